This is an optimization exercise on Yosys and OpenROAD, whose aim is a short achievable clock period and few clock cycles, not a production implementation.
Where RTL was checked, it was by simulation tests only, not by an equivalence proof against the original.
The runs stand in the order in which they began. Some may have run side by side, so a run need not build on the results above it, and the first need not be the original design.
Some runs may be left out. An edit can pass the tests and still lose a function that they never use.
For runs 2 and 3, only the layout was checked, not whether the RTL still works.
Power figures rest on the tool's default switching activity, not on a simulated workload.

$ cat flow/run.sh
#!/bin/bash
# synth_recipe.tcl (not shown) runs the flow's synth.tcl, then flattens the netlist and writes it again
# the make line also repeats each setting of config.mk as NAME=value (left out here)
make -C /OpenROAD-flow-scripts/flow DESIGN_CONFIG=/design/flow/config.mk WORK_HOME=/design/flow/orfs CLKGATE_MAP_FILE= SYNTH_SCRIPT=/design/flow/synth_recipe.tcl finish
$ cat flow/config.mk
export PLATFORM = sky130hd
export DESIGN_NAME = avion_cpu
export DESIGN_NICKNAME = avion_cpu
export VERILOG_FILES = /design/flow/design.v
export SDC_FILE = /design/flow/constraint.sdc
export NUM_CORES = 4
export LEC_CHECK = 0
export CAP_MARGIN = 20
export CORE_MARGIN = 2
export CORE_UTILIZATION = 40
export SLEW_MARGIN = 20
$ cat flow/constraint.sdc
create_clock -name core_clock -period 20.0 [get_ports {clk}]
set_input_delay 4.0000 -clock core_clock [delete_from_list [all_inputs] [get_ports {clk}]]
set_output_delay 4.0000 -clock core_clock [all_outputs]
set_load 0.01 [all_outputs]
$ cat flow/design.v
module avion_cpu #(
    parameter ADDRESS_WIDTH = 6,
    parameter DATA_WIDTH = 10
)(
    input clk, 
    input rst, 
    output reg [DATA_WIDTH-1:0] MDRIn, 
    output reg RAMWr, 
    output reg [ADDRESS_WIDTH-1:0] MAR, 
    input [DATA_WIDTH-1:0] MDROut, 
    output reg [5:0] PC,
    output halted
);
reg [DATA_WIDTH - 1:0] IR, IRNext;
reg [5:0] PCNext;
reg [9:0] ACC, ACCNext;
reg [2:0] state, stateNext;
assign halted = (state == 4);
always @(posedge clk) begin
    state <= stateNext;
    PC    <= PCNext;
    IR    <= IRNext;
    ACC   <= ACCNext;
end
always @(*) begin
    stateNext = state;
    PCNext    = PC;
    IRNext    = IR;
    ACCNext   = ACC;
    MAR       = 0;
    RAMWr     = 0;
    MDRIn     = 0;
    if (rst) begin
        stateNext = 0;
        PCNext    = 0;
        IRNext    = 0;
        ACCNext   = 0;
        MAR       = 0;
        RAMWr     = 0;
        MDRIn     = 0;
    end else begin
        case (state)
            0: begin
                MAR = PC;
                RAMWr = 0;
                stateNext = 1;
            end
            1: begin
                IRNext = MDROut;
                PCNext = PC + 1;
                stateNext = 2;
            end
            2: begin
                if (IR[9:6] < 6) begin
                    MAR = IR[5:0];
                    stateNext = 3;
                end else if (IR[9:6] == 6) begin
                    PCNext = IR[5:0];
                    stateNext = 0;
                end else if (IR[9:6] == 7) begin
                    if (ACC == 0)
                        PCNext = IR[5:0];
                    stateNext = 0;
                end else if (IR[9:6] == 8) begin
                    stateNext = 0;
                end else if (IR[9:6] == 9) begin
                    stateNext = 4;
                end
            end
            3: begin
                stateNext = 0;
                RAMWr = 0;
                MAR = 0;
                if (IR[9:6] == 0) begin
                    ACCNext = MDROut;
                end else if (IR[9:6] == 1) begin
                    MAR    = IR[5:0];
                    RAMWr  = 1;
                    MDRIn  = ACC;
                end else if (IR[9:6] == 2) begin
                    ACCNext = ACC + MDROut;
                end else if (IR[9:6] == 3) begin
                    ACCNext = ACC - MDROut;
                end else if (IR[9:6] == 4) begin
                    ACCNext = ACC * MDROut;
                end else if (IR[9:6] == 5) begin
                    if (MDROut != 0)
                        ACCNext = ACC / MDROut;
                    else
                        ACCNext = 0;
                end
            end
            4: begin
                stateNext = 4;  
            end
        endcase
    end
end
endmodule
==> results of run 1 <==
power by group through the flow:
stage | Combinational [W] | Sequential [W] | Clock [W]
floorplan | 0.0000896 | 0.0000654 | 0
finish | 0.000125 | 0.0000682 | 0.0000816
detailed placement | 0.000122 | 0.0000692 | 0
CTS | 0.000123 | 0.0000681 | 0.0000814
global placement | 0.000122 | 0.0000694 | 0
global route | 0.000138 | 0.0000688 | 0.0000852
critical path: cells and delay by family:
kind | cells | cell delay [ps]
muxes | 3 | 1130
and+or+nand+nor | 16 | 3050
buffers and inverters | 2 | 850
AOI/OAI and AO/OA | 32 | 6910
adders and majority gates | 9 | 2800
cells by family after synthesis:
logic type,count (synthesis),share of synthesized area
mux,30,0.0517
flops,29,0.0902
buf+inv,106,0.0626
simple gates,297,0.223
xor+xnor,52,0.0750
compound gates,211,0.227
fa+ha+maj,125,0.271
cell type report:
type                       count  area (sq um)
fill                        1618          8610
multi-input combinational    715          5460
sequential                    29           581
timing repair buffer          55           500
tap                          216           270
inverter                      67           251
clock buffer                   7           153
clock inverter                 1          5.00
per-layer routing:
metal,vias to the layer above,GRT usage,wire length [um]
met4,0,0.0895,844
met3,57,0.0318,1310
met5,-,0,0
met1,2980,0.328,9140
li1,3105,-,-
met2,278,0.419,9380
state kept, by name, indices dropped and copies added (netlist names):
signal  count
ACC        10
PC          6
IR         10
state       3
cell usage in the layout (no fill, tap or decap), types with 10 or more instances in the layout:
| cell | n |
|---|---|
| nand3_1 | 18 |
| nor3_1 | 26 |
| o21ai_0 | 32 |
| buf_4 | 20 |
| o211ai_1 | 18 |
| xor2_1 | 13 |
| mux2_2 | 14 |
| a22oi_1 | 12 |
| clkdlybuf4s50_1 | 35 |
| nand2_1 | 79 |
| nor2_1 | 93 |
| mux2i_1 | 13 |
| a31oi_1 | 10 |
| nor2b_1 | 10 |
| ha_1 | 101 |
| a21oi_1 | 49 |
| and2_1 | 14 |
| xnor2_1 | 37 |
| o21a_1 | 13 |
| inv_1 | 66 |
| dfxtp_1 | 29 |
| fa_1 | 24 |
repair_timing:
item | 4_1_cts | 5_1_grt
hold buffers | 0 | 0
setup buffers | 0 | 1
endpoints found under the setup margin | 0 | 1
resized for setup | 0 | 3
how the worst max path moves through the flow:
stage	startpoint	to	slack, ps	cells after the start
6_report	MDROut[7]	ACC[0]	1360	62
5_1_grt	MDROut[7]	ACC[0]	30	62
4_1_cts	MDROut[7]	ACC[0]	830	62
3_5_place_dp	MDROut[7]	ACC[0]	600	62
3_3_place_gp	MDROut[7]	ACC[0]	990	62
2_1_floorplan	MDROut[6]	ACC[0]	2340	61
stage by stage:
| stage | setup WS (ps) | total power, W |
|---|---|---|
| 4_1_cts | 831 | 0.000272 |
| 3_3_place_gp | 993 | 0.000192 |
| 3_5_place_dp | 596 | 0.000191 |
| 2_1_floorplan | 2340 | 0.000155 |
| 6_report | 1360 | 0.000274 |
| 5_1_grt | 33.7 | 0.000292 |
==> impl_results.md, run 1 <==
* Synth area leader: ha_1
* Residual DRC at 0
* First-pass GRT wire length at between 30000 and 40000 um
* Slowest-stage cell, CP: clkdlybuf4s50_1
* Lkg Pwr at around 3.2 nW
* RSZ-0062 raised after global routing: false
* Largest net degree at the start of global routing at 41
* Main flop type after synthesis: dfxtp_1
* Commonest cells post-synth: 101 x ha_1, 93 x nor2_1, 79 x nand2_1
* Util after Layout at 0.456
* Post-synth EDFFs at 0
* Status: timing/DRC/antenna clean
* Combinational Power Share at 0.454
* Critical R2R Capture: ACC[0]
* Sw frac at 0.401
* Fmax at approximately 0.054 GHz
* IO buf count at 35
* WHS at 516 ps
* Crit path largest cell delay at 670 ps
* # clock sinks at 29
* Dpl cells at 1081
* Reg-to-reg slack, setup at around 5400 ps
* Placeable Area at around 16000 sq um
* Design Area, Final at approximately 7200 sq um
* Most frequent cell after synthesis: ha_1
* Syn_nets at 987
* Yosys top cell area share at 0.196
* Crit Path Class: input pin to flop
* Die height at between 100 and 150 um
* Final Critical Period at roughly 19000 ps
* Critical Path Start Type: input pin
* Cell Area, Synth at around 6400 sq um
* Vias in the first global route at roughly 6.2k
* R2R depth at 61
* Maxcap violations at 0
* I/O Pins at 36
* FF+latch count, synth at 29
* Setup_tns at 0 ps
* Slew HR at 0.420
* Sequential share of the synthesized area at 0.0902
* CTS tree: built
* Area delta synth->final at 12.2%
* CP endpoint kind: flop
* Part of the cycle the worst path needs at 0.932
* Vias/cell at between 5 and 6
* Initial antenna violation count at 0
* Final Setup Violations at 0
* Clock Latency Late Sink at 280 ps
* CTS Buffer Depth at 2
* Syn Area/Cell at 7.57 sq um
* HP Start: IR[0]
* Initial Utilization at 0.407
* Net Sw Power at roughly 0.00011 W
* Root buffer cell: clkbuf_16
* # diodes at 0
* Hpwl dp at roughly 16000 um
* Synth area leaders: ha_1 20%, dfxtp_1 9.0%, fa_1 7.5%, nor2_1 5.4%, xnor2_1 5.0%
* Max Clock Skew at between 6 and 7 ps
* Sequential share of power at 0.249
* Routability Congestion at 0.932
* Remaining Overflow, GRT at 0
* Drt initial violations at about 650
* Synthesized instance count at 850
* Drt total wl at 20700 um
* Die width at around 130 um
* Total track usage at 0.249
* Cell row count at 46
* Nets at just over 1k
* Worst EP required at between 20000 and 25000 ps
* Die ar. at approximately 17000 sq um
* Hold Crit Class: flop to flop
* P per Cell Area at 38.0 nW/um^2
* Worst path most repeated cell: ha_1
* Hold Crit Endpoint: PC[0]
* DRT antenna net count at 0
* Worst Path Arrival at between 15000 and 20000 ps
* Worst slew pin tran at about 860 ps
* Peak VDD IR at roughly 0.000031 V
* Slew Viols, Final at 0
* Clock network power share at 0.297
* Drt pass-1 iters at 5
* R2r startpoint: ACC[9]
* CTS Buf Count at 5
* Via count at ~6.4k
* Placed inst area at roughly 7000 sq um
* Post-synthesis async set-or-reset flop share at 0
* Hold path depth at 2
* Synth warnings at 1
* Unique masters post-synth at 72
* Critical path fanouts, max at 14
* Clock-pin slew on the worst setup and hold paths at 60 ps
* Finished Layout Cells at around 1.1k
* H-tree Lvls at 2
* Hold Vio Cnt, Final at 0
* Int Pwr at 0.000164 W
* Layout cells sized above 1 at 0.0709
* Wire per inst at 19.0 um
Testbench counts, summed over its fixed seeds: cycles 95,145.
==> run 2: changes to the inputs <==
==> flow/design.v (replaced) <==
module avion_cpu #(
    parameter ADDRESS_WIDTH = 6,
    parameter DATA_WIDTH = 10
)(
    input clk,
    input rst,
    output reg [DATA_WIDTH-1:0] MDRIn,
    output reg RAMWr,
    output reg [ADDRESS_WIDTH-1:0] MAR,
    input [DATA_WIDTH-1:0] MDROut,
    output reg [5:0] PC,
    output reg halted
);
localparam OP_LOD = 4'd0, OP_STO = 4'd1, OP_ADD = 4'd2, OP_SUB = 4'd3,
           OP_MUL = 4'd4, OP_DIV = 4'd5, OP_JMP = 4'd6, OP_JMZ = 4'd7,
           OP_HLT = 4'd9;
reg [9:0]  cd [0:63];    
reg [63:0] cv;           
reg [63:0] rq;           
reg [5:0] fpc;           
reg       s2v;           
reg [9:0] s2ir;
reg [5:0] s2pc1;         
reg [9:0] acc;
reg       rdv;           
reg       flv;           
reg [5:0] fla;
reg        mdb;          
reg [1:0]  mdph;
reg [9:0]  opr;
reg [9:0]  dq;           
reg [10:0] drem;         
reg [2:0]  dcnt;
wire [3:0] op  = s2ir[9:6];
wire [5:0] ea  = s2ir[5:0];
wire       run = s2v & ~halted;
wire       uses_opnd = run & (op == OP_LOD || op == OP_ADD || op == OP_SUB ||
                              op == OP_MUL || op == OP_DIV);
wire [9:0] opnd  = cd[ea];
wire       opnd_ok = cv[ea];
wire       s2_miss = uses_opnd & ~opnd_ok & ~mdb;
wire       is_md = (op == OP_MUL || op == OP_DIV);
reg [10:0] r1, r2;
reg [9:0]  q1, q2;
always @(*) begin
    r1 = {drem[9:0], dq[9]};
    q1 = {dq[8:0], 1'b0};
    if (r1 >= {1'b0, opr}) begin r1 = r1 - {1'b0, opr}; q1[0] = 1'b1; end
    r2 = {r1[9:0], q1[9]};
    q2 = {q1[8:0], 1'b0};
    if (r2 >= {1'b0, opr}) begin r2 = r2 - {1'b0, opr}; q2[0] = 1'b1; end
end
wire md_done = mdb & ((s2ir[9:6] == OP_MUL) ? 1'b1 : (dcnt == 3'd4));
wire s2_busy = s2_miss | (run & is_md & ~md_done);    
wire sto     = run & (op == OP_STO);
wire jmz_tk  = run & (op == OP_JMZ) & (acc == 10'd0);
wire hlt     = run & (op == OP_HLT);
wire       byp   = sto & (ea == fpc);
wire [9:0] fw    = byp ? acc : cd[fpc];
wire       f_hit = byp | cv[fpc];
wire       f_jmp = (fw[9:6] == OP_JMP);
wire [63:0] need = ~(cv | rq);
wire        d2   = s2_miss & need[ea];
wire        d1   = ~halted & ~f_hit & need[fpc];
wire [127:0] need2 = {need, need} >> fpc;
reg  [5:0]  pfo;
reg         pfv;
integer k;
always @(*) begin
    pfo = 6'd0; pfv = 1'b0;
    for (k = 63; k >= 0; k = k - 1)
        if (need2[k]) begin pfo = k[5:0]; pfv = 1'b1; end
end
wire [5:0] pfa = fpc + pfo;
always @(posedge clk) begin
    if (rst) begin
        cv <= 64'd0; rq <= 64'd1;
        fpc <= 6'd0; s2v <= 1'b0; s2ir <= 10'd0; s2pc1 <= 6'd0; acc <= 10'd0;
        MAR <= 6'd0; RAMWr <= 1'b0; MDRIn <= 10'd0; rdv <= 1'b1; flv <= 1'b0; fla <= 6'd0;
        halted <= 1'b0; PC <= 6'd0;
        mdb <= 1'b0; mdph <= 2'd0; dcnt <= 3'd0;
    end else begin
        flv <= rdv; fla <= MAR;
        if (flv && !cv[fla]) begin cd[fla] <= MDROut; cv[fla] <= 1'b1; end
        RAMWr <= 1'b0; rdv <= 1'b0;
        if (sto) begin
            cd[ea] <= acc; cv[ea] <= 1'b1; rq[ea] <= 1'b1;
            MAR <= ea; RAMWr <= 1'b1; MDRIn <= acc;
        end else if (d2) begin
            MAR <= ea; rdv <= 1'b1; rq[ea] <= 1'b1;
        end else if (d1) begin
            MAR <= fpc; rdv <= 1'b1; rq[fpc] <= 1'b1;
        end else if (pfv) begin
            MAR <= pfa; rdv <= 1'b1; rq[pfa] <= 1'b1;
        end
        if (run && !s2_busy) begin
            case (op)
                OP_LOD: acc <= opnd;
                OP_ADD: acc <= acc + opnd;
                OP_SUB: acc <= acc - opnd;
                OP_MUL: acc <= acc * opr;
                OP_DIV: acc <= (opr == 10'd0) ? 10'd0 : q2;
                default: ;
            endcase
        end
        if (hlt) begin halted <= 1'b1; PC <= s2pc1; end
        if (run && is_md && !s2_miss) begin
            if (!mdb) begin
                mdb <= 1'b1; opr <= opnd; dq <= acc; drem <= 11'd0; dcnt <= 3'd0;
            end else if (md_done) begin
                mdb <= 1'b0;
            end else begin
                dq <= q2; drem <= r2; dcnt <= dcnt + 3'd1;
            end
        end
        if (!s2_busy && !halted) begin
            if (jmz_tk) begin
                fpc <= ea; s2v <= 1'b0;
            end else if (f_hit && !hlt) begin
                fpc <= f_jmp ? fw[5:0] : fpc + 6'd1;
                s2v <= ~f_jmp; s2ir <= fw; s2pc1 <= fpc + 6'd1;
            end else begin
                s2v <= 1'b0;
            end
        end
    end
end
endmodule
==> impl_results.md, run 2 <==
* Crit Path Class: flop to flop
* Unique masters post-synth at a little over 90
* Max FFs per register at between 600 and 700
* Sequential share of power at 0.287
* Yosys top cell area share at 0.324
* CP Buf/Inv Count at 2
* Post-CTS Hold Buffers at 0
* Syn Area/Cell at 11.9 sq um
* Post-route setup slack at 11060 ps
* Combinational Power Share at 0.472
* Initial Utilization at 0.403
* Max Clock Skew at 144 ps
* Part of the cycle the worst path needs at 0.447
* Hpwl dp at 176000 um
* R2R depth at 25
* Placeable Area at roughly 150000 sq um
* FF+latch count, synth at 879
* Post-synthesis async set-or-reset flop share at 0
* Status: timing/DRC/antenna clean
* Int Pwr at between 0.004 and 0.005 W
* Die height at ~400 um
* DRT antenna net count at 0
* RSZ-0062 raised after global routing: false
* Biggest register: cd
* Residual DRC at 0
* Main flop type after synthesis: edfxtp_1
* Critical Path Start Type: flop
* Wire per inst at 35.4 um
* Root buffer cell: clkbuf_16
* Critical path fanouts, max at between 60 and 70
* First-pass GRT wire length at about 360000 um
* Slew Viols, Final at 0
* Sequential share of the synthesized area at 0.391
* Synth warnings at 1
* Initial antenna violation count at 13
* Peak VDD IR at 0.0000843 V
* Via count at 49.1k
* Pre-CTS setup slack at approximately 11000 ps
* Most frequent cells in the layout: 670 x edfxtp_1, 647 x mux2_2, 540 x mux4_2
* Cell Area, Synth at between 60000 and 70000 sq um
* Worst slew pin tran at ~1300 ps
* Largest regs: cd (640), cv (64), rq (64)
* Setup_tns at 0 ps
* Syn_nets at 5348
* Net Sw Power at 0.00336 W
* Clock Latency Late Sink at roughly 800 ps
* Largest net degree at the start of global routing at 94
* Synthesized instance count at around 5.2k
* # clock sinks at between 800 and 900
* CP endpoint kind: flop
* Total track usage at 0.314
* Slowest-stage cell, CP: o31ai_1
* Sw frac at 0.433
* Fmax at 0.112 GHz
* Die ar. at approximately 160000 sq um
* Clock network power share at 0.241
* Most common cell after layout, fill and taps aside: edfxtp_1
* Post-cts resize count at 0
* Vias/cell at just under 7
* Hold path depth at 2
* Crit path largest cell delay at between 800 and 900 ps
* Most frequent cell after synthesis: edfxtp_1
* CTS Buf Count at slightly below 100
* Worst EP required at approximately 21000 ps
* Area delta synth->final at 8.76%
* Cell family with most CP delay: compound AO/OA/AOI/OAI gates
* Clock-pin slew on the worst setup and hold paths at 70 ps
* Hold Vio Cnt, Final at 0
* Hold Crit Class: flop to flop
* Drt pass-1 iters at 6
* Routability Congestion at slightly above 1
* Synth area leader: edfxtp_1
* Cell row count at around 140
* Commonest cells post-synth: 670 x edfxtp_1, 647 x mux2_2, 540 x mux4_2
* CTS tree: built
* WP depth at 25
* Nets at roughly 5k
* Final Critical Period at roughly 8900 ps
* IO buf count at 35
* Post-CTS Setup Bufs at 0
* Post-synth EDFFs at 670
* Final Setup Violations at 0
* Die width at 398 um
* P per Cell Area at 115 nW/um^2
* Drt total wl at approximately 250000 um
* Remaining Overflow, GRT at 0
* Vias in the first global route at ~47k
* Maxcap violations at 0
* Synth area leaders: edfxtp_1 32%, mux4_2 20%, mux2_2 12%, dfxtp_1 6.7%, clkbuf_1 2.4%
* Worst Path Arrival at 9630 ps
* WHS at roughly 460 ps
* Slew HR at 0.147
* Lkg Pwr at between 20 and 25 nW
* Drt initial violations at between 7k and 8k
* Layout cells sized above 1 at 0.322
* H-tree Lvls at 3
* I/O Pins at 36
* CTS Buffer Depth at 3
-- run 2: changes by cell type after synthesis, sizes merged, moves of 101 or more --
cell    change
clkbuf    +372
edfxtp    +670
o21ai     +229
nand2     +298
a21oi     +117
mux4      +540
mux2      +631
dfxtp     +180
nor2      +256
buf       +120
nor3      +101
-- run 2: kinds of logic after synthesis --
logic type                 Yosys count  share of synthesized area
xor gates and xnor gates            83                     0.0119
buffers and inverters              619                     0.0394
and+or+nand+nor                   1281                     0.0991
DFF                                879                      0.391
muxes                             1292                      0.330
adders and majority gates          104                     0.0241
AOI/OAI and AO/OA                  974                      0.105
-- run 2: worst paths after layout --
check | to | slack [ps] | start
max | rq[33] | 11060 | fpc[1]
min | MDRIn[7] | 460 | MDRIn[7]
max reg2reg | rq[33] | 11060 | fpc[1]
min reg2reg | MDRIn[7] | 460 | MDRIn[7]
-- run 2: routing by layer --
metal / routed length (um) / GRT usage / up-vias
met5: 81 / 0 / -
met4: 14500 / 0.154 / 12
met3: 28600 / 0.0804 / 625
met2: 113000 / 0.479 / 3133
met1: 96400 / 0.417 / 25200
li1: - / - / 20100
-- run 2: stage by stage --
step | instances | area [sq um] | total power (W) | utilization
floorplan | 5232 | 62200 | 0.00449 | -
global placement | 6951 | 64300 | 0.00580 | 0.417
detailed placement | 6951 | 64300 | 0.00580 | 0.417
CTS | 7136 | 67600 | 0.00765 | 0.438
global route | 7136 | 67600 | 0.00798 | 0.438
finish | 7141 | 67600 | 0.00776 | 0.439
-- run 2: layout make-up --
class                           instances  area (sq um)
Fill cell                           14400         86600
Multi-Input combinational cell       3734         35500
Sequential cell                       879         24400
Clock buffer                          125          2620
Tap cell                             2044          2560
Timing Repair Buffer                  206          1610
Clock inverter                         60           643
Inverter                               88           332
Antenna cell                            5          12.5
-- run 2: tightest hold or removal path, cell delays in order, from the launching register on --
cell	delay (ps)
dfxtp_1	310
nand2_1	50
a21oi_1	50
-- run 2: power by group through the flow --
stage	Clock (W)	Sequential [W]	Combinational, W
3_5_place_dp	0	0.00225	0.00354
2_1_floorplan	0	0.00213	0.00236
6_report	0.00187	0.00223	0.00367
5_1_grt	0.00195	0.00223	0.00381
4_1_cts	0.00188	0.00222	0.00355
3_3_place_gp	0	0.00225	0.00355
==> run 3: changes to the inputs <==
==> flow/design.v (replaced) <==
module avion_cpu #(
    parameter ADDRESS_WIDTH = 6,
    parameter DATA_WIDTH = 10
)(
    input clk,
    input rst,
    output reg [DATA_WIDTH-1:0] MDRIn,
    output reg RAMWr,
    output reg [ADDRESS_WIDTH-1:0] MAR,
    input [DATA_WIDTH-1:0] MDROut,
    output reg [5:0] PC,
    output reg halted
);
localparam OP_LOD = 4'd0, OP_STO = 4'd1, OP_ADD = 4'd2, OP_SUB = 4'd3,
           OP_MUL = 4'd4, OP_DIV = 4'd5, OP_JMP = 4'd6, OP_JMZ = 4'd7,
           OP_HLT = 4'd9;
function is_dop(input [3:0] o);    
    is_dop = (o == OP_LOD) | (o == OP_ADD) | (o == OP_SUB) | (o == OP_MUL) | (o == OP_DIV);
endfunction
reg [9:0]  cd [0:63];    
reg [63:0] cv;           
reg [63:0] rq;           
reg [5:0] fpc;           
reg       s2v;           
reg [9:0] s2ir;
reg [9:0] acc;
reg       rdv;           
reg       flv;           
reg [5:0] fla;
reg       oqv;           
reg [5:0] oqa;
reg [5:0] pp;            
reg        mdb;          
reg [9:0]  opr;
reg [9:0]  dq;           
reg [10:0] drem;         
reg [2:0]  dcnt;
wire [3:0] op  = s2ir[9:6];
wire [5:0] ea  = s2ir[5:0];
wire       run = s2v & ~halted;
wire       uses_opnd = run & is_dop(op);
wire [9:0] opnd  = cd[ea];
wire       s2_miss = uses_opnd & ~cv[ea] & ~mdb;
wire       is_mul = (op == OP_MUL);
wire       is_div = (op == OP_DIV);
wire       dz  = (opnd == 10'd0);
wire       ge1 = (acc >= opnd);
wire       ge2 = ({1'b0, acc} >= {opnd, 1'b0});
wire       dfast = dz | ~ge2;
reg [10:0] r1, r2;
reg [9:0]  q1, q2;
always @(*) begin
    r1 = {drem[9:0], dq[9]};
    q1 = {dq[8:0], 1'b0};
    if (r1 >= {1'b0, opr}) begin r1 = r1 - {1'b0, opr}; q1[0] = 1'b1; end
    r2 = {r1[9:0], q1[9]};
    q2 = {q1[8:0], 1'b0};
    if (r2 >= {1'b0, opr}) begin r2 = r2 - {1'b0, opr}; q2[0] = 1'b1; end
end
wire [2:0] lzp = acc[9:8] != 2'd0 ? 3'd0 :
                 acc[7:6] != 2'd0 ? 3'd1 :
                 acc[5:4] != 2'd0 ? 3'd2 :
                 acc[3:2] != 2'd0 ? 3'd3 : 3'd4;
wire md_first = run & (is_mul | is_div) & ~mdb & ~s2_miss;
wire md_start = md_first & (is_mul | ~dfast);
wire md_done  = mdb & (is_mul | (dcnt == 3'd4));
wire s2_busy  = s2_miss | md_start | (mdb & ~md_done);
wire sto      = run & (op == OP_STO);
wire jmz_tk   = run & (op == OP_JMZ) & (acc == 10'd0);
wire hlt2     = run & (op == OP_HLT);
wire [5:0] fpc1  = fpc + 6'd1;
wire       byp0  = sto & (ea == fpc);
wire       byp1  = sto & (ea == fpc1);
wire [9:0] w0    = byp0 ? acc : cd[fpc];
wire [9:0] w1    = byp1 ? acc : cd[fpc1];
wire       h0    = byp0 | cv[fpc];
wire       h1    = byp1 | cv[fpc1];
wire       j0    = (w0[9:6] == OP_JMP);
wire       fold  = h1 & (w1[9:6] == OP_JMP) & (w0[9:6] != OP_HLT) &
                   ~((w0[9:6] == OP_STO) & (w0[5:0] == fpc1));
wire       hlt1  = h0 & (w0[9:6] == OP_HLT) & ~(run & ((op == OP_STO) | (op == OP_JMZ)));
wire       halt_now = ~halted & (hlt2 | hlt1);
wire [63:0] need = ~(cv | rq);
wire        d2   = s2_miss & need[ea];
wire        d1   = ~halted & ~h0 & need[fpc];
wire        o1   = oqv & need[oqa];
wire        p1   = need[pp];
always @(posedge clk) begin
    if (rst) begin
        cv <= 64'd0; rq <= 64'd1;
        fpc <= 6'd0; s2v <= 1'b0; s2ir <= 10'd0; acc <= 10'd0;
        MAR <= 6'd0; RAMWr <= 1'b0; MDRIn <= 10'd0; rdv <= 1'b1; flv <= 1'b0; fla <= 6'd0;
        oqv <= 1'b0; oqa <= 6'd0; pp <= 6'd1;
        halted <= 1'b0; PC <= 6'd0;
        mdb <= 1'b0; dcnt <= 3'd0;
    end else begin
        flv <= rdv; fla <= MAR;
        if (flv && !cv[fla]) begin cd[fla] <= MDROut; cv[fla] <= 1'b1; end
        if (flv && is_dop(MDROut[9:6])) begin oqv <= 1'b1; oqa <= MDROut[5:0]; end
        else if (o1) oqv <= 1'b0;
        RAMWr <= 1'b0; rdv <= 1'b0;
        if (sto) begin
            cd[ea] <= acc; cv[ea] <= 1'b1; rq[ea] <= 1'b1;
            MAR <= ea; RAMWr <= 1'b1; MDRIn <= acc;
        end else if (d2) begin
            MAR <= ea; rdv <= 1'b1; rq[ea] <= 1'b1;
        end else if (d1) begin
            MAR <= fpc; rdv <= 1'b1; rq[fpc] <= 1'b1;
        end else if (o1) begin
            MAR <= oqa; rdv <= 1'b1; rq[oqa] <= 1'b1;
        end else if (p1) begin
            MAR <= pp; rdv <= 1'b1; rq[pp] <= 1'b1; pp <= pp + 6'd1;
        end else begin
            pp <= pp + 6'd1;
        end
        if (run && !s2_busy) begin
            case (op)
                OP_LOD: acc <= opnd;
                OP_ADD: acc <= acc + opnd;
                OP_SUB: acc <= acc - opnd;
                OP_MUL: acc <= acc * opr;
                OP_DIV: acc <= mdb ? q2 : {9'd0, ge1 & ~dz};
                default: ;
            endcase
        end
        if (halt_now) begin halted <= 1'b1; PC <= hlt2 ? fpc : fpc1; end
        if (md_start) begin
            mdb <= 1'b1; opr <= opnd;
            dq <= acc << {lzp, 1'b0}; drem <= 11'd0; dcnt <= lzp;
        end else if (md_done) begin
            mdb <= 1'b0;
        end else if (mdb) begin
            dq <= q2; drem <= r2; dcnt <= dcnt + 3'd1;
        end
        if (!s2_busy && !halted) begin
            if (jmz_tk) begin
                fpc <= ea; s2v <= 1'b0;
            end else if (h0 && !hlt2) begin
                fpc <= j0 ? w0[5:0] : fold ? w1[5:0] : fpc1;
                s2v <= ~j0; s2ir <= w0;
            end else begin
                s2v <= 1'b0;
            end
        end
    end
end
endmodule
==> flow/flow/run.sh (new file) <==
#!/bin/bash
set -euo pipefail
bash standard.sh SETUP_SLACK_MARGIN=${MARGIN:-14.5} finish > standard_flow.log 2>&1
==> flow/standard.sh (new file) <==
#!/bin/bash
# synth_recipe.tcl (not shown) runs the flow's synth.tcl, then flattens the netlist and writes it again
# the make line also repeats each setting of config.mk as NAME=value (left out here)
make -C /OpenROAD-flow-scripts/flow DESIGN_CONFIG=/design/flow/config.mk WORK_HOME=/design/flow/orfs CLKGATE_MAP_FILE= SYNTH_SCRIPT=/design/flow/synth_recipe.tcl "${@:-finish}"
removed: flow/run.sh
==> impl_results.md, run 3 <==
* Status: timing/DRC/antenna clean
* Slowest-stage cell, CP: nor2_2
* Synth area leader: edfxtp_1
* Crit Path Class: input pin to flop
* Main flop type after synthesis: edfxtp_1
* Sequential share of the synthesized area at 0.381
* Drt total wl at between 200000 and 300000 um
* Hpwl dp at about 200000 um
* Synth warnings at 1
* Largest net degree at the start of global routing at 100
* Area delta synth->final at 13.3%
* Reg area at approximately 25000 sq um
* R2r startpoint: s2ir[2]
* I/O Pins at 36
* Syn Area/Cell at around 11 sq um
* Largest regs: cd (640), cv (64), rq (64)
* Most common cell after layout, fill and taps aside: edfxtp_1
* Synth area leaders: edfxtp_1 31%, mux4_2 19%, mux2_2 9.1%, dfxtp_1 6.7%, nand2_1 3.0%
* Post-route setup slack at 14430 ps
* Critical path fanouts, max at 76
* DRT antenna net count at 0
* Slew Viols, Final at 0
* Total track usage at 0.347
* Worst path cell trace: buf_12, nor2_4, nand4b_1, buf_4, nor2_2, mux2_2
* Slew HR at 0.177
* Post-synth EDFFs at 670
* Setup_tns at 0 ps
* CTS Buf Count at between 100 and 150
* # clock sinks at ~890
* Via count at approximately 55k
* First-pass GRT wire length at between 400000 and 500000 um
* Setup crit start: rst
* Max FFs per register at 640
* Cell Area, Synth at 64100 sq um
* Post-CTS Hold Buffers at 0
* Fill cells at roughly 14k
* Most frequent cells in the layout: 670 x edfxtp_1, 552 x mux4_2, 520 x mux2_2
* Die height at around 400 um
* RSZ-0062 raised after global routing: true
* Cell row count at 146
* Part of the cycle the worst path needs at 0.278
* Nets at about 5.6k
* Critical R2R Capture: rq[62]
* Pre-CTS setup slack at about 13000 ps
* P per Cell Area at roughly 120 nW/um^2
* Hold Crit Class: flop to flop
* Synthesized instance count at roughly 5.7k
* Finished Layout Cells at 7669
* Worst EP required at roughly 20000 ps
* Syn_nets at around 5.8k
* Wire per inst at between 30 and 40 um
* Crit path largest cell delay at between 500 and 600 ps
* Initial antenna violation count at 28
* Fmax at approximately 0.18 GHz
* Post-synthesis async set-or-reset flop share at 0
* Placed inst area at 66700 sq um
* Final Setup Violations at 0
* Maxcap violations at 0
* Reg-to-reg slack, setup at 14560 ps
* Routability Congestion at ~1.1
* Unique masters post-synth at 87
* Clock Latency Late Sink at roughly 800 ps
* Commonest cells post-synth: 670 x edfxtp_1, 552 x mux4_2, 520 x mux2_2
* Critical Path Start Type: input pin
* Area occupied by multi-input gates at roughly 38000 sq um
* Vias/cell at ~7.1
* Biggest register: cd
* Drt initial violations at around 9.5k
* Initial Utilization at 0.404
* Vias in the first global route at around 50k
* Hold Vio Cnt, Final at 0
* Root buffer cell: clkbuf_16
* CP Capture Point: cd[40][9]
* Lkg Pwr at around 23 nW
* Residual DRC at 0
* Die width at between 400 and 500 um
* Final Critical Period at approximately 5600 ps
* CP endpoint kind: flop
* Most frequent cell after synthesis: edfxtp_1
* CTS tree: built
* Dpl cells at roughly 7.4k
* Max Clock Skew at 60.7 ps
* Design Area, Final at a little over 70000 sq um
* WHS at 442 ps
* Layout cells sized above 1 at 0.312
* Worst slew pin tran at roughly 1200 ps
* Drt pass-1 iters at 8
* IO buf count at 35
* Placeable Area at between 150000 and 200000 sq um
* R2R depth at 13
* H-tree Lvls at 3
* Peak VDD IR at 0.000104 V
* Yosys top cell area share at 0.314
* FF+latch count, synth at slightly below 900
* Clock-pin slew on the worst setup and hold paths at 60 ps
* Remaining Overflow, GRT at 0
* CTS Buffer Depth at 3
* Worst Path Arrival at between 6000 and 7000 ps
* Die ar. at roughly 160000 sq um
[run 3: cell types whose count changed after synthesis, sizes merged, moves of 29 or more]
cell,before,now
nand3b,8,49
a22oi,22,51
mux2i,104,162
o21ai,262,328
nand2,377,519
nand2b,98,67
nor2,350,397
inv,82,163
or2,64,11
nand3,48,83
mux2,648,520
[run 3: timing repair]
action                      CTS  global route
setup endpoints to repair  1437           712
hold endpoints to repair      0             0
buffers inserted             63            32
gates resized for setup     187            41
gates cloned                  3             1
pin swaps                    38            23
[run 3: critical path: cells and delay by family]
kind,cells,cell delay (ps)
and+or+nand+nor,3,1070
muxes,1,410
buffers and inverters,2,560
[run 3: layout make-up]
type                    count  area share
diodes                     19    0.000654
clock buffers             131      0.0385
clock inverters            56     0.00892
inverters                 168     0.00875
multi-input cells        4053       0.526
flip-flops and latches    886       0.337
well taps                2072      0.0357
repair buffers            284      0.0441
[run 3: how the worst min path moves through the flow]
stage / startpoint / endpoint / slack, ps / cells after the start
2_1_floorplan: rdv / flv / 410 / 1
3_3_place_gp: rdv / flv / 420 / 1
3_5_place_dp: rdv / flv / 440 / 1
4_1_cts: rdv / flv / 440 / 1
5_1_grt: rdv / flv / 470 / 1
6_report: rdv / flv / 440 / 1
[run 3: power breakdown]
part	total (W)	internal (W)	switching, W
logic	0.00478	0.00167	0.00311
clock network	0.00200	0.00114	0.000853
registers	0.00226	0.00206	0.000207
[run 3: logic make-up (layout without fill, tap and decap cells)]
kind of cell / count (synthesis) / count (layout) / synth area share
compound gates: 1102 / 1103 / 0.114
simple gates: 1507 / 1507 / 0.111
buf+inv: 730 / 639 / 0.0451
flops: 886 / 886 / 0.381
xor+xnor: 87 / 87 / 0.0119
other cells: 0 / 19 / 0
fa+ha+maj: 122 / 122 / 0.0269
mux: 1234 / 1234 / 0.311
[run 3: metrics by stage]
| stage | util | power, W |
|---|---|---|
| 6_report | 0.458 | 0.00904 |
| 5_1_grt | 0.457 | 0.00920 |
| 3_3_place_gp | 0.420 | 0.00667 |
| 4_1_cts | 0.453 | 0.00876 |
| 3_5_place_dp | 0.420 | 0.00667 |
| 2_1_floorplan | - | 0.00502 |
[run 3: layer usage]
metal | GRT usage | vias up | part of all wire
met5 | 0 | - | 0.00046
met4 | 0.207 | 22 | 0.074
met3 | 0.110 | 1082 | 0.14
met2 | 0.505 | 4679 | 0.43
met1 | 0.450 | 27200 | 0.36
li1 | - | 21800 | -
==> run 4: changes to the inputs <==
==> flow/design.v (replaced) <==
module avion_cpu #(
    parameter ADDRESS_WIDTH = 6,
    parameter DATA_WIDTH = 10
)(
    input clk,
    input rst,
    output reg [DATA_WIDTH-1:0] MDRIn,
    output reg RAMWr,
    output reg [ADDRESS_WIDTH-1:0] MAR,
    input [DATA_WIDTH-1:0] MDROut,
    output reg [5:0] PC,
    output reg halted
);
localparam OP_LOD = 4'd0, OP_STO = 4'd1, OP_ADD = 4'd2, OP_SUB = 4'd3,
           OP_MUL = 4'd4, OP_DIV = 4'd5, OP_JMP = 4'd6, OP_JMZ = 4'd7,
           OP_NOP = 4'd8, OP_HLT = 4'd9;
function is_dop(input [3:0] o);    
    is_dop = (o == OP_LOD) | (o == OP_ADD) | (o == OP_SUB) | (o == OP_MUL) | (o == OP_DIV);
endfunction
function is_las(input [3:0] o);    
    is_las = (o == OP_LOD) | (o == OP_ADD) | (o == OP_SUB);
endfunction
reg [9:0]  cd [0:63];    
reg [63:0] cv;           
reg [63:0] rq;           
reg [5:0] fpc;           
reg [5:0] fpc1, fpc2;    
reg [9:0] acc;
reg       s2v;           
reg [5:0] a0, a1;        
reg       u0, u1;        
reg       cb;            
reg [1:0] ct0, ct1;      
reg       cwe;           
reg       cst;           
reg       csr;           
reg [5:0] csa;           
reg       cb1;           
reg [1:0] cjz;           
reg [5:0] cja;           
reg       cmul, cdiv, chlt;
reg       cmd1;          
reg       clod0;         
reg       rdv;           
reg       rdk;           
reg       flv;           
reg       flk;
reg [5:0] fla;
reg       oqv0, oqv1;    
reg [5:0] oqa0, oqa1;
reg [5:0] pp;            
reg        mdb;          
reg [9:0]  opr;
reg        dnrm;         
reg [10:0] dr;           
reg [10:0] ds;           
reg [9:0]  dqq;          
reg [2:0]  dn;           
wire       run = s2v & ~halted;
wire       pb0 = RAMWr & (MAR == a0);
wire       pb1 = RAMWr & (MAR == a1);
wire [9:0] e0  = pb0 ? MDRIn : cd[a0];
wire [9:0] e1  = cb1 ? acc : pb1 ? MDRIn : cd[a1];
wire       m0  = run & u0 & ~cv[a0] & ~mdb;
wire       m1  = run & u1 & ~cv[a1];
wire       s2_miss = m0 | m1;
wire [9:0] t0  = ct0[0] ? e0 : ct0[1] ? ~e0 : 10'd0;
wire [9:0] t1  = ct1[0] ? e1 : ct1[1] ? ~e1 : 10'd0;
wire [9:0] sum = (cb ? acc : 10'd0) + t0 + t1 + {8'd0, ct0[1] & ct1[1], ct0[1] ^ ct1[1]};
wire [9:0] mo  = cmd1 ? e1 : e0;                      
wire [9:0] mb  = (cmd1 & clod0) ? e0 : acc;           
wire       dz  = (mo == 10'd0);
wire       ge1 = (mb >= mo);
wire       ge2 = ({1'b0, mb} >= {mo, 1'b0});
wire       dfast = dz | ~ge2;
function [3:0] msb10(input [9:0] x);
    integer b;
    begin
        msb10 = 4'd0;
        for (b = 1; b < 10; b = b + 1) if (x[b]) msb10 = b[3:0];
    end
endfunction
wire [3:0] kd  = msb10(dr[9:0]) - msb10(opr);             
wire [2:0] kc  = kd[3:1];                                 
wire [3:0] ksh = {kc, 1'b1};                              
reg [10:0] x1, x2, y1;
reg [9:0]  q3;
always @(*) begin
    q3 = {dqq[7:0], 2'b00};
    x1 = dr;
    if (x1 >= ds) begin x1 = x1 - ds; q3[1] = 1'b1; end
    y1 = {1'b0, ds[10:1]};
    x2 = x1;
    if (x2 >= y1) begin x2 = x2 - y1; q3[0] = 1'b1; end
end
wire md_first = run & (cmul | cdiv) & ~mdb & ~s2_miss;
wire md_start = md_first & (cmul | ~dfast);
wire md_done  = mdb & (cmul | (~dnrm & (dn == 3'd0)));
wire s2_busy  = s2_miss | md_start | (mdb & ~md_done);
wire s2_go    = run & ~s2_busy;
wire sto_ex   = s2_go & cst;
wire [9:0] stv = csr ? sum : acc;
wire jmz_tk = s2_go & (cjz[0] ? (acc == 10'd0) : cjz[1] ? (e0 == 10'd0) : 1'b0);
wire hlt2   = run & chlt;
wire       k0    = (sto_ex & (csa == fpc))  | (RAMWr & (MAR == fpc));
wire       k1    = (sto_ex & (csa == fpc1)) | (RAMWr & (MAR == fpc1));
wire       k2    = (sto_ex & (csa == fpc2)) | (RAMWr & (MAR == fpc2));
wire [9:0] w0    = cd[fpc];
wire [9:0] w1    = cd[fpc1];
wire [9:0] w2    = cd[fpc2];
wire       h0    = ~k0 & cv[fpc];
wire       h1    = ~k1 & cv[fpc1];
wire       h2    = ~k2 & cv[fpc2];
wire [3:0] f0    = w0[9:6];
wire [3:0] f1    = w1[9:6];
wire [3:0] f2    = w2[9:6];
wire       j0    = (f0 == OP_JMP);
wire       st0   = (f0 == OP_STO);
wire       st1   = (f1 == OP_STO);
wire       n0    = (f0 == OP_NOP);
wire       hit1  = st0 & (w0[5:0] == fpc1);            
wire       pchain = (is_las(f0) | st0 | n0) & is_las(f1);
wire       pstore = (is_las(f0) | n0) & st1;
wire       pjmz   = ((f0 == OP_LOD) | st0) & (f1 == OP_JMZ);
wire       pnop   = (f1 == OP_NOP) & ~j0 & (f0 != OP_JMZ) & (f0 != OP_HLT);
wire       pmul   = (is_las(f0) | st0 | n0) & (f1 == OP_MUL);
wire       pdiv   = ((f0 == OP_LOD) | st0 | n0) & (f1 == OP_DIV);
wire       pair  = h1 & ~hit1 & (pchain | pstore | pjmz | pnop | pmul | pdiv);
wire       fold1 = ~pair & h1 & (f1 == OP_JMP) & (f0 != OP_HLT) & ~hit1;
wire       fold2 = pair & h2 & (f2 == OP_JMP) & ~(st0 & (w0[5:0] == fpc2)) &
                   ~(st1 & (w1[5:0] == fpc2));
wire       hlt1  = h0 & (f0 == OP_HLT) & ~(run & (cst | (cjz != 2'd0)));
wire       halt_now = ~halted & (hlt2 | hlt1);
reg        nu0, nu1, ncb, ncwe, ncst, ncsr, ncb1;
reg  [1:0] nct0, nct1, ncjz;
reg  [5:0] ncsa, ncja;
always @(*) begin
    nu0 = is_dop(f0); nu1 = 1'b0;
    ncb = (f0 != OP_LOD); nct0 = (f0 == OP_ADD) ? 2'b01 : (f0 == OP_SUB) ? 2'b10 :
                                 (f0 == OP_LOD) ? 2'b01 : 2'b00;
    nct1 = 2'b00; ncwe = is_las(f0);
    ncst = st0; ncsr = 1'b0; ncsa = w0[5:0]; ncb1 = 1'b0;
    ncjz = (f0 == OP_JMZ) ? 2'b01 : 2'b00; ncja = w0[5:0];
    if (pair) begin
        if ((f1 == OP_MUL) | (f1 == OP_DIV)) begin
            ncb1 = st0 & (w1[5:0] == w0[5:0]);
            nu1 = ~ncb1;
        end
        if (is_las(f1)) begin
            ncwe = 1'b1;
            ncb1 = st0 & (w1[5:0] == w0[5:0]);
            nu1 = ~ncb1;
            if (f1 == OP_LOD) begin ncb = 1'b0; nct0 = 2'b00; nct1 = 2'b01; end
            else nct1 = (f1 == OP_ADD) ? 2'b01 : 2'b10;
        end
        if (st1) begin ncst = 1'b1; ncsr = 1'b1; ncsa = w1[5:0]; end
        if (f1 == OP_JMZ) begin ncjz = st0 ? 2'b01 : 2'b10; ncja = w1[5:0]; end
    end
end
wire [63:0] need = ~(cv | rq);
wire        d2   = m0 ? need[a0] : (m1 & need[a1]);
wire [5:0]  d2a  = m0 ? a0 : a1;
wire        d1   = ~halted & ~h0 & ~k0 & need[fpc];
wire        o1   = oqv0 & need[oqa0];
wire        p1   = need[pp];
wire [5:0]  pp1  = pp + 6'd1;
wire        p2   = need[pp1];
wire        push = flv & flk & is_dop(MDROut[9:6]);
wire        pop  = oqv0 & ~(d2 | d1 | sto_ex);    
always @(posedge clk) begin
    if (flv && !cv[fla]) cd[fla] <= MDROut;
    if (RAMWr) cd[MAR] <= MDRIn;
end
always @(posedge clk) begin
    if (rst) begin
        cv <= 64'd0; rq <= 64'd1;
        fpc <= 6'd0; fpc1 <= 6'd1; fpc2 <= 6'd2; s2v <= 1'b0; acc <= 10'd0;
        a0 <= 6'd0; a1 <= 6'd0; u0 <= 1'b0; u1 <= 1'b0; cb <= 1'b0; ct0 <= 2'd0; ct1 <= 2'd0;
        cwe <= 1'b0; cst <= 1'b0; csr <= 1'b0; csa <= 6'd0; cb1 <= 1'b0; cjz <= 2'd0; cja <= 6'd0;
        cmul <= 1'b0; cdiv <= 1'b0; chlt <= 1'b0; cmd1 <= 1'b0; clod0 <= 1'b0;
        MAR <= 6'd0; RAMWr <= 1'b0; MDRIn <= 10'd0;
        rdv <= 1'b1; rdk <= 1'b1; flv <= 1'b0; flk <= 1'b0; fla <= 6'd0;
        oqv0 <= 1'b0; oqv1 <= 1'b0; oqa0 <= 6'd0; oqa1 <= 6'd0; pp <= 6'd1;
        halted <= 1'b0; PC <= 6'd0;
        mdb <= 1'b0; opr <= 10'd0; dnrm <= 1'b0; dr <= 11'd0; ds <= 11'd0; dqq <= 10'd0; dn <= 3'd0;
    end else begin
        flv <= rdv; fla <= MAR; flk <= rdk;
        if (flv && !cv[fla]) cv[fla] <= 1'b1;
        if (pop) begin
            if (push && oqv1) begin oqa0 <= oqa1; oqa1 <= MDROut[5:0]; end
            else if (push) begin oqa0 <= MDROut[5:0]; oqv1 <= 1'b0; end
            else begin oqv0 <= oqv1; oqa0 <= oqa1; oqv1 <= 1'b0; end
        end else if (push) begin
            if (!oqv0) begin oqv0 <= 1'b1; oqa0 <= MDROut[5:0]; end
            else begin oqv1 <= 1'b1; oqa1 <= MDROut[5:0]; end
        end
        RAMWr <= 1'b0; rdv <= 1'b0; rdk <= 1'b0;
        if (sto_ex) begin
            cv[csa] <= 1'b1; rq[csa] <= 1'b1;
            MAR <= csa; RAMWr <= 1'b1; MDRIn <= stv;
        end else if (d2) begin
            MAR <= d2a; rdv <= 1'b1; rq[d2a] <= 1'b1;
        end else if (d1) begin
            MAR <= fpc; rdv <= 1'b1; rdk <= 1'b1; rq[fpc] <= 1'b1; pp <= fpc1;
        end else if (o1) begin
            MAR <= oqa0; rdv <= 1'b1; rq[oqa0] <= 1'b1;
        end else if (p1) begin
            MAR <= pp; rdv <= 1'b1; rdk <= 1'b1; rq[pp] <= 1'b1; pp <= pp1;
        end else if (p2) begin
            MAR <= pp1; rdv <= 1'b1; rdk <= 1'b1; rq[pp1] <= 1'b1; pp <= pp + 6'd2;
        end else begin
            pp <= pp + 6'd2;
        end
        if (s2_go) begin
            if (cmul)      acc <= acc * opr;
            else if (cdiv) acc <= mdb ? q3 : {9'd0, ge1 & ~dz};
            else if (cwe)  acc <= sum;
        end else if (md_start && cwe) begin
            acc <= sum;                                   
        end
        if (halt_now) begin halted <= 1'b1; PC <= hlt2 ? fpc : fpc1; end
        if (md_start) begin
            mdb <= 1'b1; opr <= mo; dr <= {1'b0, mb}; dnrm <= 1'b1;
        end else if (md_done) begin
            mdb <= 1'b0;
        end else if (mdb && dnrm) begin
            dnrm <= 1'b0; ds <= {1'b0, opr} << ksh; dqq <= 10'd0; dn <= kc;
        end else if (mdb) begin
            dr <= x2; ds <= {2'b00, ds[10:2]}; dqq <= q3; dn <= dn - 3'd1;
        end
        if (!s2_busy && !halted) begin
            if (jmz_tk) begin
                fpc <= cja; fpc1 <= cja + 6'd1; fpc2 <= cja + 6'd2; s2v <= 1'b0;
            end else if (h0 && !hlt2 && !j0) begin
                fpc  <= fold1 ? w1[5:0] : fold2 ? w2[5:0] : pair ? fpc2 : fpc1;
                fpc1 <= fold1 ? w1[5:0] + 6'd1 : fold2 ? w2[5:0] + 6'd1 : pair ? fpc2 + 6'd1 : fpc2;
                fpc2 <= fold1 ? w1[5:0] + 6'd2 : fold2 ? w2[5:0] + 6'd2 : pair ? fpc2 + 6'd2 : fpc2 + 6'd1;
                s2v <= 1'b1;
                a0 <= w0[5:0]; a1 <= w1[5:0]; u0 <= nu0; u1 <= nu1;
                cb <= ncb; ct0 <= nct0; ct1 <= nct1; cwe <= ncwe;
                cst <= ncst; csr <= ncsr; csa <= ncsa; cb1 <= ncb1; cjz <= ncjz; cja <= ncja;
                cmul <= (f0 == OP_MUL) | (pair & (f1 == OP_MUL));
                cdiv <= (f0 == OP_DIV) | (pair & (f1 == OP_DIV));
                cmd1 <= pair & ((f1 == OP_MUL) | (f1 == OP_DIV));
                clod0 <= (f0 == OP_LOD);
                chlt <= (f0 == OP_HLT);
            end else if (h0 && !hlt2 && j0) begin
                fpc <= w0[5:0]; fpc1 <= w0[5:0] + 6'd1; fpc2 <= w0[5:0] + 6'd2; s2v <= 1'b0;
            end else begin
                s2v <= 1'b0;
            end
        end
    end
end
endmodule
==> impl_results.md, run 4 <==
* Worst EP required at between 20000 and 25000 ps
* I/O Pins at 36
* Worst slew pin tran at 1330 ps
* Unique masters post-synth at 103
* Cell Area, Synth at ~86000 sq um
* H-tree Lvls at 3
* Synth area leaders: mux4_2 24%, edfxtp_1 22%, mux2_2 9.3%, dfxtp_1 7.7%, mux2i_1 5.7%
* Setup_tns at 0 ps
* Initial antenna violation count at 66
* Die height at approximately 470 um
* Final Critical Period at 6350 ps
* Finished Layout Cells at 10.8k
* Maxcap violations at 0
* Clock Latency Late Sink at approximately 850 ps
* Sw frac at 0.512
* Fmax at approximately 0.16 GHz
* Hold Crit Class: flop to flop
* Main flop type after synthesis: edfxtp_1
* Layout cells sized above 1 at 0.426
* Slew Viols, Final at 0
* Drt total wl at 509000 um
* Syn_nets at about 7.8k
* Lkg Pwr at ~33 nW
* Synthesized instance count at between 7k and 8k
* Routability Congestion at between 1 and 1.5
* Remaining Overflow, GRT at 0
* Syn Area/Cell at ~11 sq um
* Dpl cells at ~10k
* RSZ-0062 raised after global routing: true
* Reg-to-reg slack, setup at 13650 ps
* Biggest register: cd
* Worst Path Arrival at between 7000 and 8000 ps
* First-pass GRT wire length at slightly below 700000 um
* Synth area leader: mux4_2
* Clock network power share at 0.135
* Critical path fanouts, max at 38
* Most frequent cell after synthesis: mux4_2
* Largest regs: cd (640), cv (64), rq (64)
* Drt initial violations at 17.0k
* R2R depth at 27
* Max FFs per register at 640
* Fill cells at 18.7k
* Initial Utilization at 0.403
* Wire per inst at ~47 um
* Vias in the first global route at 77.2k
* CTS Buffer Depth at 3
* Critical Path Start Type: flop
* Placeable Area at around 210000 sq um
* Hpwl dp at around 340000 um
* Die ar. at around 220000 sq um
* Placed inst area at just under 90000 sq um
* Synth warnings at 1
* Final Setup Violations at 0
* Yosys top cell area share at 0.235
* Total track usage at 0.453
* Vias/cell at around 8
* Die width at 467 um
* Hold path depth at 2
* Max Clock Skew at ~47 ps
* Hold Vio Cnt, Final at 0
* Slew HR at 0.102
* Cell row count at 169
* Via count at 84.4k
* CTS Buf Count at 117
* DRT antenna net count at 0
* IO buf count at 35
* Sequential share of the synthesized area at 0.301
* Pre-CTS setup slack at about 10000 ps
* P per Cell Area at between 150 and 200 nW/um^2
* CTS tree: built
* # clock sinks at approximately 970
* Residual DRC at 0
* Critical R2R Capture: MDRIn[9]
* CP endpoint kind: flop
* Area delta synth->final at 22.4%
* Net Sw Power at about 0.0091 W
* Commonest cells post-synth: 894 x mux4_2, 706 x mux2_2, 640 x edfxtp_1
* Design Area, Final at roughly 100000 sq um
* Largest net degree at the start of global routing at around 100
* Most common cell after layout, fill and taps aside: mux4_2
* Int Pwr at around 0.0087 W
* Peak VDD IR at 0.000136 V
* FF+latch count, synth at between 900 and 1k
* Drt pass-1 iters at 14
* Status: timing/DRC/antenna clean
* Sequential share of power at 0.148
* Post-route setup slack at approximately 14000 ps
* Hold Crit Endpoint: dqq[7]
* Most frequent cells in the layout: 894 x mux4_2, 701 x mux2_2, 640 x edfxtp_1
* Root buffer cell: clkbuf_16
* Util after Layout at 0.494
* Clock-pin slew on the worst setup and hold paths at 60 ps
* Crit Path Class: flop to flop
* Nets at just under 8k
* Post-synth EDFFs at 640
* HP Start: dqq[7]
* Part of the cycle the worst path needs at 0.317
* Combinational Power Share at 0.717
* Post-synthesis async set-or-reset flop share at 0
run 4: cell count changes after synthesis, sizes merged, moves of 57 or more:
| cell | previous run | this run |
|---|---|---|
| a21oi | 187 | 298 |
| buf | 151 | 284 |
| mux2i | 162 | 488 |
| o221ai | 92 | 17 |
| xnor2 | 64 | 121 |
| a22oi | 51 | 170 |
| nand3 | 83 | 155 |
| mux2 | 520 | 706 |
| a211oi | 43 | 104 |
| o21ai | 328 | 218 |
| nor2 | 397 | 549 |
| clkbuf | 411 | 532 |
| dfxtp | 216 | 328 |
| mux4 | 552 | 894 |
run 4: timing repair:
item                        CTS  global route
gates resized for setup    1049           344
setup endpoints to repair   323           305
buffers inserted            356            86
hold buffers                  0             0
cloned                       71             6
pin swaps                   277           203
run 4: cell families (layout without fill, tap and decap cells):
kind of cell / count (synthesis) / after routing / share of synthesized area
multiplexers: 2088 / 2088 / 0.385
adder cells (fa/ha/maj): 160 / 160 / 0.0265
flip-flops: 968 / 968 / 0.301
buffers and inverters: 967 / 1196 / 0.0480
AO/OA/AOI/OAI: 1459 / 1462 / 0.118
other: 0 / 57 / 0
AND/OR/NAND/NOR: 1815 / 1825 / 0.102
XOR/XNOR: 190 / 190 / 0.0194
run 4: power groups by stage:
| stage | logic (W) | registers, W | clock network (W) |
|---|---|---|---|
| 4_1_cts | 0.0112 | 0.00260 | 0.00238 |
| 3_5_place_dp | 0.00851 | 0.00273 | 0 |
| 6_report | 0.0128 | 0.00264 | 0.00240 |
| 5_1_grt | 0.0127 | 0.00263 | 0.00246 |
| 3_3_place_gp | 0.00848 | 0.00272 | 0 |
| 2_1_floorplan | 0.00544 | 0.00240 | 0 |
run 4: how the worst max path moves through the flow:
stage,to
floorplan,acc[9]
global placement,flop
detailed placement,fpc2[4]
CTS,MDRIn[9]
global route,MDRIn[9]
finish,MDRIn[9]
run 4: layout make-up:
class | count | area (sq um) | area share
inverter | 151 | 567 | 0.00541
timing repair buffer | 824 | 9900 | 0.0945
multi-input combinational | 5725 | 60600 | 0.578
sequential | 968 | 25900 | 0.247
clock inverter | 90 | 1130 | 0.0108
tap | 2821 | 3530 | 0.0337
clock buffer | 131 | 3050 | 0.0291
antenna | 57 | 143 | 0.00136
run 4: per-stage QoR:
step                power [W]  hold WS, ps
floorplan             0.00783          414
global placement       0.0112          435
detailed placement     0.0112          449
CTS                    0.0162          456
global route           0.0178          478
finish                 0.0178          457
run 4: worst max-delay path: stages (launching register included):
cell and delay, ps:
dfxtp_2 320, buf_8 240, nor2_1 930, a32oi_2 240
nand4_1 480, a211oi_2 130, buf_4 210, a21oi_4 140
mux2i_2 310, fa_2 250, inv_2 40, fa_1 490
ha_2 180, inv_2 40, fa_2 350, inv_2 70
a21oi_2 50, o21bai_1 180, a21oi_1 100, o21bai_1 190
a21o_1 160, a21oi_2 60, xnor2_2 150, xnor2_2 160
xnor2_2 210, nand2_1 80, o211ai_1 220, a21oi_1 120
run 4: metal layers:
layer,global-route usage,routed length [um],up-vias
met4,0.271,41300,66
met1,0.555,176000,42800
li1,-,-,30800
met3,0.262,93100,2121
met2,0.605,197000,8576
met5,0.0314,1490,-
Testbench counts for the RTL of run 4, summed over its fixed seeds: cycles 22,558.
==> run 5: changes to the inputs <==
--- a/flow/design.v
+++ b/flow/design.v
@@ -25,15 +25,18 @@
 reg [63:0] rq;           
 reg [5:0] fpc;           
 reg [5:0] fpc1, fpc2;    
+reg [63:0] foh;          
 reg [9:0] acc;
 reg       s2v;           
 reg [5:0] a0, a1;        
+reg [63:0] oh0, oh1;     
 reg       u0, u1;        
 reg       cb;            
 reg [1:0] ct0, ct1;      
 reg       cwe;           
 reg       cst;           
 reg       csr;           
+reg       csl;           
 reg [5:0] csa;           
 reg       cb1;           
 reg [1:0] cjz;           
@@ -56,17 +59,62 @@
 reg [10:0] ds;           
 reg [9:0]  dqq;          
 reg [2:0]  dn;           
+function [63:0] dec6(input [5:0] x);
+    begin
+        dec6 = 64'd0;
+        dec6[x] = 1'b1;
+    end
+endfunction
+function [9:0] ks_add(input [9:0] a, input [9:0] b, input ci);
+    reg [9:0] g, p, gg, pp_;
+    integer d, b_;
+    begin
+        g = a & b; p = a ^ b;
+        g[0] = g[0] | (p[0] & ci);
+        gg = g; pp_ = p;
+        for (d = 1; d < 10; d = d * 2)
+            for (b_ = 9; b_ >= d; b_ = b_ - 1) begin
+                gg[b_]  = gg[b_] | (pp_[b_] & gg[b_ - d]);
+                pp_[b_] = pp_[b_] & pp_[b_ - d];
+            end
+        ks_add = p ^ {gg[8:0], ci};
+    end
+endfunction
+reg [9:0] w0, w1, w2, w3, e0r, e1r;
+reg       cf0, cf1, cf2, cf3, cva0, cva1;
+integer i;
+always @(*) begin
+    w0 = 10'd0; w1 = 10'd0; w2 = 10'd0; w3 = 10'd0; e0r = 10'd0; e1r = 10'd0;
+    cf0 = 1'b0; cf1 = 1'b0; cf2 = 1'b0; cf3 = 1'b0; cva0 = 1'b0; cva1 = 1'b0;
+    for (i = 0; i < 64; i = i + 1) begin
+        w0  = w0  | (cd[i] & {10{foh[i]}});
+        w1  = w1  | (cd[(i + 1) & 63] & {10{foh[i]}});
+        w2  = w2  | (cd[(i + 2) & 63] & {10{foh[i]}});
+        w3  = w3  | (cd[(i + 3) & 63] & {10{foh[i]}});
+        e0r = e0r | (cd[i] & {10{oh0[i]}});
+        e1r = e1r | (cd[i] & {10{oh1[i]}});
+        cf0  = cf0  | (cv[i] & foh[i]);
+        cf1  = cf1  | (cv[(i + 1) & 63] & foh[i]);
+        cf2  = cf2  | (cv[(i + 2) & 63] & foh[i]);
+        cf3  = cf3  | (cv[(i + 3) & 63] & foh[i]);
+        cva0 = cva0 | (cv[i] & oh0[i]);
+        cva1 = cva1 | (cv[i] & oh1[i]);
+    end
+end
 wire       run = s2v & ~halted;
 wire       pb0 = RAMWr & (MAR == a0);
 wire       pb1 = RAMWr & (MAR == a1);
-wire [9:0] e0  = pb0 ? MDRIn : cd[a0];
-wire [9:0] e1  = cb1 ? acc : pb1 ? MDRIn : cd[a1];
-wire       m0  = run & u0 & ~cv[a0] & ~mdb;
-wire       m1  = run & u1 & ~cv[a1];
+wire [9:0] e0  = pb0 ? MDRIn : e0r;
+wire [9:0] e1  = cb1 ? acc : pb1 ? MDRIn : e1r;
+wire       m0  = run & u0 & ~cva0 & ~mdb;
+wire       m1  = run & u1 & ~cva1;
 wire       s2_miss = m0 | m1;
 wire [9:0] t0  = ct0[0] ? e0 : ct0[1] ? ~e0 : 10'd0;
 wire [9:0] t1  = ct1[0] ? e1 : ct1[1] ? ~e1 : 10'd0;
-wire [9:0] sum = (cb ? acc : 10'd0) + t0 + t1 + {8'd0, ct0[1] & ct1[1], ct0[1] ^ ct1[1]};
+wire [9:0] xb  = cb ? acc : 10'd0;
+wire [9:0] cs  = xb ^ t0 ^ t1;
+wire [9:0] cc  = {(xb[8:0] & t0[8:0]) | (xb[8:0] & t1[8:0]) | (t0[8:0] & t1[8:0]), ct0[1]};
+wire [9:0] sum = ks_add(cs, cc, ct1[1]);
 wire [9:0] mo  = cmd1 ? e1 : e0;                      
 wire [9:0] mb  = (cmd1 & clod0) ? e0 : acc;           
 wire       dz  = (mo == 10'd0);
@@ -98,22 +146,24 @@
 wire md_done  = mdb & (cmul | (~dnrm & (dn == 3'd0)));
 wire s2_busy  = s2_miss | md_start | (mdb & ~md_done);
 wire s2_go    = run & ~s2_busy;
-wire sto_ex   = s2_go & cst;
-wire [9:0] stv = csr ? sum : acc;
+wire sto_ex   = run & cst & ~s2_miss & (csl ? mdb : ~mdb);
+wire [9:0] prod = acc * opr;
+wire [9:0] stv = csl ? prod : csr ? sum : acc;
 wire jmz_tk = s2_go & (cjz[0] ? (acc == 10'd0) : cjz[1] ? (e0 == 10'd0) : 1'b0);
 wire hlt2   = run & chlt;
 wire       k0    = (sto_ex & (csa == fpc))  | (RAMWr & (MAR == fpc));
 wire       k1    = (sto_ex & (csa == fpc1)) | (RAMWr & (MAR == fpc1));
 wire       k2    = (sto_ex & (csa == fpc2)) | (RAMWr & (MAR == fpc2));
-wire [9:0] w0    = cd[fpc];
-wire [9:0] w1    = cd[fpc1];
-wire [9:0] w2    = cd[fpc2];
-wire       h0    = ~k0 & cv[fpc];
-wire       h1    = ~k1 & cv[fpc1];
-wire       h2    = ~k2 & cv[fpc2];
+wire [5:0] fpc3  = fpc2 + 6'd1;
+wire       k3    = (sto_ex & (csa == fpc3)) | (RAMWr & (MAR == fpc3));
+wire       h0    = ~k0 & cf0;
+wire       h1    = ~k1 & cf1;
+wire       h2    = ~k2 & cf2;
+wire       h3    = ~k3 & cf3;
 wire [3:0] f0    = w0[9:6];
 wire [3:0] f1    = w1[9:6];
 wire [3:0] f2    = w2[9:6];
+wire [3:0] f3    = w3[9:6];
 wire       j0    = (f0 == OP_JMP);
 wire       st0   = (f0 == OP_STO);
 wire       st1   = (f1 == OP_STO);
@@ -125,13 +175,16 @@
 wire       pnop   = (f1 == OP_NOP) & ~j0 & (f0 != OP_JMZ) & (f0 != OP_HLT);
 wire       pmul   = (is_las(f0) | st0 | n0) & (f1 == OP_MUL);
 wire       pdiv   = ((f0 == OP_LOD) | st0 | n0) & (f1 == OP_DIV);
-wire       pair  = h1 & ~hit1 & (pchain | pstore | pjmz | pnop | pmul | pdiv);
+wire       pmst   = (f0 == OP_MUL) & st1;
+wire       pair  = h1 & ~hit1 & (pchain | pstore | pjmz | pnop | pmul | pdiv | pmst);
+wire       triple = pair & pchain & ~st0 & h2 & (f2 == OP_STO);
 wire       fold1 = ~pair & h1 & (f1 == OP_JMP) & (f0 != OP_HLT) & ~hit1;
-wire       fold2 = pair & h2 & (f2 == OP_JMP) & ~(st0 & (w0[5:0] == fpc2)) &
+wire       fold2 = pair & ~triple & h2 & (f2 == OP_JMP) & ~(st0 & (w0[5:0] == fpc2)) &
                    ~(st1 & (w1[5:0] == fpc2));
+wire       fold3 = triple & h3 & (f3 == OP_JMP) & (w2[5:0] != fpc3);
 wire       hlt1  = h0 & (f0 == OP_HLT) & ~(run & (cst | (cjz != 2'd0)));
 wire       halt_now = ~halted & (hlt2 | hlt1);
-reg        nu0, nu1, ncb, ncwe, ncst, ncsr, ncb1;
+reg        nu0, nu1, ncb, ncwe, ncst, ncsr, ncsl, ncb1;
 reg  [1:0] nct0, nct1, ncjz;
 reg  [5:0] ncsa, ncja;
 always @(*) begin
@@ -139,7 +192,7 @@
     ncb = (f0 != OP_LOD); nct0 = (f0 == OP_ADD) ? 2'b01 : (f0 == OP_SUB) ? 2'b10 :
                                  (f0 == OP_LOD) ? 2'b01 : 2'b00;
     nct1 = 2'b00; ncwe = is_las(f0);
-    ncst = st0; ncsr = 1'b0; ncsa = w0[5:0]; ncb1 = 1'b0;
+    ncst = st0; ncsr = 1'b0; ncsl = 1'b0; ncsa = w0[5:0]; ncb1 = 1'b0;
     ncjz = (f0 == OP_JMZ) ? 2'b01 : 2'b00; ncja = w0[5:0];
     if (pair) begin
         if ((f1 == OP_MUL) | (f1 == OP_DIV)) begin
@@ -153,14 +206,15 @@
             if (f1 == OP_LOD) begin ncb = 1'b0; nct0 = 2'b00; nct1 = 2'b01; end
             else nct1 = (f1 == OP_ADD) ? 2'b01 : 2'b10;
         end
-        if (st1) begin ncst = 1'b1; ncsr = 1'b1; ncsa = w1[5:0]; end
+        if (st1) begin ncst = 1'b1; ncsr = 1'b1; ncsl = (f0 == OP_MUL); ncsa = w1[5:0]; end
         if (f1 == OP_JMZ) begin ncjz = st0 ? 2'b01 : 2'b10; ncja = w1[5:0]; end
+        if (triple) begin ncst = 1'b1; ncsr = 1'b1; ncsa = w2[5:0]; end
     end
 end
 wire [63:0] need = ~(cv | rq);
-wire        d2   = m0 ? need[a0] : (m1 & need[a1]);
+wire        d2   = m0 ? ~rq[a0] : (m1 & ~rq[a1]);
 wire [5:0]  d2a  = m0 ? a0 : a1;
-wire        d1   = ~halted & ~h0 & ~k0 & need[fpc];
+wire        d1   = ~halted & ~h0 & ~k0 & ~cf0 & ~rq[fpc];
 wire        o1   = oqv0 & need[oqa0];
 wire        p1   = need[pp];
 wire [5:0]  pp1  = pp + 6'd1;
@@ -171,16 +225,23 @@
     if (flv && !cv[fla]) cd[fla] <= MDROut;
     if (RAMWr) cd[MAR] <= MDRIn;
 end
+reg rsd;                 
+always @(posedge clk) rsd <= rst;
 always @(posedge clk) begin
     if (rst) begin
-        cv <= 64'd0; rq <= 64'd1;
-        fpc <= 6'd0; fpc1 <= 6'd1; fpc2 <= 6'd2; s2v <= 1'b0; acc <= 10'd0;
+        cv <= 64'd0;
+        fpc <= 6'd0; fpc1 <= 6'd1; fpc2 <= 6'd2; foh <= 64'd1; oh0 <= 64'd0; oh1 <= 64'd0; s2v <= 1'b0; acc <= 10'd0;
         a0 <= 6'd0; a1 <= 6'd0; u0 <= 1'b0; u1 <= 1'b0; cb <= 1'b0; ct0 <= 2'd0; ct1 <= 2'd0;
-        cwe <= 1'b0; cst <= 1'b0; csr <= 1'b0; csa <= 6'd0; cb1 <= 1'b0; cjz <= 2'd0; cja <= 6'd0;
+        cwe <= 1'b0; cst <= 1'b0; csr <= 1'b0; csl <= 1'b0; csa <= 6'd0; cb1 <= 1'b0; cjz <= 2'd0; cja <= 6'd0;
         cmul <= 1'b0; cdiv <= 1'b0; chlt <= 1'b0; cmd1 <= 1'b0; clod0 <= 1'b0;
-        MAR <= 6'd0; RAMWr <= 1'b0; MDRIn <= 10'd0;
-        rdv <= 1'b1; rdk <= 1'b1; flv <= 1'b0; flk <= 1'b0; fla <= 6'd0;
-        oqv0 <= 1'b0; oqv1 <= 1'b0; oqa0 <= 6'd0; oqa1 <= 6'd0; pp <= 6'd1;
+        RAMWr <= 1'b0; MDRIn <= 10'd0;
+        rdv <= 1'b1; rdk <= 1'b1; fla <= 6'd0; flk <= 1'b1;
+        oqv0 <= 1'b0; oqv1 <= 1'b0; oqa0 <= 6'd0; oqa1 <= 6'd0;
+        if (MAR == 6'd0 && !rsd) begin
+            flv <= 1'b1; MAR <= 6'd1; rq <= 64'd3; pp <= 6'd2;
+        end else begin
+            flv <= (MAR == 6'd0); MAR <= 6'd0; rq <= 64'd1; pp <= 6'd1;
+        end
         halted <= 1'b0; PC <= 6'd0;
         mdb <= 1'b0; opr <= 10'd0; dnrm <= 1'b0; dr <= 11'd0; ds <= 11'd0; dqq <= 10'd0; dn <= 3'd0;
     end else begin
@@ -211,8 +272,9 @@
         end else begin
             pp <= pp + 6'd2;
         end
+        if (halted || halt_now) begin MAR <= 6'd0; rdv <= 1'b0; end
         if (s2_go) begin
-            if (cmul)      acc <= acc * opr;
+            if (cmul)      acc <= prod;
             else if (cdiv) acc <= mdb ? q3 : {9'd0, ge1 & ~dz};
             else if (cwe)  acc <= sum;
         end else if (md_start && cwe) begin
@@ -230,22 +292,30 @@
         end
         if (!s2_busy && !halted) begin
             if (jmz_tk) begin
-                fpc <= cja; fpc1 <= cja + 6'd1; fpc2 <= cja + 6'd2; s2v <= 1'b0;
+                fpc <= cja; fpc1 <= cja + 6'd1; fpc2 <= cja + 6'd2; foh <= dec6(cja); s2v <= 1'b0;
             end else if (h0 && !hlt2 && !j0) begin
-                fpc  <= fold1 ? w1[5:0] : fold2 ? w2[5:0] : pair ? fpc2 : fpc1;
-                fpc1 <= fold1 ? w1[5:0] + 6'd1 : fold2 ? w2[5:0] + 6'd1 : pair ? fpc2 + 6'd1 : fpc2;
-                fpc2 <= fold1 ? w1[5:0] + 6'd2 : fold2 ? w2[5:0] + 6'd2 : pair ? fpc2 + 6'd2 : fpc2 + 6'd1;
+                fpc  <= fold1 ? w1[5:0] : fold2 ? w2[5:0] : fold3 ? w3[5:0] :
+                        triple ? fpc3 : pair ? fpc2 : fpc1;
+                fpc1 <= fold1 ? w1[5:0] + 6'd1 : fold2 ? w2[5:0] + 6'd1 : fold3 ? w3[5:0] + 6'd1 :
+                        triple ? fpc2 + 6'd2 : pair ? fpc2 + 6'd1 : fpc2;
+                fpc2 <= fold1 ? w1[5:0] + 6'd2 : fold2 ? w2[5:0] + 6'd2 : fold3 ? w3[5:0] + 6'd2 :
+                        triple ? fpc2 + 6'd3 : pair ? fpc2 + 6'd2 : fpc2 + 6'd1;
+                foh  <= fold1 ? dec6(w1[5:0]) : fold2 ? dec6(w2[5:0]) : fold3 ? dec6(w3[5:0]) :
+                        triple ? {foh[60:0], foh[63:61]} :
+                        pair ? {foh[61:0], foh[63:62]} : {foh[62:0], foh[63]};
+                oh0 <= dec6(w0[5:0]); oh1 <= dec6(w1[5:0]);
                 s2v <= 1'b1;
                 a0 <= w0[5:0]; a1 <= w1[5:0]; u0 <= nu0; u1 <= nu1;
                 cb <= ncb; ct0 <= nct0; ct1 <= nct1; cwe <= ncwe;
-                cst <= ncst; csr <= ncsr; csa <= ncsa; cb1 <= ncb1; cjz <= ncjz; cja <= ncja;
+                cst <= ncst; csr <= ncsr; csl <= ncsl; csa <= ncsa; cb1 <= ncb1; cjz <= ncjz; cja <= ncja;
                 cmul <= (f0 == OP_MUL) | (pair & (f1 == OP_MUL));
                 cdiv <= (f0 == OP_DIV) | (pair & (f1 == OP_DIV));
                 cmd1 <= pair & ((f1 == OP_MUL) | (f1 == OP_DIV));
                 clod0 <= (f0 == OP_LOD);
                 chlt <= (f0 == OP_HLT);
             end else if (h0 && !hlt2 && j0) begin
-                fpc <= w0[5:0]; fpc1 <= w0[5:0] + 6'd1; fpc2 <= w0[5:0] + 6'd2; s2v <= 1'b0;
+                fpc <= w0[5:0]; fpc1 <= w0[5:0] + 6'd1; fpc2 <= w0[5:0] + 6'd2; foh <= dec6(w0[5:0]);
+                s2v <= 1'b0;
             end else begin
                 s2v <= 1'b0;
             end
==> impl_results.md, run 5 <==
* CTS Buffer Depth at 3
* First-pass GRT wire length at between 1000000 and 1500000 um
* Post-CTS Hold Buffers at 0
* Synth warnings at 1
* H-tree Lvls at 4
* Die width at 488 um
* Syn Area/Cell at a little under 9 sq um
* IO buf count at 35
* Remaining Overflow, GRT at between 400 and 500
* Cell row count at 177
* Cell Area, Synth at 93800 sq um
* Stopped at: 5_1_grt
* Synthesized instance count at about 11k
* Status: stopped before the end
* Synth area leaders: edfxtp_1 23%, dfxtp_1 8.9%, a221oi_1 8.4%, a22o_1 7.5%, mux2_2 7.3%
* Hpwl dp at 592000 um
* Sequential share of the synthesized area at 0.318
* Commonest cells post-synth: 904 x nand2_1, 900 x a221oi_1, 816 x clkbuf_1
* Die height at slightly below 500 um
* Largest net degree at the start of global routing at about 220
* Syn_nets at 10.7k
* CTS Buf Count at around 140
* # clock sinks at 1132
* Main flop type after synthesis: edfxtp_1
* Post-synth EDFFs at between 700 and 800
* Yosys top cell area share at 0.229
* I/O Pins at 36
* Routability Congestion at 1.30
* Initial Utilization at 0.403
* Pre-CTS setup slack at 9970 ps
* Vias in the first global route at approximately 130k
* Post-synthesis async set-or-reset flop share at 0
* Error: [ERROR GRT-0116] Global routing finished with congestion. Check the congestion regions in the DRC Viewer.
* Synth area leader: edfxtp_1
* FF+latch count, synth at around 1.1k
* Unique masters post-synth at 102
* Total track usage at 0.815
* Most frequent cell after synthesis: nand2_1
* Root buffer cell: clkbuf_16
[run 5: cell types whose count changed after synthesis, moves of 199 or more]
cell / delta
clkbuf_1: +286
a221oi_1: +838
mux4_2: -770
a22oi_1: +343
nand4_1: +263
nor3_1: +199
a22o_1: +767
mux2i_1: -408
nor2_1: +222
nand2_1: +442
[run 5: cells by family after synthesis]
kind of cell / count (synthesis) / synth area share
AO/OA/AOI/OAI: 3796 / 0.306
XOR/XNOR: 250 / 0.0233
adder cells (fa/ha/maj): 179 / 0.0268
buffers and inverters: 1385 / 0.0619
flip-flops: 1132 / 0.318
multiplexers: 810 / 0.111
AND/OR/NAND/NOR: 3002 / 0.153
[run 5: repair_timing]
| item | in CTS |
|---|---|
| gates resized for setup | 1218 |
| pin swaps | 268 |
| buffers inserted | 486 |
| setup endpoints to repair | 428 |
| cloned | 95 |
[run 5: worst min-delay path by stage]
stage          from  endpoint  cells past startpoint
2_1_floorplan   rdk       flk                      1
3_3_place_gp    rdk       flk                      1
4_1_cts         rdk       flk                      1
3_5_place_dp    rdk       flk                      1
[run 5: per-stage QoR]
step	utilization	power (W)	area, sq um	std cells
3_5_place_dp	0.422	0.00860	98300	13100
3_3_place_gp	0.422	0.00861	98300	13100
2_1_floorplan	-	0.00610	93800	10600
4_1_cts	0.491	0.0122	114000	13900
[run 5: per-layer routing]
layer / overflow / global-route usage
met4: 156 / 0.753
met1: 46 / 0.838
met3: 33 / 0.726
met5: 9 / 0.548
met2: 160 / 0.911
[run 5: power groups by stage]
| stage | logic [W] | registers (W) | clock network (W) |
|---|---|---|---|
| 4_1_cts | 0.00638 | 0.00304 | 0.00278 |
| 3_5_place_dp | 0.00549 | 0.00310 | 0 |
| 3_3_place_gp | 0.00550 | 0.00311 | 0 |
| 2_1_floorplan | 0.00330 | 0.00280 | 0 |
Testbench counts for the RTL of run 5, summed over its fixed seeds: cycles 20,942.
==> run 6: changes to the inputs <==
--- a/flow/design.v
+++ b/flow/design.v
@@ -80,6 +80,22 @@
         ks_add = p ^ {gg[8:0], ci};
     end
 endfunction
+function [11:0] ks_sub11(input [10:0] a, input [10:0] b);
+    reg [10:0] g, p, gg, pp_, bn;
+    integer d, b_;
+    begin
+        bn = ~b;
+        g = a & bn; p = a ^ bn;
+        g[0] = g[0] | p[0];
+        gg = g; pp_ = p;
+        for (d = 1; d < 11; d = d * 2)
+            for (b_ = 10; b_ >= d; b_ = b_ - 1) begin
+                gg[b_]  = gg[b_] | (pp_[b_] & gg[b_ - d]);
+                pp_[b_] = pp_[b_] & pp_[b_ - d];
+            end
+        ks_sub11 = {gg[10], p ^ {gg[9:0], 1'b1}};
+    end
+endfunction
 reg [9:0] w0, w1, w2, w3, e0r, e1r;
 reg       cf0, cf1, cf2, cf3, cva0, cva1;
 integer i;
@@ -118,8 +134,10 @@
 wire [9:0] mo  = cmd1 ? e1 : e0;                      
 wire [9:0] mb  = (cmd1 & clod0) ? e0 : acc;           
 wire       dz  = (mo == 10'd0);
-wire       ge1 = (mb >= mo);
-wire       ge2 = ({1'b0, mb} >= {mo, 1'b0});
+wire [11:0] cg1 = ks_sub11({1'b0, mb}, {1'b0, mo});
+wire [11:0] cg2 = ks_sub11({1'b0, mb}, {mo, 1'b0});
+wire       ge1 = cg1[11];
+wire       ge2 = cg2[11];
 wire       dfast = dz | ~ge2;
 function [3:0] msb10(input [9:0] x);
     integer b;
@@ -132,14 +150,17 @@
 wire [2:0] kc  = kd[3:1];                                 
 wire [3:0] ksh = {kc, 1'b1};                              
 reg [10:0] x1, x2, y1;
+reg [11:0] sb1, sb2;
 reg [9:0]  q3;
 always @(*) begin
     q3 = {dqq[7:0], 2'b00};
-    x1 = dr;
-    if (x1 >= ds) begin x1 = x1 - ds; q3[1] = 1'b1; end
+    sb1 = ks_sub11(dr, ds);
+    q3[1] = sb1[11];
+    x1 = sb1[11] ? sb1[10:0] : dr;
     y1 = {1'b0, ds[10:1]};
-    x2 = x1;
-    if (x2 >= y1) begin x2 = x2 - y1; q3[0] = 1'b1; end
+    sb2 = ks_sub11(x1, y1);
+    q3[0] = sb2[11];
+    x2 = sb2[11] ? sb2[10:0] : x1;
 end
 wire md_first = run & (cmul | cdiv) & ~mdb & ~s2_miss;
 wire md_start = md_first & (cmul | ~dfast);
==> flow/flow/run.sh (replaced) <==
#!/bin/bash
set -euo pipefail
bash standard.sh ADDER_MAP_FILE= SETUP_SLACK_MARGIN=${MARGIN:-14.5} finish > standard_flow.log 2>&1
--- a/flow/config.mk
+++ b/flow/config.mk
@@ -7,5 +7,6 @@
 export LEC_CHECK = 0
 export CAP_MARGIN = 20
 export CORE_MARGIN = 2
-export CORE_UTILIZATION = 40
+export CORE_UTILIZATION = 30
+export PLACE_DENSITY = 0.45
 export SLEW_MARGIN = 20
==> impl_results.md, run 6 <==
* Status: stopped before the end
* Stopped at: 5_1_grt
* Error: [ERROR GRT-0232] Routing congestion too high. Check the congestion heatmap in the GUI.
* Synthesized instance count at ~11k
* Root buffer cell: clkbuf_16
* Synth area leader: edfxtp_1
* Remaining Overflow, GRT at 2
* CTS Buffer Depth at 4
* Syn Area/Cell at 8.79 sq um
* Synth area leaders: edfxtp_1 23%, a221oi_1 9.2%, dfxtp_1 9.0%, a22o_1 8.8%, mux2_2 8.0%
* CTS Buf Count at between 150 and 200
* Largest net degree at the start of global routing at between 150 and 200
* FF+latch count, synth at between 1k and 1.5k
* Routability Congestion at 1.21
* Initial Utilization at 0.302
* Unique masters post-synth at just over 90
* Commonest cells post-synth: 1047 x clkbuf_1, 970 x a221oi_1, 967 x nand2_1
* Yosys top cell area share at 0.233
* Cell row count at roughly 200
* # clock sinks at between 1k and 1.5k
* Hpwl dp at between 600000 and 700000 um
* IO buf count at 35
* Total track usage at 0.655
* Die height at 559 um
* Post-synth EDFFs at 716
* Post-synthesis async set-or-reset flop share at 0
* Cell Area, Synth at around 92000 sq um
* Most frequent cell after synthesis: clkbuf_1
* Syn_nets at about 11k
* Synth warnings at 1
* Die width at 559 um
* Post-CTS Hold Buffers at 0
* Sequential share of the synthesized area at 0.323
* I/O Pins at 36
* H-tree Lvls at 4
* Main flop type after synthesis: edfxtp_1
* Pre-CTS setup slack at 12130 ps
-- run 6: cell count changes after synthesis, moves of 109 or more --
cell / delta
o21ai_0: -114
ha_1: -143
a22oi_1: -210
buf_2: -195
clkbuf_1: +231
nor3_1: -133
a22o_1: +131
a21oi_1: +109
-- run 6: worst max path at each step --
stage | to | start | slack (ps)
after CTS | oh0[33] | cd[8][7] | 14330
after detailed placement | foh[29] | foh[59] | 12130
after global placement | foh[29] | foh[29] | 10830
after floorplan | rq[0] | rst | 14520
-- run 6: cell families after synthesis --
family | synth area share
and+or+nand+nor | 0.159
muxes | 0.123
AOI/OAI and AO/OA | 0.309
DFF | 0.323
buffers and inverters | 0.0554
xor gates and xnor gates | 0.0271
adders and majority gates | 0.00390
-- run 6: power by group through the flow --
stage	Combinational, W	Clock [W]	Sequential (W)
global placement	0.00760	0	0.00317
floorplan	0.00419	0	0.00284
detailed placement	0.00747	0	0.00317
CTS	0.00837	0.00305	0.00312
-- run 6: metal layers --
layer	GRT overflow	GRT usage
met5	0	0.345
met4	0	0.616
met3	0	0.509
met2	1	0.782
met1	1	0.681
-- run 6: timing repair --
| item | CTS |
|---|---|
| resized for setup | 888 |
| setup endpoints to repair | 426 |
| pin swaps | 92 |
| gates cloned | 36 |
| buffers inserted | 299 |
-- run 6: stage by stage --
stage | std cells | area [sq um] | util | hold slack [ps]
3_5_place_dp | 14000 | 98900 | 0.323 | 443
3_3_place_gp | 14000 | 98800 | 0.323 | 445
4_1_cts | 14600 | 111000 | 0.362 | 450
2_1_floorplan | 10500 | 92300 | - | 389
Testbench counts for the RTL of run 6, summed over its fixed seeds: cycles 20,942.
==> run 7: changes to the inputs <==
--- a/flow/design.v
+++ b/flow/design.v
@@ -20,16 +20,17 @@
 function is_las(input [3:0] o);    
     is_las = (o == OP_LOD) | (o == OP_ADD) | (o == OP_SUB);
 endfunction
-reg [9:0]  cd [0:63];    
+reg [639:0] cd;          
 reg [63:0] cv;           
 reg [63:0] rq;           
 reg [5:0] fpc;           
 reg [5:0] fpc1, fpc2;    
-reg [63:0] foh;          
+reg [15:0] frow;         
+reg [3:0]  fcol;         
+reg [3:0]  fge;          
 reg [9:0] acc;
 reg       s2v;           
 reg [5:0] a0, a1;        
-reg [63:0] oh0, oh1;     
 reg       u0, u1;        
 reg       cb;            
 reg [1:0] ct0, ct1;      
@@ -40,10 +41,15 @@
 reg [5:0] csa;           
 reg       cb1;           
 reg [1:0] cjz;           
+reg [5:0] a2;            
+reg       u2;
 reg [5:0] cja;           
 reg       cmul, cdiv, chlt;
 reg       cmd1;          
 reg       clod0;         
+reg       wv;            
+reg [5:0] wa;            
+reg [9:0] wd;            
 reg       rdv;           
 reg       rdk;           
 reg       flv;           
@@ -55,16 +61,13 @@
 reg        mdb;          
 reg [9:0]  opr;
 reg        dnrm;         
+reg        mmul;         
+reg        mst;          
+reg [5:0]  msa;          
 reg [10:0] dr;           
 reg [10:0] ds;           
 reg [9:0]  dqq;          
 reg [2:0]  dn;           
-function [63:0] dec6(input [5:0] x);
-    begin
-        dec6 = 64'd0;
-        dec6[x] = 1'b1;
-    end
-endfunction
 function [9:0] ks_add(input [9:0] a, input [9:0] b, input ci);
     reg [9:0] g, p, gg, pp_;
     integer d, b_;
@@ -96,35 +99,62 @@
         ks_sub11 = {gg[10], p ^ {gg[9:0], 1'b1}};
     end
 endfunction
-reg [9:0] w0, w1, w2, w3, e0r, e1r;
-reg       cf0, cf1, cf2, cf3, cva0, cva1;
-integer i;
+wire [5:0] fpc3  = fpc2 + 6'd1;
+wire [15:0] frow1 = {frow[14:0], frow[15]};
+reg  [39:0] bw;          
+reg  [3:0]  bv;
+integer b, r;
 always @(*) begin
-    w0 = 10'd0; w1 = 10'd0; w2 = 10'd0; w3 = 10'd0; e0r = 10'd0; e1r = 10'd0;
-    cf0 = 1'b0; cf1 = 1'b0; cf2 = 1'b0; cf3 = 1'b0; cva0 = 1'b0; cva1 = 1'b0;
-    for (i = 0; i < 64; i = i + 1) begin
-        w0  = w0  | (cd[i] & {10{foh[i]}});
-        w1  = w1  | (cd[(i + 1) & 63] & {10{foh[i]}});
-        w2  = w2  | (cd[(i + 2) & 63] & {10{foh[i]}});
-        w3  = w3  | (cd[(i + 3) & 63] & {10{foh[i]}});
-        e0r = e0r | (cd[i] & {10{oh0[i]}});
-        e1r = e1r | (cd[i] & {10{oh1[i]}});
-        cf0  = cf0  | (cv[i] & foh[i]);
-        cf1  = cf1  | (cv[(i + 1) & 63] & foh[i]);
-        cf2  = cf2  | (cv[(i + 2) & 63] & foh[i]);
-        cf3  = cf3  | (cv[(i + 3) & 63] & foh[i]);
-        cva0 = cva0 | (cv[i] & oh0[i]);
-        cva1 = cva1 | (cv[i] & oh1[i]);
-    end
+    bw = 40'd0; bv = 4'd0;
+    for (b = 0; b < 4; b = b + 1)
+        for (r = 0; r < 16; r = r + 1) begin
+            bw[10*b +: 10] = bw[10*b +: 10] |
+                (cd[10*(4*r + b) +: 10] & {10{fge[b] ? frow[r] : frow1[r]}});
+            bv[b] = bv[b] | (cv[4*r + b] & (fge[b] ? frow[r] : frow1[r]));
+        end
 end
+wire [39:0] bwr  = ({40{fcol[0]}} & bw) | ({40{fcol[1]}} & {bw[9:0], bw[39:10]}) |
+                   ({40{fcol[2]}} & {bw[19:0], bw[39:20]}) | ({40{fcol[3]}} & {bw[29:0], bw[39:30]});
+wire [3:0]  bvr  = ({4{fcol[0]}} & bv) | ({4{fcol[1]}} & {bv[0], bv[3:1]}) |
+                   ({4{fcol[2]}} & {bv[1:0], bv[3:2]}) | ({4{fcol[3]}} & {bv[2:0], bv[3]});
+wire [9:0] w0    = bwr[9:0];
+wire [9:0] w1    = bwr[19:10];
+wire [9:0] w2    = bwr[29:20];
+wire [9:0] w3    = bwr[39:30];
+wire       cf0   = bvr[0];
+wire       cf1   = bvr[1];
+wire       cf2   = bvr[2];
+wire       cf3   = bvr[3];
+wire [9:0] e0r   = cd[10*a0 +: 10];
+wire [9:0] e1r   = cd[10*a1 +: 10];
+wire [9:0] e2r   = cd[10*a2 +: 10];
+wire       cva0  = cv[a0];
+wire       cva1  = cv[a1];
+wire       cva2  = cv[a2];
+function [3:0] dec2(input [1:0] x);
+    dec2 = 4'd1 << x;
+endfunction
+function [3:0] gem(input [1:0] x);       
+    gem = 4'b1111 << x;
+endfunction
+function [15:0] dec4(input [3:0] x);
+    begin
+        dec4 = 16'd0;
+        dec4[x] = 1'b1;
+    end
+endfunction
 wire       run = s2v & ~halted;
-wire       pb0 = RAMWr & (MAR == a0);
-wire       pb1 = RAMWr & (MAR == a1);
-wire [9:0] e0  = pb0 ? MDRIn : e0r;
-wire [9:0] e1  = cb1 ? acc : pb1 ? MDRIn : e1r;
-wire       m0  = run & u0 & ~cva0 & ~mdb;
+wire       pb0 = wv & (wa == a0);
+wire       pb1 = wv & (wa == a1);
+wire [9:0] e0  = pb0 ? wd : e0r;
+wire [9:0] e1  = cb1 ? acc : pb1 ? wd : e1r;
+wire       m0  = run & u0 & ~cva0;
 wire       m1  = run & u1 & ~cva1;
-wire       s2_miss = m0 | m1;
+wire       pb2 = wv & (wa == a2);
+wire [9:0] e2  = pb2 ? wd : e2r;
+wire       z2  = (e2 == 10'd0);
+wire       m2  = run & u2 & ~cva2;
+wire       s2_miss = m0 | m1 | m2;
 wire [9:0] t0  = ct0[0] ? e0 : ct0[1] ? ~e0 : 10'd0;
 wire [9:0] t1  = ct1[0] ? e1 : ct1[1] ? ~e1 : 10'd0;
 wire [9:0] xb  = cb ? acc : 10'd0;
@@ -162,21 +192,24 @@
     q3[0] = sb2[11];
     x2 = sb2[11] ? sb2[10:0] : x1;
 end
-wire md_first = run & (cmul | cdiv) & ~mdb & ~s2_miss;
-wire md_start = md_first & (cmul | ~dfast);
-wire md_done  = mdb & (cmul | (~dnrm & (dn == 3'd0)));
-wire s2_busy  = s2_miss | md_start | (mdb & ~md_done);
+wire s2_busy  = s2_miss | mdb;
 wire s2_go    = run & ~s2_busy;
-wire sto_ex   = run & cst & ~s2_miss & (csl ? mdb : ~mdb);
+wire md_start = s2_go & (cmul | (cdiv & ~dfast));
+wire md_done  = mdb & (mmul | (~dnrm & (dn == 3'd0)));
+wire sto_g    = s2_go & cst & ~csl;
+wire sto_l    = md_done & mst;
+wire sto_ex   = sto_g | sto_l;
+wire [5:0] sta = sto_l ? msa : csa;
 wire [9:0] prod = acc * opr;
-wire [9:0] stv = csl ? prod : csr ? sum : acc;
-wire jmz_tk = s2_go & (cjz[0] ? (acc == 10'd0) : cjz[1] ? (e0 == 10'd0) : 1'b0);
-wire hlt2   = run & chlt;
-wire       k0    = (sto_ex & (csa == fpc))  | (RAMWr & (MAR == fpc));
-wire       k1    = (sto_ex & (csa == fpc1)) | (RAMWr & (MAR == fpc1));
-wire       k2    = (sto_ex & (csa == fpc2)) | (RAMWr & (MAR == fpc2));
-wire [5:0] fpc3  = fpc2 + 6'd1;
-wire       k3    = (sto_ex & (csa == fpc3)) | (RAMWr & (MAR == fpc3));
+wire [9:0] stv = sto_l ? prod : csr ? sum : acc;
+wire jmz_tk = s2_go & ((cjz == 2'b11) ? z2 : cjz[0] ? (acc == 10'd0) : cjz[1] ? (e0 == 10'd0) : 1'b0);
+wire hlt2   = run & chlt & ~mdb;
+wire       lsp   = (run & cst & csl) | (mdb & mst);
+wire [5:0] lsa   = mdb ? msa : csa;
+wire       k0    = (sto_ex & (sta == fpc)) | (lsp & (lsa == fpc))  | (wv & (wa == fpc));
+wire       k1    = (sto_ex & (sta == fpc1)) | (lsp & (lsa == fpc1)) | (wv & (wa == fpc1));
+wire       k2    = (sto_ex & (sta == fpc2)) | (lsp & (lsa == fpc2)) | (wv & (wa == fpc2));
+wire       k3    = (sto_ex & (sta == fpc3)) | (lsp & (lsa == fpc3)) | (wv & (wa == fpc3));
 wire       h0    = ~k0 & cf0;
 wire       h1    = ~k1 & cf1;
 wire       h2    = ~k2 & cf2;
@@ -199,11 +232,13 @@
 wire       pmst   = (f0 == OP_MUL) & st1;
 wire       pair  = h1 & ~hit1 & (pchain | pstore | pjmz | pnop | pmul | pdiv | pmst);
 wire       triple = pair & pchain & ~st0 & h2 & (f2 == OP_STO);
+wire       quad  = h1 & h2 & h3 & (f0 == OP_LOD) & (f1 == OP_JMZ) & (f2 == OP_LOD) & is_las(f3);
+wire [5:0] fpc4  = fpc2 + 6'd2;
 wire       fold1 = ~pair & h1 & (f1 == OP_JMP) & (f0 != OP_HLT) & ~hit1;
 wire       fold2 = pair & ~triple & h2 & (f2 == OP_JMP) & ~(st0 & (w0[5:0] == fpc2)) &
                    ~(st1 & (w1[5:0] == fpc2));
 wire       fold3 = triple & h3 & (f3 == OP_JMP) & (w2[5:0] != fpc3);
-wire       hlt1  = h0 & (f0 == OP_HLT) & ~(run & (cst | (cjz != 2'd0)));
+wire       hlt1  = h0 & (f0 == OP_HLT) & ~(run & (cst | (cjz != 2'd0))) & ~mdb;
 wire       halt_now = ~halted & (hlt2 | hlt1);
 reg        nu0, nu1, ncb, ncwe, ncst, ncsr, ncsl, ncb1;
 reg  [1:0] nct0, nct1, ncjz;
@@ -231,10 +266,17 @@
         if (f1 == OP_JMZ) begin ncjz = st0 ? 2'b01 : 2'b10; ncja = w1[5:0]; end
         if (triple) begin ncst = 1'b1; ncsr = 1'b1; ncsa = w2[5:0]; end
     end
+    if (quad) begin
+        nu0 = 1'b1; nu1 = 1'b1; ncb1 = 1'b0; ncwe = 1'b1; ncst = 1'b0;
+        ncb = 1'b0; nct0 = 2'b01;
+        if (f3 == OP_LOD) begin nct0 = 2'b00; nct1 = 2'b01; end
+        else nct1 = (f3 == OP_ADD) ? 2'b01 : 2'b10;
+        ncjz = 2'b11; ncja = w1[5:0];
+    end
 end
 wire [63:0] need = ~(cv | rq);
-wire        d2   = m0 ? ~rq[a0] : (m1 & ~rq[a1]);
-wire [5:0]  d2a  = m0 ? a0 : a1;
+wire        d2   = m2 ? ~rq[a2] : m0 ? ~rq[a0] : (m1 & ~rq[a1]);
+wire [5:0]  d2a  = m2 ? a2 : m0 ? a0 : a1;
 wire        d1   = ~halted & ~h0 & ~k0 & ~cf0 & ~rq[fpc];
 wire        o1   = oqv0 & need[oqa0];
 wire        p1   = need[pp];
@@ -242,20 +284,30 @@
 wire        p2   = need[pp1];
 wire        push = flv & flk & is_dop(MDROut[9:6]);
 wire        pop  = oqv0 & ~(d2 | d1 | sto_ex);    
+integer j;
 always @(posedge clk) begin
-    if (flv && !cv[fla]) cd[fla] <= MDROut;
-    if (RAMWr) cd[MAR] <= MDRIn;
+    for (j = 0; j < 64; j = j + 1) begin
+        if (wv && wa == j) cd[10*j +: 10] <= wd;
+        if (flv && !cv[fla] && fla == j) cd[10*j +: 10] <= MDROut;
+    end
+end
+always @(posedge clk) begin
+    MDRIn  <= stv;
+    PC     <= halt_now ? (hlt2 ? fpc : fpc1) : fpc;    
+    halted <= ~rst & (halted | halt_now);
+    wv <= sto_ex;
+    if (sto_ex) begin wa <= sta; wd <= stv; end
 end
 reg rsd;                 
 always @(posedge clk) rsd <= rst;
 always @(posedge clk) begin
     if (rst) begin
         cv <= 64'd0;
-        fpc <= 6'd0; fpc1 <= 6'd1; fpc2 <= 6'd2; foh <= 64'd1; oh0 <= 64'd0; oh1 <= 64'd0; s2v <= 1'b0; acc <= 10'd0;
+        fpc <= 6'd0; fpc1 <= 6'd1; fpc2 <= 6'd2; frow <= 16'd1; fcol <= 4'd1; fge <= 4'b1111; s2v <= 1'b0; acc <= 10'd0;
         a0 <= 6'd0; a1 <= 6'd0; u0 <= 1'b0; u1 <= 1'b0; cb <= 1'b0; ct0 <= 2'd0; ct1 <= 2'd0;
-        cwe <= 1'b0; cst <= 1'b0; csr <= 1'b0; csl <= 1'b0; csa <= 6'd0; cb1 <= 1'b0; cjz <= 2'd0; cja <= 6'd0;
+        cwe <= 1'b0; cst <= 1'b0; csr <= 1'b0; csl <= 1'b0; csa <= 6'd0; cb1 <= 1'b0; cjz <= 2'd0; cja <= 6'd0; a2 <= 6'd0; u2 <= 1'b0;
         cmul <= 1'b0; cdiv <= 1'b0; chlt <= 1'b0; cmd1 <= 1'b0; clod0 <= 1'b0;
-        RAMWr <= 1'b0; MDRIn <= 10'd0;
+        RAMWr <= 1'b0;
         rdv <= 1'b1; rdk <= 1'b1; fla <= 6'd0; flk <= 1'b1;
         oqv0 <= 1'b0; oqv1 <= 1'b0; oqa0 <= 6'd0; oqa1 <= 6'd0;
         if (MAR == 6'd0 && !rsd) begin
@@ -263,8 +315,7 @@
         end else begin
             flv <= (MAR == 6'd0); MAR <= 6'd0; rq <= 64'd1; pp <= 6'd1;
         end
-        halted <= 1'b0; PC <= 6'd0;
-        mdb <= 1'b0; opr <= 10'd0; dnrm <= 1'b0; dr <= 11'd0; ds <= 11'd0; dqq <= 10'd0; dn <= 3'd0;
+        mdb <= 1'b0; mmul <= 1'b0; mst <= 1'b0; msa <= 6'd0; opr <= 10'd0; dnrm <= 1'b0; dr <= 11'd0; ds <= 11'd0; dqq <= 10'd0; dn <= 3'd0;
     end else begin
         flv <= rdv; fla <= MAR; flk <= rdk;
         if (flv && !cv[fla]) cv[fla] <= 1'b1;
@@ -278,8 +329,8 @@
         end
         RAMWr <= 1'b0; rdv <= 1'b0; rdk <= 1'b0;
         if (sto_ex) begin
-            cv[csa] <= 1'b1; rq[csa] <= 1'b1;
-            MAR <= csa; RAMWr <= 1'b1; MDRIn <= stv;
+            cv[sta] <= 1'b1; rq[sta] <= 1'b1;
+            MAR <= sta; RAMWr <= 1'b1;
         end else if (d2) begin
             MAR <= d2a; rdv <= 1'b1; rq[d2a] <= 1'b1;
         end else if (d1) begin
@@ -291,19 +342,18 @@
         end else if (p2) begin
             MAR <= pp1; rdv <= 1'b1; rdk <= 1'b1; rq[pp1] <= 1'b1; pp <= pp + 6'd2;
         end else begin
-            pp <= pp + 6'd2;
+            MAR <= 6'd0; pp <= pp + 6'd2;
         end
         if (halted || halt_now) begin MAR <= 6'd0; rdv <= 1'b0; end
-        if (s2_go) begin
-            if (cmul)      acc <= prod;
-            else if (cdiv) acc <= mdb ? q3 : {9'd0, ge1 & ~dz};
-            else if (cwe)  acc <= sum;
-        end else if (md_start && cwe) begin
-            acc <= sum;                                   
+        if (md_done) begin
+            acc <= mmul ? prod : q3;
+        end else if (s2_go) begin
+            if (cdiv && dfast) acc <= {9'd0, ge1 & ~dz};
+            else if (cwe)      acc <= ((cjz == 2'b11) && z2) ? 10'd0 : sum;
         end
-        if (halt_now) begin halted <= 1'b1; PC <= hlt2 ? fpc : fpc1; end
         if (md_start) begin
             mdb <= 1'b1; opr <= mo; dr <= {1'b0, mb}; dnrm <= 1'b1;
+            mmul <= cmul; mst <= cst & csl; msa <= csa;
         end else if (md_done) begin
             mdb <= 1'b0;
         end else if (mdb && dnrm) begin
@@ -313,34 +363,42 @@
         end
         if (!s2_busy && !halted) begin
             if (jmz_tk) begin
-                fpc <= cja; fpc1 <= cja + 6'd1; fpc2 <= cja + 6'd2; foh <= dec6(cja); s2v <= 1'b0;
+                fpc <= cja; fpc1 <= cja + 6'd1; fpc2 <= cja + 6'd2; frow <= dec4(cja[5:2]); fcol <= dec2(cja[1:0]); fge <= gem(cja[1:0]);
+                s2v <= 1'b0;
             end else if (h0 && !hlt2 && !j0) begin
-                fpc  <= fold1 ? w1[5:0] : fold2 ? w2[5:0] : fold3 ? w3[5:0] :
+                fpc  <= quad ? fpc4 : fold1 ? w1[5:0] : fold2 ? w2[5:0] : fold3 ? w3[5:0] :
                         triple ? fpc3 : pair ? fpc2 : fpc1;
-                fpc1 <= fold1 ? w1[5:0] + 6'd1 : fold2 ? w2[5:0] + 6'd1 : fold3 ? w3[5:0] + 6'd1 :
-                        triple ? fpc2 + 6'd2 : pair ? fpc2 + 6'd1 : fpc2;
-                fpc2 <= fold1 ? w1[5:0] + 6'd2 : fold2 ? w2[5:0] + 6'd2 : fold3 ? w3[5:0] + 6'd2 :
-                        triple ? fpc2 + 6'd3 : pair ? fpc2 + 6'd2 : fpc2 + 6'd1;
-                foh  <= fold1 ? dec6(w1[5:0]) : fold2 ? dec6(w2[5:0]) : fold3 ? dec6(w3[5:0]) :
-                        triple ? {foh[60:0], foh[63:61]} :
-                        pair ? {foh[61:0], foh[63:62]} : {foh[62:0], foh[63]};
-                oh0 <= dec6(w0[5:0]); oh1 <= dec6(w1[5:0]);
+                fpc1 <= quad ? fpc2 + 6'd3 : fold1 ? w1[5:0] + 6'd1 : fold2 ? w2[5:0] + 6'd1 :
+                        fold3 ? w3[5:0] + 6'd1 : triple ? fpc2 + 6'd2 : pair ? fpc2 + 6'd1 : fpc2;
+                fpc2 <= quad ? fpc2 + 6'd4 : fold1 ? w1[5:0] + 6'd2 : fold2 ? w2[5:0] + 6'd2 :
+                        fold3 ? w3[5:0] + 6'd2 : triple ? fpc2 + 6'd3 : pair ? fpc2 + 6'd2 : fpc2 + 6'd1;
+                frow <= quad ? dec4(fpc4[5:2]) : fold1 ? dec4(w1[5:2]) : fold2 ? dec4(w2[5:2]) :
+                        fold3 ? dec4(w3[5:2]) : triple ? dec4(fpc3[5:2]) : pair ? dec4(fpc2[5:2]) :
+                        dec4(fpc1[5:2]);
+                fcol <= quad ? dec2(fpc4[1:0]) : fold1 ? dec2(w1[1:0]) : fold2 ? dec2(w2[1:0]) :
+                        fold3 ? dec2(w3[1:0]) : triple ? dec2(fpc3[1:0]) : pair ? dec2(fpc2[1:0]) :
+                        dec2(fpc1[1:0]);
+                fge  <= quad ? gem(fpc4[1:0]) : fold1 ? gem(w1[1:0]) : fold2 ? gem(w2[1:0]) :
+                        fold3 ? gem(w3[1:0]) : triple ? gem(fpc3[1:0]) : pair ? gem(fpc2[1:0]) :
+                        gem(fpc1[1:0]);
                 s2v <= 1'b1;
-                a0 <= w0[5:0]; a1 <= w1[5:0]; u0 <= nu0; u1 <= nu1;
+                a0 <= quad ? w2[5:0] : w0[5:0]; a1 <= quad ? w3[5:0] : w1[5:0]; u0 <= nu0; u1 <= nu1;
+                a2 <= w0[5:0]; u2 <= quad;
                 cb <= ncb; ct0 <= nct0; ct1 <= nct1; cwe <= ncwe;
                 cst <= ncst; csr <= ncsr; csl <= ncsl; csa <= ncsa; cb1 <= ncb1; cjz <= ncjz; cja <= ncja;
-                cmul <= (f0 == OP_MUL) | (pair & (f1 == OP_MUL));
+                cmul <= (f0 == OP_MUL) | (pair & ~quad & (f1 == OP_MUL));
                 cdiv <= (f0 == OP_DIV) | (pair & (f1 == OP_DIV));
                 cmd1 <= pair & ((f1 == OP_MUL) | (f1 == OP_DIV));
                 clod0 <= (f0 == OP_LOD);
                 chlt <= (f0 == OP_HLT);
             end else if (h0 && !hlt2 && j0) begin
-                fpc <= w0[5:0]; fpc1 <= w0[5:0] + 6'd1; fpc2 <= w0[5:0] + 6'd2; foh <= dec6(w0[5:0]);
+                fpc <= w0[5:0]; fpc1 <= w0[5:0] + 6'd1; fpc2 <= w0[5:0] + 6'd2; frow <= dec4(w0[5:2]); fcol <= dec2(w0[1:0]); fge <= gem(w0[1:0]);
                 s2v <= 1'b0;
             end else begin
                 s2v <= 1'b0;
             end
         end
+        if (halt_now && !hlt2) fpc <= fpc1;               
     end
 end
 endmodule
==> flow/flow/run.sh (replaced) <==
#!/bin/bash
set -euo pipefail
bash standard.sh ADDER_MAP_FILE= SETUP_SLACK_MARGIN=${MARGIN:-14.7} finish > standard_flow.log 2>&1
--- a/flow/config.mk
+++ b/flow/config.mk
@@ -7,6 +7,6 @@
 export LEC_CHECK = 0
 export CAP_MARGIN = 20
 export CORE_MARGIN = 2
-export CORE_UTILIZATION = 30
-export PLACE_DENSITY = 0.45
+export CORE_UTILIZATION = 35
+export PLACE_DENSITY = 0.5
 export SLEW_MARGIN = 20
==> impl_results.md, run 7 <==
* Largest regs: cd (640), cv (64), rq (64)
* Crit Path Class: flop to flop
* Peak VDD IR at between 0.00015 and 0.0002 V
* Residual DRC at 0
* Initial antenna violation count at 148
* P per Cell Area at between 150 and 200 nW/um^2
* Max Clock Skew at about 53 ps
* Clock Latency Late Sink at ~900 ps
* Syn_nets at 8066
* Reg area at around 27000 sq um
* Nets at between 8k and 9k
* Worst Path Arrival at roughly 6300 ps
* Via count at 92.4k
* Wire per inst at 57.6 um
* Slowest-stage cell, CP: mux4_2
* Drt initial violations at ~17k
* Synthesized instance count at 8054
* Hpwl dp at ~470000 um
* Vias/cell at around 7.9
* Final Setup Violations at 0
* RSZ-0062 raised after global routing: true
* Slew HR at 0.0804
* Cell row count at roughly 180
* Die height at 491 um
* CTS Buf Count at around 130
* CTS Buffer Depth at 3
* Die ar. at 241000 sq um
* Fmax at between 0.15 and 0.2 GHz
* Total track usage at 0.538
* IO buf count at 35
* Hold Vio Cnt, Final at 0
* Area delta synth->final at 23.2%
* Placed inst area at 86800 sq um
* Synth warnings at 1
* First-pass GRT wire length at between 800000 and 900000 um
* Maxcap violations at 0
* Drt pass-1 iters at 9
* Final Critical Period at approximately 5700 ps
* Lkg Pwr at 32.7 nW
* Placeable Area at roughly 240000 sq um
* Initial Utilization at 0.352
* CTS tree: built
* Vias in the first global route at 80.8k
* Die width at 491 um
* Synth area leaders: edfxtp_1 26%, mux4_2 16%, mux2_2 12%, dfxtp_1 6.5%, clkbuf_1 2.7%
* Unique masters post-synth at ~120
* Sequential share of the synthesized area at 0.328
* Hold Crit Class: flop to flop
* Slew Viols, Final at 0
* Clock-pin slew on the worst setup and hold paths at 60 ps
* Critical path fanouts, max at 14
* Critical Path Start Type: flop
* Commonest cells post-synth: 849 x mux2_2, 726 x edfxtp_1, 606 x clkbuf_1, 606 x nand2_1, 572 x mux4_2
* DRT antenna net count at 0
* Most frequent cells in the layout: 825 x mux2_2, 726 x edfxtp_1, 657 x buf_4
* Drt total wl at around 670000 um
* Largest net degree at the start of global routing at slightly below 100
* Most common cell after layout, fill and taps aside: mux2_2
* Setup_tns at 0 ps
* Max FFs per register at 640
* Post-synthesis async set-or-reset flop share at 0
* H-tree Lvls at 4
* Synth area leader: edfxtp_1
* Worst path cell trace: buf_12, buf_12, bufbuf_16, mux4_2, mux4_2, a211oi_4, o31ai_4, o21ai_0, xnor3_1, a2111oi_2, o211a_1, a31oi_2, nand3_4, buf_6, a21oi_4, mux2i_1, a211oi_2, a21o_1, o21ai_2
* Part of the cycle the worst path needs at 0.287
* # clock sinks at 994
* Most frequent cell after synthesis: mux2_2
* Post-synth EDFFs at ~730
* Main flop type after synthesis: edfxtp_1
* Yosys top cell area share at 0.263
* Biggest register: cd
* Worst EP required at 20580 ps
* Routability Congestion at approximately 1.1
* Root buffer cell: clkbuf_16
* Design Area, Final at a little over 100000 sq um
* I/O Pins at 36
* Cell Area, Synth at around 83000 sq um
* Syn Area/Cell at 10.3 sq um
* Crit path largest cell delay at slightly above 800 ps
* Fill cells at 22.4k
* CP endpoint kind: flop
* Area occupied by multi-input gates at 55200 sq um
* Layout cells sized above 1 at 0.382
* Remaining Overflow, GRT at 0
* Worst slew pin tran at 1380 ps
* Status: timing/DRC/antenna clean
* FF+latch count, synth at 994
[run 7: power by group]
group          internal [W]  switching, W  leakage [nW]
Clock               0.00140       0.00112          2.13
Sequential          0.00241      0.000477          8.93
Combinational       0.00451       0.00780          21.6
Total               0.00831       0.00940          32.7
[run 7: final timing paths]
| kind | start | endpoint | slack (ps) | depth (start not counted) |
|---|---|---|---|---|
| worst min-delay path | rdk | flk | 430 | 1 |
| worst max-delay path | a0[0] | wd[9] | 14260 | 19 |
| worst max register to register | a0[0] | wd[9] | 14260 | 19 |
| worst min register to register | rdk | flk | 430 | 1 |
[run 7: repair_timing]
| action | in CTS | in global routing |
|---|---|---|
| resized for setup | 776 | 279 |
| setup endpoints to repair | 768 | 517 |
| pin swaps | 172 | 152 |
| gates cloned | 49 | 22 |
| hold buffers | 0 | 0 |
| setup buffers | 317 | 164 |
[run 7: routing by layer]
layer  GRT usage  up-vias  share of wire
li1            -    32600              -
met1       0.602    46700           0.34
met2       0.738     9782           0.40
met3       0.267     3258           0.15
met4       0.503       40           0.12
met5      0.0192        -         0.0015
[run 7: final cells by class]
| type | count | area share |
|---|---|---|
| clock buffer | 177 | 0.0351 |
| timing repair buffer | 958 | 0.103 |
| timing repair inverter | 3 | 0.000233 |
| multi-input combinational | 6130 | 0.540 |
| clock inverter | 67 | 0.00841 |
| tap | 3150 | 0.0386 |
| antenna | 137 | 0.00335 |
| sequential | 994 | 0.267 |
| inverter | 96 | 0.00428 |
[run 7: cells by family (layout without fill, tap and decap cells)]
family	count (synthesis)	count (layout)	synth area share
compound gates	2008	2009	0.165
other cells	0	137	0
xor+xnor	356	356	0.0379
buf+inv	939	1301	0.0481
mux	1602	1602	0.293
fa+ha+maj	41	41	0.00498
flops	994	994	0.328
simple gates	2114	2122	0.123
[run 7: metrics by stage]
step                      worst slack (ps)  hold slack, ps   util  total power, W  instances
after floorplan                      14660             389      -         0.00799       8054
after global placement               12040             407  0.369          0.0120      10800
after detailed placement             11950             398  0.369          0.0120      10800
after CTS                            14480             425  0.419          0.0161      11400
after global routing                 14220             438  0.433          0.0177      11600
final                                14260             428  0.434          0.0177      11700
[run 7: critical path, delay by kind of cell, from the launching register on]
kind | cells | cell delay (ps)
simple gates | 1 | 120
compound gates | 10 | 2420
mux | 3 | 1340
flops | 1 | 400
buf+inv | 4 | 750
xor+xnor | 1 | 380
Testbench counts for the RTL of run 7, summed over its fixed seeds: cycles 20,200.
==> run 8: changes to the inputs <==
--- a/flow/design.v
+++ b/flow/design.v
@@ -128,9 +128,7 @@
 wire [9:0] e0r   = cd[10*a0 +: 10];
 wire [9:0] e1r   = cd[10*a1 +: 10];
 wire [9:0] e2r   = cd[10*a2 +: 10];
-wire       cva0  = cv[a0];
-wire       cva1  = cv[a1];
-wire       cva2  = cv[a2];
+reg        mr0, mr1, mr2;
 function [3:0] dec2(input [1:0] x);
     dec2 = 4'd1 << x;
 endfunction
@@ -148,12 +146,12 @@
 wire       pb1 = wv & (wa == a1);
 wire [9:0] e0  = pb0 ? wd : e0r;
 wire [9:0] e1  = cb1 ? acc : pb1 ? wd : e1r;
-wire       m0  = run & u0 & ~cva0;
-wire       m1  = run & u1 & ~cva1;
+wire       m0  = run & mr0;
+wire       m1  = run & mr1;
 wire       pb2 = wv & (wa == a2);
 wire [9:0] e2  = pb2 ? wd : e2r;
 wire       z2  = (e2 == 10'd0);
-wire       m2  = run & u2 & ~cva2;
+wire       m2  = run & mr2;
 wire       s2_miss = m0 | m1 | m2;
 wire [9:0] t0  = ct0[0] ? e0 : ct0[1] ? ~e0 : 10'd0;
 wire [9:0] t1  = ct1[0] ? e1 : ct1[1] ? ~e1 : 10'd0;
@@ -240,6 +238,12 @@
 wire       fold3 = triple & h3 & (f3 == OP_JMP) & (w2[5:0] != fpc3);
 wire       hlt1  = h0 & (f0 == OP_HLT) & ~(run & (cst | (cjz != 2'd0))) & ~mdb;
 wire       halt_now = ~halted & (hlt2 | hlt1);
+wire [5:0] na0 = quad ? w2[5:0] : w0[5:0];
+wire [5:0] na1 = quad ? w3[5:0] : w1[5:0];
+wire [5:0] na2 = w0[5:0];
+wire       nh0 = cv[na0] | (flv & (fla == na0)) | (sto_ex & (sta == na0));
+wire       nh1 = cv[na1] | (flv & (fla == na1)) | (sto_ex & (sta == na1));
+wire       nh2 = cv[na2] | (flv & (fla == na2)) | (sto_ex & (sta == na2));
 reg        nu0, nu1, ncb, ncwe, ncst, ncsr, ncsl, ncb1;
 reg  [1:0] nct0, nct1, ncjz;
 reg  [5:0] ncsa, ncja;
@@ -306,6 +310,7 @@
         fpc <= 6'd0; fpc1 <= 6'd1; fpc2 <= 6'd2; frow <= 16'd1; fcol <= 4'd1; fge <= 4'b1111; s2v <= 1'b0; acc <= 10'd0;
         a0 <= 6'd0; a1 <= 6'd0; u0 <= 1'b0; u1 <= 1'b0; cb <= 1'b0; ct0 <= 2'd0; ct1 <= 2'd0;
         cwe <= 1'b0; cst <= 1'b0; csr <= 1'b0; csl <= 1'b0; csa <= 6'd0; cb1 <= 1'b0; cjz <= 2'd0; cja <= 6'd0; a2 <= 6'd0; u2 <= 1'b0;
+        mr0 <= 1'b0; mr1 <= 1'b0; mr2 <= 1'b0;
         cmul <= 1'b0; cdiv <= 1'b0; chlt <= 1'b0; cmd1 <= 1'b0; clod0 <= 1'b0;
         RAMWr <= 1'b0;
         rdv <= 1'b1; rdk <= 1'b1; fla <= 6'd0; flk <= 1'b1;
@@ -361,6 +366,9 @@
         end else if (mdb) begin
             dr <= x2; ds <= {2'b00, ds[10:2]}; dqq <= q3; dn <= dn - 3'd1;
         end
+        if ((flv && fla == a0) || (sto_ex && sta == a0)) mr0 <= 1'b0;
+        if ((flv && fla == a1) || (sto_ex && sta == a1)) mr1 <= 1'b0;
+        if ((flv && fla == a2) || (sto_ex && sta == a2)) mr2 <= 1'b0;
         if (!s2_busy && !halted) begin
             if (jmz_tk) begin
                 fpc <= cja; fpc1 <= cja + 6'd1; fpc2 <= cja + 6'd2; frow <= dec4(cja[5:2]); fcol <= dec2(cja[1:0]); fge <= gem(cja[1:0]);
@@ -382,8 +390,9 @@
                         fold3 ? gem(w3[1:0]) : triple ? gem(fpc3[1:0]) : pair ? gem(fpc2[1:0]) :
                         gem(fpc1[1:0]);
                 s2v <= 1'b1;
-                a0 <= quad ? w2[5:0] : w0[5:0]; a1 <= quad ? w3[5:0] : w1[5:0]; u0 <= nu0; u1 <= nu1;
-                a2 <= w0[5:0]; u2 <= quad;
+                a0 <= na0; a1 <= na1; u0 <= nu0; u1 <= nu1;
+                a2 <= na2; u2 <= quad;
+                mr0 <= nu0 & ~nh0; mr1 <= nu1 & ~nh1; mr2 <= quad & ~nh2;
                 cb <= ncb; ct0 <= nct0; ct1 <= nct1; cwe <= ncwe;
                 cst <= ncst; csr <= ncsr; csl <= ncsl; csa <= ncsa; cb1 <= ncb1; cjz <= ncjz; cja <= ncja;
                 cmul <= (f0 == OP_MUL) | (pair & ~quad & (f1 == OP_MUL));
--- a/flow/config.mk
+++ b/flow/config.mk
@@ -7,6 +7,6 @@
 export LEC_CHECK = 0
 export CAP_MARGIN = 20
 export CORE_MARGIN = 2
-export CORE_UTILIZATION = 35
-export PLACE_DENSITY = 0.5
+export CORE_UTILIZATION = 30
+export PLACE_DENSITY = 0.45
 export SLEW_MARGIN = 20
==> impl_results.md, run 8 <==
* Status: timing/DRC/antenna clean
* Worst Path Arrival at 6880 ps
* I/O Pins at 36
* Syn Area/Cell at 9.82 sq um
* Commonest cells post-synth: 807 x nand2_1, 747 x mux2_2, 726 x edfxtp_1
* Critical path fanouts, max at 18
* Worst path cell trace: buf_16, mux4_2, mux2i_4, mux4_2, nand2_1, o211ai_1, a2bb2oi_2, mux2i_1, or2_1, maj3_2, maj3_2, maj3_2, maj3_2, o311ai_4, nor2_2, o21a_2, buf_12, or3b_1, a31o_1, o41ai_1
* Syn_nets at between 8k and 9k
* Slew HR at 0.128
* Worst EP required at 20700 ps
* Part of the cycle the worst path needs at 0.309
* Mux share of post-synthesis cell area at 0.272
* Most frequent cells in the layout: 761 x nand2_1, 728 x mux2_2, 726 x edfxtp_1
* Clock Latency Late Sink at around 910 ps
* Placeable Area at 279000 sq um
* Drt total wl at 751000 um
* Synth area leaders: edfxtp_1 26%, mux4_2 14%, mux2_2 10%, dfxtp_1 6.4%, nand2_1 3.6%
* Sequential share of the synthesized area at 0.323
* Cell row count at 194
* Worst slew pin tran at 1310 ps
* CTS Buf Count at between 100 and 150
* Hpwl dp at around 530000 um
* Post-synth EDFFs at approximately 730
* Residual DRC at 0
* Synth Area in Adders at 0.00478
* Remaining Overflow, GRT at 0
* Int Pwr at roughly 0.0080 W
* Biggest register: cd
* Largest regs: cd (640), cv (64), rq (64)
* Most common cell after layout, fill and taps aside: nand2_1
* Simple-gate portion of the synthesized area at 0.137
* Total track usage at 0.510
* RSZ-0062 raised after global routing: true
* Clock network power share at 0.163
* Via count at between 90k and 100k
* Maxcap violations at 0
* Design Area, Final at approximately 110000 sq um
* Slowest-stage cell, CP: mux4_2
* Die width at 534 um
* Max FFs per register at 640
* Yosys top cell area share at 0.259
* Unique masters post-synth at between 100 and 150
* Die ar. at approximately 280000 sq um
* Initial Utilization at 0.301
* Sequential share of power at 0.166
* Slew Viols, Final at 0
* Largest family of logic cells by synthesized area: multiplexers
* Final Setup Violations at 0
* Cell Area, Synth at approximately 84000 sq um
* Synth warnings at 1
* FF+latch count, synth at 994
* Die height at about 530 um
* Vias/cell at between 7 and 8
* # clock sinks at 994
* Clock-pin slew on the worst setup and hold paths at ~70 ps
* Placed inst area at 89600 sq um
* Net Sw Power at roughly 0.0089 W
* Critical Path Start Type: flop
* Peak VDD IR at 0.000136 V
* Crit path largest cell delay at roughly 630 ps
* IO buf count at 35
* Drt pass-1 iters at 7
* Max Clock Skew at about 110 ps
* Layout cells sized above 1 at 0.355
* Initial antenna violation count at ~150
* Hold Vio Cnt, Final at 0
* Fmax at 0.162 GHz
* CTS tree: built
* Wire per inst at roughly 60 um
* Post-synthesis async set-or-reset flop share at 0
* Sw frac at 0.525
* Util after Layout at 0.378
* Crit Path Class: flop to flop
* Largest net degree at the start of global routing at between 70 and 80
* CP endpoint kind: flop
* P per Cell Area at about 160 nW/um^2
* Area delta synth->final at 25.5%
* Root buffer cell: clkbuf_16
* Nets at a little under 9k
* Final Critical Period at 6180 ps
* Post-CTS Hold Buffers at 0
* DRT antenna net count at 0
* Setup_tns at 0 ps
* Drt initial violations at about 17k
* Most frequent cell after synthesis: nand2_1
* Hold Crit Class: flop to flop
* Lkg Pwr at approximately 34 nW
* Vias in the first global route at between 80k and 90k
* Routability Congestion at around 1.1
* Worst path most repeated cell: maj3_2
* First-pass GRT wire length at between 900000 and 1000000 um
* Synthesized instance count at approximately 8.6k
* Post-synthesis compound-gate area fraction at 0.171
* CTS Buffer Depth at 4
* Main flop type after synthesis: edfxtp_1
* Combinational Power Share at 0.671
* Synth Area in XOR/XNOR at 0.0429
* Synth area leader: edfxtp_1
* H-tree Lvls at 4
-- run 8: cell count changes in the layout (fill, tap and decap cells not counted), moves of 47 or more --
| cell | delta |
|---|---|
| nand2_1 | +178 |
| nor2_1 | +100 |
| mux2i_1 | +122 |
| o21ai_0 | +66 |
| mux4_2 | -65 |
| mux2_2 | -97 |
| xnor2_1 | +54 |
| a211oi_1 | +47 |
| diode_2 | +49 |
| o22ai_1 | -58 |
-- run 8: final timing paths --
kind	depth (start not counted)	end	slack [ps]	start
max	20	dr[1]	13820	a1[1]
min	1	flk	420	rdk
max reg2reg	20	dr[1]	13820	a1[1]
min reg2reg	1	flk	420	rdk
-- run 8: metal layers --
metal	routed length, um	track usage
met3	95900	0.216
met1	261000	0.576
met5	579	0.00983
met2	308000	0.722
met4	85700	0.477
-- run 8: worst max-delay path, delay by kind of cell, from the launching register on --
| family | cells | cell delay [ps] |
|---|---|---|
| AOI/OAI and AO/OA | 6 | 1610 |
| adders and majority gates | 4 | 1260 |
| buffers and inverters | 2 | 400 |
| and+or+nand+nor | 4 | 810 |
| DFF | 1 | 610 |
| muxes | 4 | 1220 |
-- run 8: repair_timing --
item	4_1_cts	5_1_grt
buffers inserted	381	77
pin swaps	182	139
gates cloned	63	7
gates resized for setup	953	274
endpoints found under the setup margin	505	344
-- run 8: final cells by class --
type	count	area [sq um]
antenna	186	465
tap	3724	4660
multi-input combinational	6599	56800
fill	27700	174000
sequential	994	27300
clock inverter	70	833
inverter	99	418
timing repair buffer	1013	11300
clock buffer	181	3890
-- run 8: power by group through the flow --
stage | clock [W] | combinational (W) | sequential, W
2_1_floorplan | 0 | 0.00478 | 0.00252
3_3_place_gp | 0 | 0.00828 | 0.00282
3_5_place_dp | 0 | 0.00826 | 0.00282
4_1_cts | 0.00274 | 0.0103 | 0.00275
5_1_grt | 0.00280 | 0.0114 | 0.00278
6_report | 0.00275 | 0.0113 | 0.00281
-- run 8: kinds of logic (layout without fill, tap and decap cells) --
family / after synthesis / in the layout
buf+inv: 996 / 1363
xor+xnor: 412 / 412
flops: 994 / 994
compound gates: 2107 / 2107
mux: 1560 / 1569
simple gates: 2469 / 2472
other cells: 0 / 186
fa+ha+maj: 39 / 39
-- run 8: per-stage QoR --
step           hold WS [ps]  total power (W)  setup WS, ps  cells
3_3_place_gp            402           0.0111         11790  11900
2_1_floorplan           389          0.00730         13020   8577
6_report                417           0.0169         13820  12900
5_1_grt                 439           0.0169         13930  12700
4_1_cts                 419           0.0158         14040  12600
3_5_place_dp            399           0.0111         11770  11900
Testbench counts for the RTL of run 8, summed over its fixed seeds: cycles 20,200.

-- what the ideal ports hide --
How much do the figures lean on ideal ports? The routed layouts below were timed once more, with nothing changed but the port constraints. Step 1 (the two cells are an assumption about what drives the block):
set clk [get_ports {clk}]
set_driving_cell -lib_cell sky130_fd_sc_hd__clkbuf_16 $clk
set_driving_cell -lib_cell sky130_fd_sc_hd__buf_2 [delete_from_list [all_inputs] $clk]
Step 2 times the ports against the registers' clock, not the clock port: input delays grow and output delays shrink by t, the midpoint of the rising clock arrivals with the driver on. a / b / c = no drivers / after step 1 / after step 2; a / b = the first two.
run	t, ns	setup slack, ns	latest minus earliest clock arrival (ns)	pins driven straight from the clock port
run 1	0.311	1.360 / 1.371 / 1.060	0.006 / 0.006	1
run 2	0.822	11.064 / 11.064 / 11.064	0.144 / 0.144	1
run 3	0.847	14.432 / 14.461 / 13.618	0.061 / 0.061	1
run 4	0.920	13.650 / 13.650 / 13.277	0.049 / 0.049	1
run 7	0.972	14.261 / 14.261 / 13.740	0.059 / 0.059	1
run 8	0.966	13.825 / 13.825 / 13.631	0.109 / 0.109	1
After both steps setup and hold are still met in every run listed. The setup slack of run 3, which loses most, moves by +0.029 ns with the drivers and by -0.814 ns with both steps.
